What follows belongs to an exercise in optimizing a design on an open flow for a short achievable clock period and few clock cycles; a production flow would make more cautious choices. Only simulation tests tie the RTL to the original design; equivalence was not proved. Runs are listed by start time; runs that overlapped did not see each other's results, and the first one shown may already differ from the original design. Not every run is shown, and edits may drop behaviour that the tests do not exercise. Power is estimated from default activity; no workload was simulated.

==> design/flow/design.v <==
module mips_sys(clk, reset, DIn, DOut, imem_addr, imem_data, dm_addr, dm_wdata, dm_we, dm_rdata);
    input clk, reset;
    input [31:0] DIn;
    output reg [31:0] DOut;
    output [15:0] imem_addr;
    input [31:0] imem_data;
    output reg [13:0] dm_addr;
    output reg [31:0] dm_wdata;
    output reg dm_we;
    input [31:0] dm_rdata;
    localparam [31:0] RESET_PC = 32'h0000_3000;
    localparam [31:0] INT_PC   = 32'h0000_4180;
    localparam [29:0] EPC_INIT = 30'h3210_fedc;
    localparam [31:0] PRID     = 32'h8384_8410;
    integer i;
    function [32:0] add32;
        input [31:0] a, b;
        input cin;
        reg [31:0] g, p, gn, pn;
        integer k, d;
        begin
            g = a & b;
            p = a ^ b;
            g[0] = g[0] | (p[0] & cin);
            for (d = 1; d < 32; d = d * 2) begin
                gn = g;
                pn = p;
                for (k = d; k < 32; k = k + 1) begin
                    gn[k] = g[k] | (p[k] & g[k - d]);
                    pn[k] = p[k] & p[k - d];
                end
                g = gn;
                p = pn;
            end
            add32 = {g[31], a ^ b ^ {g[30:0], cin}};
        end
    endfunction
    function [13:0] add14;
        input [13:0] a, b;
        reg [13:0] g, p, gn, pn;
        integer k, d;
        begin
            g = a & b;
            p = a ^ b;
            for (d = 1; d < 14; d = d * 2) begin
                gn = g;
                pn = p;
                for (k = d; k < 14; k = k + 1) begin
                    gn[k] = g[k] | (p[k] & g[k - d]);
                    pn[k] = p[k] & p[k - d];
                end
                g = gn;
                p = pn;
            end
            add14 = a ^ b ^ {g[12:0], 1'b0};
        end
    endfunction
    function [29:0] inc30;
        input [29:0] x;
        integer k;
        begin
            for (k = 0; k < 30; k = k + 1)
                inc30[k] = x[k] ^ (k == 0 ? 1'b1 : &(x | ~((30'd1 << k) - 30'd1)));
        end
    endfunction
    function [29:0] dec30;
        input [29:0] x;
        integer k;
        begin
            for (k = 0; k < 30; k = k + 1)
                dec30[k] = x[k] ^ (k == 0 ? 1'b1 : ~|(x & ((30'd1 << k) - 30'd1)));
        end
    endfunction
    function [31:0] dec32;
        input [31:0] x;
        integer k;
        begin
            for (k = 0; k < 32; k = k + 1)
                dec32[k] = x[k] ^ (k == 0 ? 1'b1 : ~|(x & ((32'd1 << k) - 32'd1)));
        end
    endfunction
    reg         boot;
    reg  [31:0] pc_f, ras;
    reg         v_d, pt_d;
    reg  [31:0] ir_d, pc4_d, tgt_d;
    reg         v_e, sq_e;
    reg  [31:0] a_e, b_e, c_e, pc4_e, tgt_e;
    reg  [1:0]  fa_e, fb_e, fc_e;         
    reg  [4:0]  dest_e, rt_e;
    reg  [1:0]  rd_e;
    reg         wk_e;                     
    reg         sub_e;
    reg         r_sum_e, r_slt_e, r_or_e, r_link_e, r_cp0_e;
    reg         addi_e, beq_e, bltzal_e, jr_e, mtc0_e, eret_e, pt_e;
    reg         load_e, lb_e, sw_e, sb_e, byte_e;
    reg         we_m, load_m, lb_m, st_m, sbm_m, dev_m, bl_m;
    reg  [4:0]  dest_m;
    reg  [31:0] res_m, c_m;
    reg         we_w;
    reg  [4:0]  dest_w;
    reg  [31:0] res_w;
    reg  [31:0] rf [1:31];
    reg  [31:0] sr;
    reg         cause_ip;
    reg  [29:0] epc;
    reg  [3:0]  tc_ctrl;
    reg  [31:0] tc_preset, tc_last, tc_count;
    reg         ctrl_wr;                  
    wire [31:0] pc4_f = {inc30(pc_f[31:2]), pc_f[1:0]};
    assign imem_addr = pc_f[15:0];
    wire [31:0] fi = imem_data;
    wire f_j    = fi[31:27] == 5'b00001;                        
    wire f_jal  = fi[31:26] == 6'h03;
    wire f_beqt = fi[31:26] == 6'h04 && (fi[15] || fi[25:21] == fi[20:16]);
    wire f_jr   = fi[31:26] == 6'h00 && fi[5:0] == 6'h08;
    wire f_eret = fi[31:26] == 6'h10 && fi[5:0] == 6'h18;
    wire f_pred = f_j || f_beqt || f_jr || f_eret;
    wire [31:0] jtgt_f = {pc4_f[31:28], fi[25:0], 2'b00};
    wire [31:0] btgt_f = {pc4_f[31:16], add14(pc4_f[15:2], fi[13:0]), pc4_f[1:0]};
    wire [31:0] ptgt_f = f_j ? jtgt_f : f_beqt ? btgt_f : f_jr ? ras : {epc, 2'b00};
    wire [5:0]  op_d  = ir_d[31:26];
    wire [4:0]  rs_d  = ir_d[25:21];
    wire [4:0]  rt_d  = ir_d[20:16];
    wire [4:0]  rd_d  = ir_d[15:11];
    wire [5:0]  fn_d  = ir_d[5:0];
    wire [15:0] imm_d = ir_d[15:0];
    wire sp_d     = op_d == 6'h00;
    wire d_addu   = sp_d && fn_d == 6'h21;
    wire d_subu   = sp_d && fn_d == 6'h23;
    wire d_slt    = sp_d && fn_d == 6'h2a;
    wire d_jr     = sp_d && fn_d == 6'h08;
    wire d_ori    = op_d == 6'h0d;
    wire d_lui    = op_d == 6'h0f;
    wire d_addiu  = op_d == 6'h09;
    wire d_addi   = op_d == 6'h08;
    wire d_lw     = op_d == 6'h23;
    wire d_sw     = op_d == 6'h2b;
    wire d_lb     = op_d == 6'h20;
    wire d_sb     = op_d == 6'h28;
    wire d_beq    = op_d == 6'h04;
    wire d_bltzal = op_d == 6'h01;
    wire d_jal    = op_d == 6'h03;
    wire d_cop0   = op_d == 6'h10;
    wire d_eret   = d_cop0 && fn_d == 6'h18;
    wire d_mfc0   = d_cop0 && !d_eret && rs_d == 5'd0;
    wire d_mtc0   = d_cop0 && !d_eret && rs_d == 5'd4;
    wire d_rtype  = d_addu || d_subu || d_slt;
    wire d_mem    = d_lw || d_sw || d_lb || d_sb;
    wire d_useimm = d_ori || d_lui || d_addiu || d_addi || d_mem;
    wire d_use1   = d_rtype || d_jr || d_useimm || d_beq || d_bltzal;
    wire d_use2   = d_rtype || d_beq || d_bltzal || d_sw || d_sb || d_mtc0 || d_addi;
    wire [4:0] p2_d = d_addi ? 5'd30 : rt_d;
    wire [4:0] dest_d = d_rtype ? rd_d : (d_jal || d_bltzal) ? 5'd31 : rt_d;
    wire wk_d = (d_rtype && rd_d != 5'd0) ||
                ((d_ori || d_lui || d_addiu || d_lw || d_lb || d_mfc0) && rt_d != 5'd0) ||
                d_jal;
    wire hz1 = rs_d != 5'd0 && v_e && (
                 (load_e && wk_e && dest_e == rs_d) ||
                 (addi_e && (rt_e == rs_d || rs_d == 5'd30)) ||
                 (bltzal_e && rs_d == 5'd31));
    wire hz2 = p2_d != 5'd0 && v_e && (
                 (load_e && wk_e && dest_e == p2_d) ||
                 (addi_e && (rt_e == p2_d || p2_d == 5'd30)) ||
                 (bltzal_e && p2_d == 5'd31));
    wire [1:0] fs1 = (rs_d != 5'd0 && wk_e && dest_e == rs_d) ? 2'd1 :
                     (rs_d != 5'd0 && we_m && dest_m == rs_d) ? 2'd2 : 2'd0;
    wire [1:0] fs2 = (p2_d != 5'd0 && wk_e && dest_e == p2_d) ? 2'd1 :
                     (p2_d != 5'd0 && we_m && dest_m == p2_d) ? 2'd2 : 2'd0;
    wire stall_d = v_d && ((d_use1 && hz1) || (d_use2 && hz2) || (sb_e && d_mem) || bltzal_e);
    wire [31:0] rf1 = rs_d == 5'd0 ? 32'b0 : (we_w && dest_w == rs_d) ? res_w : rf[rs_d];
    wire [31:0] rf2 = p2_d == 5'd0 ? 32'b0 : (we_w && dest_w == p2_d) ? res_w : rf[p2_d];
    wire [31:0] imm_val = d_ori ? {16'b0, imm_d} :
                          d_lui ? {imm_d, 16'b0} :
                          {{16{imm_d[15]}}, imm_d};
    wire ve = v_e && !sq_e;
    wire [31:0] A = fa_e == 2'd1 ? res_m : fa_e == 2'd2 ? res_w : a_e;
    wire [31:0] B = fb_e == 2'd1 ? res_m : fb_e == 2'd2 ? res_w : b_e;
    wire [31:0] C = fc_e == 2'd1 ? res_m : fc_e == 2'd2 ? res_w : c_e;
    wire [31:0] Bx = sub_e ? ~B : B;
    wire [32:0] sum33 = add32(A, Bx, sub_e);
    wire [31:0] sum = sum33[31:0];
    wire lt  = (A[31] ^ B[31]) ? A[31] : sum[31];
    wire eq  = A == B;
    wire ovf = (A[31] == B[31]) && (sum[31] != A[31]);
    wire [31:0] px = A ^ B;
    wire [31:0] ox = A | B;
    wire zs = !px[0] && (&(px[31:1] ~^ ox[30:0]));
    wire flagged = C[0] || ovf;
    wire irq = tc_ctrl[3] && tc_ctrl[2:1] == 2'b00 && tc_count == 32'b0;
    wire int_req = irq && !ctrl_wr && sr[10] && sr[0] && !sr[1];
    wire int_take = ve && int_req;
    reg [31:0] cp0_val;
    always @(*) begin
        case (rd_e)
            2'd0: cp0_val = sr;
            2'd1: cp0_val = {16'b0, 5'b0, cause_ip, 10'b0};
            2'd2: cp0_val = {epc, 2'b00};
            default: cp0_val = PRID;
        endcase
    end
    wire [31:0] res_e = ({32{r_sum_e}} & sum) |
                        ({32{r_slt_e}} & {31'b0, lt}) |
                        ({32{r_or_e}} & (A | B)) |
                        ({32{r_link_e}} & pc4_e) |
                        ({32{r_cp0_e}} & cp0_val) |
                        ({32{addi_e}} & (flagged ? {C[31:2], zs, 1'b1} : sum));
    wire tk = beq_e && eq;
    wire misp = (beq_e && (tk != pt_e)) || (jr_e && A != tgt_e);
    wire e_redirect = int_take || (ve && misp) || bl_m;
    wire [31:0] tgt_E = bl_m ? c_m : int_take ? INT_PC : jr_e ? A : tk ? tgt_e : pc4_e;
    wire e_ok = ve && !int_take && !boot;    
    wire we_e = wk_e || (addi_e && (flagged || rt_e != 5'd0)) || (bltzal_e && lt);
    wire [4:0] dst_e = (addi_e && flagged) ? 5'd30 : dest_e;
    wire dev_e = (|sum[31:15]) || (&sum[14:8]);
    reg [7:0] lbyte;
    always @(*) begin
        case (res_m[1:0])
            2'd0: lbyte = dm_rdata[7:0];
            2'd1: lbyte = dm_rdata[15:8];
            2'd2: lbyte = dm_rdata[23:16];
            default: lbyte = dm_rdata[31:24];
        endcase
    end
    reg [31:0] merged;
    always @(*) begin
        case (res_m[1:0])
            2'd0: merged = {dm_rdata[31:8], c_m[7:0]};
            2'd1: merged = {dm_rdata[31:16], c_m[7:0], dm_rdata[7:0]};
            2'd2: merged = {dm_rdata[31:24], c_m[7:0], dm_rdata[15:0]};
            default: merged = {c_m[7:0], dm_rdata[23:0]};
        endcase
    end
    reg [31:0] tc_rd, dev_rd;
    always @(*) begin
        case (res_m[3:0])
            4'h0: tc_rd = {28'b0, tc_ctrl};
            4'h4: tc_rd = tc_preset;
            4'h8: tc_rd = tc_count;
            default: tc_rd = 32'b0;
        endcase
        case (res_m[5:4])
            2'd0: dev_rd = tc_rd;
            2'd1: dev_rd = DIn;
            2'd2: dev_rd = DOut;
            default: dev_rd = 32'b0;
        endcase
    end
    wire [31:0] ld_m = dev_m ? dev_rd : lb_m ? {{24{lbyte[7]}}, lbyte} : dm_rdata;
    wire dev_wr = st_m && dev_m && !boot;
    wire tc_we = dev_wr && res_m[5:4] == 2'd0;
    wire out_we = dev_wr && res_m[5:4] == 2'd2;
    wire wr_ctrl = tc_we && res_m[3:0] == 4'h0;
    wire wr_pst = tc_we && res_m[3:0] == 4'h4;
    wire [3:0]  n_ctrl = wr_ctrl ? c_m[3:0] : tc_ctrl;
    wire [31:0] n_preset = wr_pst ? c_m : tc_preset;
    wire [31:0] pm1 = wr_pst ? dec32(c_m) : dec32(tc_preset);
    wire pz = wr_pst ? c_m == 32'b0 : tc_preset == 32'b0;
    wire [31:0] n_pre_dec = pz ? 32'b0 : pm1;           
    wire cz = tc_count == 32'b0;
    wire [31:0] cnt_dec = cz ? 32'b0 : dec32(tc_count);
    wire pchg = wr_pst ? c_m != tc_last : tc_preset != tc_last;
    wire load0 = tc_ctrl[2:1] == 2'b00 ? pchg : tc_ctrl[2:1] == 2'b01 ? cz : 1'b0;
    wire [31:0] n_count = !tc_ctrl[0] || tc_ctrl[2] ? tc_count : load0 ? n_pre_dec : cnt_dec;
    wire [31:0] n_last = tc_ctrl[0] ? n_preset : tc_last;
    always @(posedge clk or posedge reset) begin
        if (reset) boot <= 1'b1;
        else boot <= 1'b0;
    end
    always @(posedge clk) begin
        if (boot) begin
            pc_f <= RESET_PC;
            v_d <= 1'b0;
        end else if (e_redirect) begin
            pc_f <= tgt_E;
            v_d <= 1'b0;
        end else if (!stall_d) begin
            pc_f <= f_pred ? ptgt_f : pc4_f;
            v_d <= 1'b1;
        end
        if (!boot && !e_redirect && !stall_d && f_jal) ras <= pc4_f;
    end
    always @(posedge clk) begin
        if (!stall_d) begin
            ir_d <= imem_data;
            pc4_d <= pc4_f;
            pt_d <= f_pred;
            tgt_d <= f_jr ? ras : btgt_f;
        end
    end
    wire d_go = v_d && !stall_d && !boot;
    always @(posedge clk) begin
        v_e <= d_go;
        sq_e <= e_redirect;
        wk_e <= d_go && wk_d;
        addi_e <= d_go && d_addi;
        beq_e <= d_go && d_beq;
        bltzal_e <= d_go && d_bltzal;
        jr_e <= d_go && d_jr;
        mtc0_e <= d_go && d_mtc0;
        eret_e <= d_go && d_eret;
        load_e <= d_go && (d_lw || d_lb);
        sw_e <= d_go && d_sw;
        sb_e <= d_go && d_sb;
    end
    always @(posedge clk) begin
        a_e <= rf1;
        b_e <= d_useimm ? imm_val : rf2;
        c_e <= rf2;
        fa_e <= fs1;
        fb_e <= d_useimm ? 2'd0 : fs2;
        fc_e <= fs2;
        pc4_e <= pc4_d;
        tgt_e <= tgt_d;
        dest_e <= dest_d;
        rt_e <= rt_d;
        rd_e <= rd_d[1:0];
        sub_e <= d_subu || d_slt || d_bltzal;
        r_sum_e <= d_addu || d_subu || d_addiu || d_mem;
        r_slt_e <= d_slt;
        r_or_e <= d_ori || d_lui;
        r_link_e <= d_jal || d_bltzal;
        r_cp0_e <= d_mfc0;
        pt_e <= pt_d;
        lb_e <= d_lb;
        byte_e <= d_lb || d_sb;
    end
    always @(posedge clk) begin
        we_m <= e_ok && we_e;
        load_m <= e_ok && load_e;
        st_m <= e_ok && (sw_e || sb_e);
        sbm_m <= e_ok && sb_e && !dev_e;
        bl_m <= e_ok && bltzal_e && lt;
        dest_m <= dst_e;
        res_m <= res_e;
        c_m <= bltzal_e ? tgt_e : C;
        lb_m <= lb_e;
        dev_m <= dev_e;
    end
    always @(posedge clk) begin
        if (!sbm_m) dm_addr <= byte_e ? {sum[13:2], 2'b00} : sum[13:0];
        dm_wdata <= sbm_m ? merged : C;
    end
    always @(posedge clk or posedge reset) begin
        if (reset) dm_we <= 1'b0;
        else dm_we <= !boot && (sbm_m || (e_ok && sw_e && !dev_e));
    end
    always @(posedge clk) begin
        we_w <= we_m && !boot;
        dest_w <= dest_m;
        res_w <= load_m ? ld_m : res_m;
    end
    always @(posedge clk) begin
        for (i = 1; i < 32; i = i + 1)
            if (boot) rf[i] <= 32'b0;
            else if (we_w && dest_w == i) rf[i] <= res_w;
    end
    always @(posedge clk) begin
        cause_ip <= irq && !boot;
        if (boot) begin
            sr <= 32'h0000_0001;
            epc <= EPC_INIT;
        end else if (int_take) begin
            sr[1] <= 1'b1;
            epc <= dec30(pc4_e[31:2]);
        end else if (ve && mtc0_e && rd_e == 2'd0) begin
            sr <= C;
        end else if (ve && eret_e) begin
            sr[1] <= 1'b0;
        end
    end
    always @(posedge clk or posedge reset) begin
        if (reset) DOut <= 32'b0;
        else if (out_we) DOut <= c_m;
    end
    always @(posedge clk) begin
        if (boot) begin
            tc_ctrl <= 4'b0;
            tc_preset <= 32'b0;
            tc_last <= 32'b0;
            tc_count <= 32'b0;
            ctrl_wr <= 1'b0;
        end else begin
            ctrl_wr <= tc_we && res_m[3:0] == 4'h0;
            tc_ctrl <= n_ctrl;
            tc_preset <= n_preset;
            tc_last <= n_last;
            tc_count <= n_count;
        end
    end
endmodule
==> design/flow/flow/run.sh <==
#!/bin/bash
# Standard ORFS layout; the only change is a larger setup margin for the
# timing repair steps, so that repair keeps improving the paths well past the
# 10 ns the constraints ask for. Each step's full output goes to its own log.
set -euo pipefail
bash standard.sh synth > synth.log 2>&1
bash standard.sh SETUP_SLACK_MARGIN=7 finish > layout.log 2>&1
==> design/flow/standard.sh <==
#!/bin/bash
# synth_recipe.tcl (not shown) runs the flow's synth.tcl, then flattens the netlist and writes it again
# the make line also repeats each setting of config.mk as NAME=value (left out here)
make -C /OpenROAD-flow-scripts/flow DESIGN_CONFIG=/design/flow/config.mk WORK_HOME=/design/flow/orfs CLKGATE_MAP_FILE= SYNTH_SCRIPT=/design/flow/synth_recipe.tcl "${@:-finish}"
==> design/flow/config.mk <==
export PLATFORM = sky130hd
export DESIGN_NAME = mips_sys
export DESIGN_NICKNAME = mips_sys
export VERILOG_FILES = /design/flow/design.v
export SDC_FILE = /design/flow/constraint.sdc
export NUM_CORES = 4
export LEC_CHECK = 0
export ABC_CLOCK_PERIOD_IN_PS = 2500
export CAP_MARGIN = 20
export CORE_MARGIN = 2
export CORE_UTILIZATION = 30
export PLACE_DENSITY = 0.5
export SETUP_SLACK_MARGIN = 5
export SLEW_MARGIN = 20
==> design/flow/constraint.sdc <==
create_clock -name core_clock -period 10.0 [get_ports {clk}]
set_input_delay 2.0000 -clock core_clock [delete_from_list [all_inputs] [get_ports {clk}]]
set_output_delay 2.0000 -clock core_clock [all_outputs]
set_load 0.01 [all_outputs]
==> results.json, run 1 <==
{
  "outcome": "timing/DRC/antenna clean",
  "hold_buffers": 0,
  "largest_family_of_logic_cells_by_synthesized_area": "compound AO/OA/AOI/OAI gates",
  "ctsLongestPathBuffers": 4,
  "die_width_um": 536,
  "drt_pass1_iterations": 14,
  "htreeDepth": 4,
  "highest_layer": "met5",
  "path_max_fanout": 5,
  "synth_area_um2": 84800,
  "timing_hold_violations_final": 0,
  "hold-path-cell-count": 0,
  "avgViaCountPerCell": 6.63,
  "data_arrival_time_of_the_critical_path_ps": 5470,
  "antenna_found_initial": 57,
  "holdCritPathClass": "register to register",
  "end_kind": "register",
  "synthesis.instances": 10584,
  "num_rows": 195,
  "cts_tree": "yes",
  "hp-start": "tgt_d[29]$_DFFE_PP_",
  "pin_count_of_the_biggest_net_entering_global_routing": 175,
  "clk-insertion-delay-late_ps": 950,
  "worst-setup-path-type": "register to register",
  "synth-seq-cells": 1711,
  "globalRouteOverflowTotal": 0,
  "totalWireLength_um": 578000,
  "power.leakage_nw": 38.9,
  "start_util": 0.301,
  "ioPinCount": 193,
  "clock_root_buffer_master": "sky130_fd_sc_hd__clkbuf_16",
  "synth-edff-count": 143,
  "rr_worst_depth": 17,
  "yosysWarnings": 34,
  "post_synth_num_cell_types": 98,
  "power_frac_clock": 0.460,
  "die_h_um": 536,
  "power.sequential.fraction": 0.442,
  "via_count": 99003,
  "timing_max_transition_violations_final": 0,
  "groute.usage.overall": 0.380,
  "detailroute.wirelength.met2_um": 217000,
  "floorplan_die_area_um2": 287000,
  "syn-mean-instance-area_um2": 8.01,
  "grt_first_pass_wirelength_um": 759000,
  "cts_num_sinks": 1711,
  "core_area_um2": 282000,
  "share_of_final_layout_standard_cells_stronger_than_drive_strength_1": 0.227,
  "setup_tns_ps": 0,
  "buffer_ports.inserted": 192,
  "regMostFlops": "rf",
  "wirelength_met1_um": 214000,
  "power_density_nw_per_um2": 143,
  "final_antenna_net_count": 0,
  "worst_slack_ps": 5350,
  "worst_setup_path_startpoint": "fb_e[1]$_SDFF_PN0_",
  "fmaxAchievable_ghz": 0.215,
  "comb_power_share": 0.099,
  "synth.yosys.seq_area_share": 0.423,
  "final_period_minus_worst_setup_slack_ps": 4650,
  "first_iter_violations": 20048,
  "p_switching_mw": 4.41,
  "place.detailed.hpwl_um": 329000,
  "cts_inserted_buffers": 196,
  "synth_fp_nets": 10784,
  "async_flop_share": 0.0199,
  "sw_frac_of_total": 0.273,
  "pre_cts_setup_slack_ps": 3250,
  "placed_cell_area_um2": 91800,
  "vias_in_the_first_global_route": 88856,
  "remaining_drc_errors": 0,
  "maxCapViolCount": 0,
  "synth_fa_ha_area_frac": 0.0152,
  "synth_area_in_xor_xnor": 0.0277,
  "post_synth_and_or_nand_nor_area_fraction": 0.188,
  "final_cell_mix": "2394 x sky130_fd_sc_hd__nand2_1, 1468 x sky130_fd_sc_hd__dfxtp_1, 1290 x sky130_fd_sc_hd__a21oi_1, 565 x sky130_fd_sc_hd__buf_4, 414 x sky130_fd_sc_hd__a22oi_1",
  "post-route-period-util": 0.465,
  "final_core_utilization": 0.401,
  "nNetsFinal": 11209,
  "synthFlopType": "sky130_fd_sc_hd__dfxtp_1",
  "worst_clock_skew_ps": 114,
  "drt-wirelength-per-cell_um": 38.7,
  "slew-limit-headroom": 0.159,
  "clkTransAtPathRegs_ps": 60,
  "finalSetupViolations": 0,
  "design_power_mw": 16.2,
  "r2r_start": "fb_e[1]$_SDFF_PN0_",
  "final_common_cell": "sky130_fd_sc_hd__nand2_1",
  "signed_area_change_from_the_synthesized_netlist_to_the_final_layout_pct": 33.2,
  "synth-compound-area-share": 0.250,
  "worst-endpoint-required_ps": 10830,
  "worst_pin_slew_ps": 1260,
  "vdd_drop_max_mv": 0.145,
  "internal_power_mw": 11.7,
  "cp-start-kind": "register",
  "final_area_um2": 113000,
  "globalplace.congestion": 1.01,
  "max_reg_flops": 992,
  "routed-wl-met3_um": 97400,
  "yosys-mux-area-fraction": 0.0445,
  "grt_setup_unrepaired": "yes"
}
-- cell families (layout without fill, tap and decap cells) --
logic type	Yosys count	in the layout
AOI/OAI and AO/OA	3255	3255
xor gates and xnor gates	268	268
adders and majority gates	102	102
buffers and inverters	1145	1695
DFF	1711	1711
muxes	358	358
other	1	47
and+or+nand+nor	3744	3763
-- metal layers --
| metal | GRT usage | vias to the layer above |
|---|---|---|
| li1 | - | 38895 |
| met1 | 0.479 | 47592 |
| met2 | 0.505 | 9608 |
| met3 | 0.185 | 2855 |
| met4 | 0.246 | 53 |
| met5 | 0.0190 | - |
-- area by class of cell --
type                       count  area (um2)
sequential                  1711       36000
antenna                       46         115
inverter                     168         663
clock buffer                 278        5670
timing repair buffer        1185       13600
fill                       27675      169000
clock inverter                64         626
multi-input combinational   7747       51500
tap                         3743        4680
-- final timing paths --
path,endpoint,slack (ps)
setup / recovery,sbm_m$_DFF_P_,5350
hold / removal,tgt_e[29]$_DFF_P_,320
setup reg to reg,sbm_m$_DFF_P_,5350
hold reg to reg,tgt_e[29]$_DFF_P_,320
max in group asynchronous,DOut[2]$_DFFE_PP0P_,8040
min in group asynchronous,DOut[20]$_DFFE_PP0P_,1540
-- power by group through the flow --
stage	registers [mW]	clock network, mW	logic (mW)
floorplan	7.20	0	0.600
finish	7.14	7.42	1.59
detailed placement	7.30	0	1.13
CTS	7.13	7.38	1.43
global route	7.14	7.65	1.60
global placement	7.30	0	1.14
-- stage by stage --
step / hold WS [ps] / cells
floorplan: 310 / 10584
detailed placement: 322 / 13845
global placement: 315 / 13844
CTS: 309 / 14714
finish: 322 / 14942
global route: 311 / 14904
-- repair_timing --
item / CTS / global route
resized for setup: 1650 / 543
pin swaps: 321 / 343
gates cloned: 58 / 18
setup endpoints to repair: 1404 / 1172
endpoints found under the hold margin: 0 / 0
setup buffers: 469 / 164
-- cells in the mapped netlist, drive strengths merged (160+ instances only) --
cell / instances / area (um2)
nand2: 2495 / 9370
dfxtp: 1534 / 30700
a21oi: 1418 / 7100
clkbuf: 884 / 3320
nor2: 496 / 1860
a22oi: 437 / 3280
o21ai: 314 / 1580
a221oi: 291 / 2550
mux2i: 243 / 2430
a22o: 192 / 1680
inv: 166 / 623
nand4: 160 / 1000
-- worst max-delay path, cell delays in order, from the launching register on --
cell                      delay [ps]
sky130_fd_sc_hd__dfxtp_4         460
sky130_fd_sc_hd__buf_6           130
sky130_fd_sc_hd__buf_6           110
sky130_fd_sc_hd__mux2_4          310
sky130_fd_sc_hd__o21ai_4         270
sky130_fd_sc_hd__xnor2_2         180
sky130_fd_sc_hd__ha_4            240
sky130_fd_sc_hd__a211o_1         340
sky130_fd_sc_hd__a21oi_2         220
sky130_fd_sc_hd__o21ai_2         100
sky130_fd_sc_hd__and2_4          200
sky130_fd_sc_hd__o41ai_4         460
sky130_fd_sc_hd__a211o_1         210
sky130_fd_sc_hd__o211a_4         200
sky130_fd_sc_hd__o21ai_2          60
sky130_fd_sc_hd__or4_4           430
sky130_fd_sc_hd__nor4_4          410
sky130_fd_sc_hd__and4_1          250
Testbench counts, summed over its fixed seeds: cycles 80,496.
==> inputs of run 2 (changes only) <==
--- a/design/flow/design.v
+++ b/design/flow/design.v
@@ -85,7 +85,6 @@
     reg  [31:0] ir_d, pc4_d, tgt_d;
     reg         v_e, sq_e;
     reg  [31:0] a_e, b_e, c_e, pc4_e, tgt_e;
-    reg  [1:0]  fa_e, fb_e, fc_e;         
     reg  [4:0]  dest_e, rt_e;
     reg  [1:0]  rd_e;
     reg         wk_e;                     
@@ -93,12 +92,13 @@
     reg         r_sum_e, r_slt_e, r_or_e, r_link_e, r_cp0_e;
     reg         addi_e, beq_e, bltzal_e, jr_e, mtc0_e, eret_e, pt_e;
     reg         load_e, lb_e, sw_e, sb_e, byte_e;
-    reg         we_m, load_m, lb_m, st_m, sbm_m, dev_m, bl_m;
+    reg         we_m, load_m, lb_m, st_m, sbm_m, dev_m, bl_m, flag_m, zs_m;
     reg  [4:0]  dest_m;
     reg  [31:0] res_m, c_m;
     reg         we_w;
     reg  [4:0]  dest_w;
     reg  [31:0] res_w;
+    wire [31:0] res_e, val_m;
     reg  [31:0] rf [1:31];
     reg  [31:0] sr;
     reg         cause_ip;
@@ -162,20 +162,31 @@
                  (load_e && wk_e && dest_e == p2_d) ||
                  (addi_e && (rt_e == p2_d || p2_d == 5'd30)) ||
                  (bltzal_e && p2_d == 5'd31));
-    wire [1:0] fs1 = (rs_d != 5'd0 && wk_e && dest_e == rs_d) ? 2'd1 :
-                     (rs_d != 5'd0 && we_m && dest_m == rs_d) ? 2'd2 : 2'd0;
-    wire [1:0] fs2 = (p2_d != 5'd0 && wk_e && dest_e == p2_d) ? 2'd1 :
-                     (p2_d != 5'd0 && we_m && dest_m == p2_d) ? 2'd2 : 2'd0;
     wire stall_d = v_d && ((d_use1 && hz1) || (d_use2 && hz2) || (sb_e && d_mem) || bltzal_e);
-    wire [31:0] rf1 = rs_d == 5'd0 ? 32'b0 : (we_w && dest_w == rs_d) ? res_w : rf[rs_d];
-    wire [31:0] rf2 = p2_d == 5'd0 ? 32'b0 : (we_w && dest_w == p2_d) ? res_w : rf[p2_d];
+    reg [31:0] rfr1, rfr2;
+    always @(*) begin
+        rfr1 = 32'b0;
+        rfr2 = 32'b0;
+        for (i = 1; i < 32; i = i + 1) begin
+            rfr1 = rfr1 | ({32{rs_d == i}} & rf[i]);
+            rfr2 = rfr2 | ({32{p2_d == i}} & rf[i]);
+        end
+    end
+    wire e1 = rs_d != 5'd0 && wk_e && dest_e == rs_d;
+    wire m1 = rs_d != 5'd0 && we_m && dest_m == rs_d;
+    wire w1 = rs_d != 5'd0 && we_w && dest_w == rs_d;
+    wire e2 = p2_d != 5'd0 && wk_e && dest_e == p2_d;
+    wire m2 = p2_d != 5'd0 && we_m && dest_m == p2_d;
+    wire w2 = p2_d != 5'd0 && we_w && dest_w == p2_d;
+    wire [31:0] op1 = e1 ? res_e : m1 ? val_m : w1 ? res_w : rfr1;
+    wire [31:0] op2 = e2 ? res_e : m2 ? val_m : w2 ? res_w : rfr2;
     wire [31:0] imm_val = d_ori ? {16'b0, imm_d} :
                           d_lui ? {imm_d, 16'b0} :
                           {{16{imm_d[15]}}, imm_d};
     wire ve = v_e && !sq_e;
-    wire [31:0] A = fa_e == 2'd1 ? res_m : fa_e == 2'd2 ? res_w : a_e;
-    wire [31:0] B = fb_e == 2'd1 ? res_m : fb_e == 2'd2 ? res_w : b_e;
-    wire [31:0] C = fc_e == 2'd1 ? res_m : fc_e == 2'd2 ? res_w : c_e;
+    wire [31:0] A = a_e;
+    wire [31:0] B = b_e;
+    wire [31:0] C = c_e;
     wire [31:0] Bx = sub_e ? ~B : B;
     wire [32:0] sum33 = add32(A, Bx, sub_e);
     wire [31:0] sum = sum33[31:0];
@@ -198,16 +209,15 @@
             default: cp0_val = PRID;
         endcase
     end
-    wire [31:0] res_e = ({32{r_sum_e}} & sum) |
+    assign res_e = ({32{r_sum_e}} & sum) |
                         ({32{r_slt_e}} & {31'b0, lt}) |
                         ({32{r_or_e}} & (A | B)) |
                         ({32{r_link_e}} & pc4_e) |
-                        ({32{r_cp0_e}} & cp0_val) |
-                        ({32{addi_e}} & (flagged ? {C[31:2], zs, 1'b1} : sum));
+                        ({32{r_cp0_e}} & cp0_val);
     wire tk = beq_e && eq;
     wire misp = (beq_e && (tk != pt_e)) || (jr_e && A != tgt_e);
     wire e_redirect = int_take || (ve && misp) || bl_m;
-    wire [31:0] tgt_E = bl_m ? c_m : int_take ? INT_PC : jr_e ? A : tk ? tgt_e : pc4_e;
+    wire [31:0] tgt_E = bl_m ? c_m : int_take ? INT_PC : jr_e ? A : pt_e ? pc4_e : tgt_e;
     wire e_ok = ve && !int_take && !boot;    
     wire we_e = wk_e || (addi_e && (flagged || rt_e != 5'd0)) || (bltzal_e && lt);
     wire [4:0] dst_e = (addi_e && flagged) ? 5'd30 : dest_e;
@@ -246,6 +256,7 @@
         endcase
     end
     wire [31:0] ld_m = dev_m ? dev_rd : lb_m ? {{24{lbyte[7]}}, lbyte} : dm_rdata;
+    assign val_m = load_m ? ld_m : flag_m ? {c_m[31:2], zs_m, 1'b1} : res_m;
     wire dev_wr = st_m && dev_m && !boot;
     wire tc_we = dev_wr && res_m[5:4] == 2'd0;
     wire out_we = dev_wr && res_m[5:4] == 2'd2;
@@ -277,7 +288,7 @@
             pc_f <= f_pred ? ptgt_f : pc4_f;
             v_d <= 1'b1;
         end
-        if (!boot && !e_redirect && !stall_d && f_jal) ras <= pc4_f;
+        if (!stall_d && f_jal) ras <= pc4_f;
     end
     always @(posedge clk) begin
         if (!stall_d) begin
@@ -303,19 +314,16 @@
         sb_e <= d_go && d_sb;
     end
     always @(posedge clk) begin
-        a_e <= rf1;
-        b_e <= d_useimm ? imm_val : rf2;
-        c_e <= rf2;
-        fa_e <= fs1;
-        fb_e <= d_useimm ? 2'd0 : fs2;
-        fc_e <= fs2;
+        a_e <= op1;
+        b_e <= d_useimm ? imm_val : op2;
+        c_e <= op2;
         pc4_e <= pc4_d;
         tgt_e <= tgt_d;
         dest_e <= dest_d;
         rt_e <= rt_d;
         rd_e <= rd_d[1:0];
         sub_e <= d_subu || d_slt || d_bltzal;
-        r_sum_e <= d_addu || d_subu || d_addiu || d_mem;
+        r_sum_e <= d_addu || d_subu || d_addiu || d_addi || d_mem;
         r_slt_e <= d_slt;
         r_or_e <= d_ori || d_lui;
         r_link_e <= d_jal || d_bltzal;
@@ -333,6 +341,8 @@
         dest_m <= dst_e;
         res_m <= res_e;
         c_m <= bltzal_e ? tgt_e : C;
+        flag_m <= addi_e && flagged;
+        zs_m <= zs;
         lb_m <= lb_e;
         dev_m <= dev_e;
     end
@@ -347,7 +357,7 @@
     always @(posedge clk) begin
         we_w <= we_m && !boot;
         dest_w <= dest_m;
-        res_w <= load_m ? ld_m : res_m;
+        res_w <= val_m;
     end
     always @(posedge clk) begin
         for (i = 1; i < 32; i = i + 1)
--- a/design/flow/config.mk
+++ b/design/flow/config.mk
@@ -6,9 +6,9 @@
 export NUM_CORES = 4
 export LEC_CHECK = 0
 export ABC_CLOCK_PERIOD_IN_PS = 2500
-export CAP_MARGIN = 20
+export CAP_MARGIN = 40
 export CORE_MARGIN = 2
 export CORE_UTILIZATION = 30
 export PLACE_DENSITY = 0.5
 export SETUP_SLACK_MARGIN = 5
-export SLEW_MARGIN = 20
+export SLEW_MARGIN = 40
==> run 2 against run 1 <==
Against the previous run:
- utilization rose by 1.6 points
- cell count up 1.7%
- clock skew down 1.7 ps
- cell area rose by 2.9%
- sequential cell count fell by 4
- largest cell class unchanged
- first-iteration DRC count rose by 5.1%
- non-clock buffer count rose by 219
- die area shrank 1.2%
- highest routed layer unchanged
- still clean on timing, DRC and antenna
- clock power rose by 6.3%
- synthesized cell count hardly changed
- sequential share of layout area shrank 0.95 points
==> results.json, run 2 <==
{
  "outcome": "timing/DRC/antenna clean",
  "power.leakage_nw": 41.6,
  "post_synth_num_cell_types": 106,
  "worst-setup-path-type": "register to register",
  "final_area_um2": 116000,
  "async_flop_share": 0.0199,
  "globalRouteMet3Util": 0.178,
  "vias_in_the_first_global_route": 90625,
  "most_frequent_cells_after_synthesis": "2518 x sky130_fd_sc_hd__nand2_1, 1530 x sky130_fd_sc_hd__dfxtp_1, 1339 x sky130_fd_sc_hd__a21oi_1",
  "placed_cells": 13842,
  "avgViaCountPerCell": 6.66,
  "num_rows": 194,
  "timing_hold_violations_final": 0,
  "worst_clock_skew_ps": 112,
  "vdd_drop_max_mv": 0.139,
  "first_iter_violations": 21062,
  "worst_pin_slew_ps": 1050,
  "power_density_nw_per_um2": 139,
  "synth-seq-cells": 1707,
  "nNetsFinal": 11435,
  "worst-endpoint-required_ps": 10800,
  "netlist.area_leader.share": 0.366,
  "global_route.usage.met2": 0.540,
  "htreeDepth": 4,
  "final_antenna_net_count": 0,
  "clk-insertion-delay-late_ps": 950,
  "buffer_ports.inserted": 192,
  "synth_fp_nets": 10775,
  "final_common_cell": "sky130_fd_sc_hd__nand2_1",
  "maxCapViolCount": 0,
  "post-route-period-util": 0.412,
  "globalRouteOverflowTotal": 0,
  "clock_root_buffer_master": "sky130_fd_sc_hd__clkbuf_16",
  "die_h_um": 532,
  "synth_area_um2": 83800,
  "yosysWarnings": 2,
  "via_count": 101221,
  "ctsLongestPathBuffers": 4,
  "placed_cell_area_um2": 91500,
  "start_util": 0.301,
  "totalWireLength_um": 592000,
  "design_power_mw": 16.1,
  "finalSetupViolations": 0,
  "drt_pass1_iterations": 15,
  "die_width_um": 532,
  "finalNonFillerCells": 15189,
  "place.detailed.hpwl_um": 339000,
  "yosysTopAreaCell": "sky130_fd_sc_hd__dfxtp_1",
  "cts_num_sinks": 1707,
  "signed_area_change_from_the_synthesized_netlist_to_the_final_layout_pct": 38.7,
  "remaining_drc_errors": 0,
  "hold_buffers": 0,
  "met1_usage": 0.451,
  "cts_inserted_buffers": 203,
  "final_cell_mix": "2428 x sky130_fd_sc_hd__nand2_1, 1440 x sky130_fd_sc_hd__dfxtp_1, 1231 x sky130_fd_sc_hd__a21oi_1, 760 x sky130_fd_sc_hd__a22oi_1, 664 x sky130_fd_sc_hd__buf_4",
  "hold-worst-slack_ps": 302,
  "clkTransAtPathRegs_ps": 60,
  "cp-start-kind": "register",
  "grt_setup_unrepaired": "yes",
  "end_kind": "register",
  "fmaxAchievable_ghz": 0.243,
  "regMostFlops": "rf",
  "core_area_um2": 279000,
  "pin_count_of_the_biggest_net_entering_global_routing": 98,
  "grt_first_pass_wirelength_um": 776000,
  "synthFlopType": "sky130_fd_sc_hd__dfxtp_1",
  "antenna_found_initial": 53,
  "floorplan_die_area_um2": 283000,
  "timing_max_transition_violations_final": 0,
  "cts_tree": "yes",
  "max_reg_flops": 992,
  "synth_most_common_cell": "sky130_fd_sc_hd__nand2_1",
  "drt-wirelength-per-cell_um": 39.0,
  "holdCritPathClass": "register to register",
  "slew-limit-headroom": 0.301,
  "cell_types_with_the_largest_area_share_after_synthesis": "sky130_fd_sc_hd__dfxtp_1 37%, sky130_fd_sc_hd__nand2_1 11%, sky130_fd_sc_hd__a21oi_1 8.0%",
  "syn-mean-instance-area_um2": 7.92,
  "path_max_fanout": 7,
  "setup_tns_ps": 0,
  "globalplace.congestion": 1.01,
  "groute.usage.overall": 0.391,
  "ioPinCount": 193,
  "data_arrival_time_of_the_critical_path_ps": 4910,
  "busiest_layer": "met2",
  "synth.yosys.seq_area_share": 0.427,
  "synthesis.instances": 10575,
  "final_period_minus_worst_setup_slack_ps": 4120,
  "share_of_final_layout_standard_cells_stronger_than_drive_strength_1": 0.255,
  "synth-edff-count": 143
}
## run 2: changes by cell type after synthesis, moves of 57 or more
cell                       delta
sky130_fd_sc_hd__a22o_1     -130
sky130_fd_sc_hd__nor2b_1     -57
sky130_fd_sc_hd__mux2i_1    -113
sky130_fd_sc_hd__o21ai_0     -64
sky130_fd_sc_hd__nor2_1      +63
sky130_fd_sc_hd__a221oi_1   -193
sky130_fd_sc_hd__a21oi_1     -79
sky130_fd_sc_hd__a22oi_1    +377
## run 2: worst paths after layout
kind	startpoint	endpoint	slack, ps	cells past startpoint
min in group asynchronous	reset	DOut[23]$_DFFE_PP0P_	1550	3
max in group asynchronous	reset	DOut[12]$_DFFE_PP0P_	8070	3
hold reg to reg	tgt_d[6]$_DFFE_PN_	tgt_e[6]$_DFF_P_	300	0
setup reg to reg	sub_e$_DFF_P_	dm_we$_DFF_PP0_	5880	15
hold / removal	tgt_d[6]$_DFFE_PN_	tgt_e[6]$_DFF_P_	300	0
setup / recovery	sub_e$_DFF_P_	dm_we$_DFF_PP0_	5880	15
## run 2: logic make-up after synthesis
| kind of cell | share of synthesized area |
|---|---|
| AO/OA/AOI/OAI | 0.250 |
| XOR/XNOR | 0.0273 |
| adder cells (fa/ha/maj) | 0.0154 |
| buffers and inverters | 0.0542 |
| flip-flops | 0.427 |
| multiplexers | 0.0276 |
| other | 0.0000448 |
| AND/OR/NAND/NOR | 0.198 |
## run 2: power by group
group	leakage, nW	switching, mW	internal [mW]
Combinational	23.8	0.780	0.410
Sequential	14.4	0.107	6.95
Clock	3.36	3.30	4.59
## run 2: stage by stage
step                setup slack [ps]  utilization
global route                    5830        0.417
detailed placement              4320        0.328
global placement                4120        0.326
finish                          5880        0.417
floorplan                       5790            -
CTS                             5990        0.399
## run 2: worst max-delay path: stages, from the launching register on
cell and delay, ps:
sky130_fd_sc_hd__dfxtp_4 360, sky130_fd_sc_hd__buf_12 140, sky130_fd_sc_hd__buf_12 140, sky130_fd_sc_hd__xor2_1 140
sky130_fd_sc_hd__ha_1 350, sky130_fd_sc_hd__and4_1 200, sky130_fd_sc_hd__a21o_1 210, sky130_fd_sc_hd__o21bai_4 110
sky130_fd_sc_hd__and3_4 190, sky130_fd_sc_hd__o41ai_4 280, sky130_fd_sc_hd__buf_4 210, sky130_fd_sc_hd__xor2_4 80
sky130_fd_sc_hd__or4_1 510, sky130_fd_sc_hd__or4_4 430, sky130_fd_sc_hd__or4_4 510, sky130_fd_sc_hd__a21oi_4 150
## run 2: repair_timing
item                                    4_1_cts  5_1_grt
buffers inserted                            584      221
gates cloned                                 85       18
resized for setup                          1923      529
pin swaps                                   370      286
endpoints found under the setup margin     1144      842
## run 2: cell type report
class	count	area, um2
antenna	68	170
sequential	1707	36000
timing repair buffer	1404	16500
clock inverter	83	1030
tap	3724	4660
clock buffer	284	5820
multi-input combinational	7701	51000
timing repair inverter	14	229
fill	27288	162000
inverter	204	812
## run 2: per-layer routing
layer	part of all wire	vias up
met3	0.15	3537
met4	0.12	54
met1	0.34	48274
li1	-	39179
met2	0.39	10177
met5	0.0026	-
Testbench counts for the RTL of run 2, summed over its fixed seeds: cycles 80,496.
==> inputs of run 3 (changes only) <==
--- a/design/flow/design.v
+++ b/design/flow/design.v
@@ -92,7 +92,8 @@
     reg         r_sum_e, r_slt_e, r_or_e, r_link_e, r_cp0_e;
     reg         addi_e, beq_e, bltzal_e, jr_e, mtc0_e, eret_e, pt_e;
     reg         load_e, lb_e, sw_e, sb_e, byte_e;
-    reg         we_m, load_m, lb_m, st_m, sbm_m, dev_m, bl_m, flag_m, zs_m;
+    reg         we_m, load_m, lb_m, sbm_m, dev_m, bl_m, flag_m, zs_m;
+    reg         wctl_m, wpst_m, wout_m;    
     reg  [4:0]  dest_m;
     reg  [31:0] res_m, c_m;
     reg         we_w;
@@ -118,51 +119,54 @@
     wire [31:0] jtgt_f = {pc4_f[31:28], fi[25:0], 2'b00};
     wire [31:0] btgt_f = {pc4_f[31:16], add14(pc4_f[15:2], fi[13:0]), pc4_f[1:0]};
     wire [31:0] ptgt_f = f_j ? jtgt_f : f_beqt ? btgt_f : f_jr ? ras : {epc, 2'b00};
-    wire [5:0]  op_d  = ir_d[31:26];
+    wire [5:0] op_f = fi[31:26];
+    wire [4:0] rs_f = fi[25:21];
+    wire [4:0] rt_f = fi[20:16];
+    wire [4:0] rd_f = fi[15:11];
+    wire [5:0] fn_f = fi[5:0];
+    wire sp_f     = op_f == 6'h00;
+    wire f_addu   = sp_f && fn_f == 6'h21;
+    wire f_subu   = sp_f && fn_f == 6'h23;
+    wire f_slt    = sp_f && fn_f == 6'h2a;
+    wire f_ori    = op_f == 6'h0d;
+    wire f_lui    = op_f == 6'h0f;
+    wire f_addiu  = op_f == 6'h09;
+    wire f_addi   = op_f == 6'h08;
+    wire f_lw     = op_f == 6'h23;
+    wire f_sw     = op_f == 6'h2b;
+    wire f_lb     = op_f == 6'h20;
+    wire f_sb     = op_f == 6'h28;
+    wire f_beq    = op_f == 6'h04;
+    wire f_bltzal = op_f == 6'h01;
+    wire f_cop0   = op_f == 6'h10;
+    wire f_mfc0   = f_cop0 && !f_eret && rs_f == 5'd0;
+    wire f_mtc0   = f_cop0 && !f_eret && rs_f == 5'd4;
+    wire f_rtype  = f_addu || f_subu || f_slt;
+    wire f_mem    = f_lw || f_sw || f_lb || f_sb;
+    wire f_useimm = f_ori || f_lui || f_addiu || f_addi || f_mem;
+    wire f_use1   = f_rtype || f_jr || f_useimm || f_beq || f_bltzal;
+    wire f_use2   = f_rtype || f_beq || f_bltzal || f_sw || f_sb || f_mtc0 || f_addi;
+    wire [4:0] p2_f = f_addi ? 5'd30 : rt_f;
+    wire [4:0] dest_f = f_rtype ? rd_f : (f_jal || f_bltzal) ? 5'd31 : rt_f;
+    wire wk_f = (f_rtype && rd_f != 5'd0) ||
+                ((f_ori || f_lui || f_addiu || f_lw || f_lb || f_mfc0) && rt_f != 5'd0) ||
+                f_jal;
+    reg d_addu, d_subu, d_slt, d_jr, d_ori, d_lui, d_addiu, d_addi, d_lw, d_sw, d_lb, d_sb;
+    reg d_beq, d_bltzal, d_jal, d_eret, d_mfc0, d_mtc0, d_mem, d_useimm, d_use1, d_use2, wk_d;
+    reg [4:0] p2_d, dest_d;
     wire [4:0]  rs_d  = ir_d[25:21];
     wire [4:0]  rt_d  = ir_d[20:16];
     wire [4:0]  rd_d  = ir_d[15:11];
-    wire [5:0]  fn_d  = ir_d[5:0];
     wire [15:0] imm_d = ir_d[15:0];
-    wire sp_d     = op_d == 6'h00;
-    wire d_addu   = sp_d && fn_d == 6'h21;
-    wire d_subu   = sp_d && fn_d == 6'h23;
-    wire d_slt    = sp_d && fn_d == 6'h2a;
-    wire d_jr     = sp_d && fn_d == 6'h08;
-    wire d_ori    = op_d == 6'h0d;
-    wire d_lui    = op_d == 6'h0f;
-    wire d_addiu  = op_d == 6'h09;
-    wire d_addi   = op_d == 6'h08;
-    wire d_lw     = op_d == 6'h23;
-    wire d_sw     = op_d == 6'h2b;
-    wire d_lb     = op_d == 6'h20;
-    wire d_sb     = op_d == 6'h28;
-    wire d_beq    = op_d == 6'h04;
-    wire d_bltzal = op_d == 6'h01;
-    wire d_jal    = op_d == 6'h03;
-    wire d_cop0   = op_d == 6'h10;
-    wire d_eret   = d_cop0 && fn_d == 6'h18;
-    wire d_mfc0   = d_cop0 && !d_eret && rs_d == 5'd0;
-    wire d_mtc0   = d_cop0 && !d_eret && rs_d == 5'd4;
-    wire d_rtype  = d_addu || d_subu || d_slt;
-    wire d_mem    = d_lw || d_sw || d_lb || d_sb;
-    wire d_useimm = d_ori || d_lui || d_addiu || d_addi || d_mem;
-    wire d_use1   = d_rtype || d_jr || d_useimm || d_beq || d_bltzal;
-    wire d_use2   = d_rtype || d_beq || d_bltzal || d_sw || d_sb || d_mtc0 || d_addi;
-    wire [4:0] p2_d = d_addi ? 5'd30 : rt_d;
-    wire [4:0] dest_d = d_rtype ? rd_d : (d_jal || d_bltzal) ? 5'd31 : rt_d;
-    wire wk_d = (d_rtype && rd_d != 5'd0) ||
-                ((d_ori || d_lui || d_addiu || d_lw || d_lb || d_mfc0) && rt_d != 5'd0) ||
-                d_jal;
-    wire hz1 = rs_d != 5'd0 && v_e && (
-                 (load_e && wk_e && dest_e == rs_d) ||
-                 (addi_e && (rt_e == rs_d || rs_d == 5'd30)) ||
-                 (bltzal_e && rs_d == 5'd31));
-    wire hz2 = p2_d != 5'd0 && v_e && (
-                 (load_e && wk_e && dest_e == p2_d) ||
-                 (addi_e && (rt_e == p2_d || p2_d == 5'd30)) ||
-                 (bltzal_e && p2_d == 5'd31));
-    wire stall_d = v_d && ((d_use1 && hz1) || (d_use2 && hz2) || (sb_e && d_mem) || bltzal_e);
+    wire hzf1 = rs_f != 5'd0 && (
+                 ((d_lw || d_lb) && wk_d && dest_d == rs_f) ||
+                 (d_addi && (rt_d == rs_f || rs_f == 5'd30)));
+    wire hzf2 = p2_f != 5'd0 && (
+                 ((d_lw || d_lb) && wk_d && dest_d == p2_f) ||
+                 (d_addi && (rt_d == p2_f || p2_f == 5'd30)));
+    wire stall_n = (f_use1 && hzf1) || (f_use2 && hzf2) || (d_sb && f_mem) || d_bltzal;
+    reg stall_q;
+    wire stall_d = v_d && stall_q;
     reg [31:0] rfr1, rfr2;
     always @(*) begin
         rfr1 = 32'b0;
@@ -187,10 +191,10 @@
     wire [31:0] A = a_e;
     wire [31:0] B = b_e;
     wire [31:0] C = c_e;
-    wire [31:0] Bx = sub_e ? ~B : B;
+    wire [31:0] Bx = B;      
     wire [32:0] sum33 = add32(A, Bx, sub_e);
     wire [31:0] sum = sum33[31:0];
-    wire lt  = (A[31] ^ B[31]) ? A[31] : sum[31];
+    wire lt  = (A[31] == B[31]) ? A[31] : sum[31];    
     wire eq  = A == B;
     wire ovf = (A[31] == B[31]) && (sum[31] != A[31]);
     wire [31:0] px = A ^ B;
@@ -257,11 +261,9 @@
     end
     wire [31:0] ld_m = dev_m ? dev_rd : lb_m ? {{24{lbyte[7]}}, lbyte} : dm_rdata;
     assign val_m = load_m ? ld_m : flag_m ? {c_m[31:2], zs_m, 1'b1} : res_m;
-    wire dev_wr = st_m && dev_m && !boot;
-    wire tc_we = dev_wr && res_m[5:4] == 2'd0;
-    wire out_we = dev_wr && res_m[5:4] == 2'd2;
-    wire wr_ctrl = tc_we && res_m[3:0] == 4'h0;
-    wire wr_pst = tc_we && res_m[3:0] == 4'h4;
+    wire out_we = wout_m && !boot;
+    wire wr_ctrl = wctl_m;
+    wire wr_pst = wpst_m;
     wire [3:0]  n_ctrl = wr_ctrl ? c_m[3:0] : tc_ctrl;
     wire [31:0] n_preset = wr_pst ? c_m : tc_preset;
     wire [31:0] pm1 = wr_pst ? dec32(c_m) : dec32(tc_preset);
@@ -293,6 +295,13 @@
     always @(posedge clk) begin
         if (!stall_d) begin
             ir_d <= imem_data;
+            d_addu <= f_addu; d_subu <= f_subu; d_slt <= f_slt; d_jr <= f_jr;
+            d_ori <= f_ori; d_lui <= f_lui; d_addiu <= f_addiu; d_addi <= f_addi;
+            d_lw <= f_lw; d_sw <= f_sw; d_lb <= f_lb; d_sb <= f_sb;
+            d_beq <= f_beq; d_bltzal <= f_bltzal; d_jal <= f_jal; d_eret <= f_eret;
+            d_mfc0 <= f_mfc0; d_mtc0 <= f_mtc0; d_mem <= f_mem; d_useimm <= f_useimm;
+            d_use1 <= f_use1; d_use2 <= f_use2; wk_d <= wk_f;
+            p2_d <= p2_f; dest_d <= dest_f;
             pc4_d <= pc4_f;
             pt_d <= f_pred;
             tgt_d <= f_jr ? ras : btgt_f;
@@ -300,6 +309,7 @@
     end
     wire d_go = v_d && !stall_d && !boot;
     always @(posedge clk) begin
+        stall_q <= d_go && stall_n;
         v_e <= d_go;
         sq_e <= e_redirect;
         wk_e <= d_go && wk_d;
@@ -315,7 +325,7 @@
     end
     always @(posedge clk) begin
         a_e <= op1;
-        b_e <= d_useimm ? imm_val : op2;
+        b_e <= d_useimm ? imm_val : (d_subu || d_slt || d_bltzal) ? ~op2 : op2;
         c_e <= op2;
         pc4_e <= pc4_d;
         tgt_e <= tgt_d;
@@ -335,9 +345,11 @@
     always @(posedge clk) begin
         we_m <= e_ok && we_e;
         load_m <= e_ok && load_e;
-        st_m <= e_ok && (sw_e || sb_e);
         sbm_m <= e_ok && sb_e && !dev_e;
         bl_m <= e_ok && bltzal_e && lt;
+        wctl_m <= e_ok && (sw_e || sb_e) && dev_e && sum[5:0] == 6'h00;
+        wpst_m <= e_ok && (sw_e || sb_e) && dev_e && sum[5:0] == 6'h04;
+        wout_m <= e_ok && (sw_e || sb_e) && dev_e && sum[5:4] == 2'd2;
         dest_m <= dst_e;
         res_m <= res_e;
         c_m <= bltzal_e ? tgt_e : C;
@@ -390,7 +402,7 @@
             tc_count <= 32'b0;
             ctrl_wr <= 1'b0;
         end else begin
-            ctrl_wr <= tc_we && res_m[3:0] == 4'h0;
+            ctrl_wr <= wctl_m;
             tc_ctrl <= n_ctrl;
             tc_preset <= n_preset;
             tc_last <= n_last;
==> design/flow/flow/run.sh (replaced) <==
#!/bin/bash
# Standard ORFS layout with two changes:
#  - synthesis leaves adders as plain gates for ABC (ADDER_MAP_FILE empty)
#    instead of mapping them to the slow full/half-adder cells; registers are
#    untouched, so they keep the standard synthesis's names and cells;
#  - a larger setup margin for the timing repair steps, so that repair keeps
#    improving the paths well past the 10 ns the constraints ask for.
# Each step's full output goes to its own log in the work folder.
set -euo pipefail
bash standard.sh ADDER_MAP_FILE= synth > synth.log 2>&1
bash standard.sh ADDER_MAP_FILE= SETUP_SLACK_MARGIN=7 finish > layout.log 2>&1
==> run 3 against run 2 <==
Against the previous run:
- sequential cell count up 28
- sequential power up 2%
- total power up 0.74%
- fmax up 8.7%
- clock skew down 24 ps
- synthesized cell count down 1.1%
- critical path depth down 3
- largest power group unchanged
- routed wire length down 5.0%
- cell count down 1.5%
- critical path type is now input port to register
- still clean
- worst hold slack better by 26 ps
==> results.json, run 3 <==
{
  "path_max_fanout": 6,
  "num_rows": 193,
  "synth_most_common_cell": "sky130_fd_sc_hd__nand2_1",
  "core_area_um2": 276000,
  "ctsLongestPathBuffers": 4,
  "most_frequent_cells_after_synthesis": "2513 x sky130_fd_sc_hd__nand2_1, 1533 x sky130_fd_sc_hd__dfxtp_1, 1335 x sky130_fd_sc_hd__a21oi_1",
  "grt_first_pass_wirelength_um": 742000,
  "placed_cells": 13742,
  "holdCritPathClass": "register to register",
  "worst-endpoint-required_ps": 10780,
  "worst_pin_slew_ps": 1010,
  "vdd_drop_max_mv": 0.138,
  "cts_tree": "yes",
  "remaining_drc_errors": 0,
  "globalplace.congestion": 1.03,
  "max_stage_delay_ps": 680,
  "via_count": 97253,
  "cts_num_sinks": 1735,
  "vias_in_the_first_global_route": 86846,
  "totalWireLength_um": 562000,
  "end_kind": "register",
  "globalRouteOverflowTotal": 0,
  "die_h_um": 531,
  "pin_count_of_the_biggest_net_entering_global_routing": 192,
  "critical_path.cell_chain": "buf_8 > mux4_2 > nand2_8 > buf_4 > o21ai_4 > o211ai_1 > o21a_2 > nor2_1 > a21oi_2 > o21ai_2 > xnor2_1 > a22o_1",
  "final_period_minus_worst_setup_slack_ps": 3790,
  "hold-path-cell-count": 0,
  "synthesis.instances": 10462,
  "timing_max_transition_violations_final": 0,
  "drt_pass1_iterations": 14,
  "timing_hold_violations_final": 0,
  "ioPinCount": 193,
  "synth_fp_nets": 10560,
  "rr_worst_depth": 14,
  "rr_endpoint": "dm_we$_DFF_PP0_",
  "htreeDepth": 4,
  "p_switching_mw": 4.28,
  "worst_clock_skew_ps": 88.2,
  "clkTransAtPathRegs_ps": 60,
  "cell_types_with_the_largest_area_share_after_synthesis": "sky130_fd_sc_hd__dfxtp_1 37%, sky130_fd_sc_hd__nand2_1 11%, sky130_fd_sc_hd__a21oi_1 8.0%",
  "sw_frac_of_total": 0.263,
  "synth_area_um2": 83200,
  "r2r_start": "a_e[0]$_DFF_P_",
  "async_flop_share": 0.0196,
  "finalSetupViolations": 0,
  "internal_power_mw": 12.0,
  "synth.yosys.seq_area_share": 0.440,
  "post_synth_num_cell_types": 104,
  "power.sequential.fraction": 0.443,
  "clk-insertion-delay-late_ps": 920,
  "synth-edff-count": 168,
  "clock_root_buffer_master": "sky130_fd_sc_hd__clkbuf_16",
  "slew-limit-headroom": 0.306,
  "max_reg_flops": 992,
  "data_arrival_time_of_the_critical_path_ps": 4560,
  "final_antenna_net_count": 0,
  "place.detailed.hpwl_um": 335000,
  "power.leakage_nw": 40.3,
  "maxCapViolCount": 0,
  "power_density_nw_per_um2": 144,
  "design_power_mw": 16.3,
  "worst_path_dominant_cell_family": "compound AO/OA/AOI/OAI gates",
  "setup_tns_ps": 0,
  "yosysTopAreaCell": "sky130_fd_sc_hd__dfxtp_1",
  "fmaxAchievable_ghz": 0.264,
  "drt-wirelength-per-cell_um": 37.6,
  "final_cell_mix": "2426 x sky130_fd_sc_hd__nand2_1, 1421 x sky130_fd_sc_hd__dfxtp_1, 1235 x sky130_fd_sc_hd__a21oi_1, 715 x sky130_fd_sc_hd__buf_4, 708 x sky130_fd_sc_hd__a22oi_1",
  "hp-start": "lb_e$_DFF_P_",
  "synth-seq-cells": 1735,
  "fillcell_total": 27265,
  "grt_setup_unrepaired": "yes",
  "start_util": 0.301,
  "syn-mean-instance-area_um2": 7.95,
  "nNetsFinal": 11177,
  "netlist.area_leader.share": 0.369,
  "die_width_um": 531,
  "post-route-period-util": 0.379,
  "worst-r2r-setup-slack_ps": 6270,
  "final_common_cell": "sky130_fd_sc_hd__nand2_1",
  "share_of_final_layout_standard_cells_stronger_than_drive_strength_1": 0.251,
  "cp-start-kind": "input port",
  "power_frac_clock": 0.482,
  "floorplan_die_area_um2": 282000,
  "outcome": "timing/DRC/antenna clean",
  "signed_area_change_from_the_synthesized_netlist_to_the_final_layout_pct": 36.0,
  "avgViaCountPerCell": 6.50,
  "first_iter_violations": 20806,
  "groute.usage.overall": 0.378,
  "buffer_ports.inserted": 192,
  "antenna_found_initial": 59,
  "critical_path.slowest_cell": "sky130_fd_sc_hd__o211ai_1",
  "cts_inserted_buffers": 201,
  "yosysWarnings": 2,
  "regMostFlops": "rf",
  "comb_power_share": 0.075,
  "synthFlopType": "sky130_fd_sc_hd__dfxtp_1",
  "final_core_utilization": 0.410,
  "critical_path_buffers_and_inverters": 2,
  "worst_min_delay_path_endpoint": "lb_m$_DFF_P_",
  "worst-setup-path-type": "input port to register",
  "finalNonFillerCells": 14967
}
[run 3: changes by cell type in the layout (fill, tap and decap cells not counted), moves of 52 or more]
cell	before	now
sky130_fd_sc_hd__a22oi_1	760	708
sky130_fd_sc_hd__a22o_1	62	144
sky130_fd_sc_hd__a221oi_1	46	117
sky130_fd_sc_hd__xnor2_1	95	173
sky130_fd_sc_hd__inv_1	183	95
sky130_fd_sc_hd__ha_1	67	0
[run 3: per-stage QoR]
step / setup slack (ps) / instance area (um2) / hold WS (ps)
2_1_floorplan: 5720 / 84100 / 310
3_3_place_gp: 3980 / 90000 / 315
3_5_place_dp: 3990 / 91000 / 314
4_1_cts: 6220 / 108000 / 328
5_1_grt: 6160 / 113000 / 346
6_report: 6210 / 113000 / 328
[run 3: area by class of cell]
type / count / area, um2 / share of cell area
antenna: 29 / 72.6 / 0.000641
clock buffer: 277 / 5730 / 0.0506
sequential: 1735 / 36800 / 0.325
timing repair inverter: 4 / 57.6 / 0.000509
multi-input combinational: 7623 / 48600 / 0.430
clock inverter: 80 / 967 / 0.00855
inverter: 123 / 526 / 0.00464
tap: 3705 / 4640 / 0.0410
timing repair buffer: 1391 / 15700 / 0.139
[run 3: layer usage]
| layer | global-route usage | share of wire |
|---|---|---|
| met1 | 0.494 | 0.37 |
| met2 | 0.507 | 0.38 |
| met3 | 0.157 | 0.16 |
| met4 | 0.240 | 0.085 |
| met5 | 0.00308 | 0.0014 |
[run 3: cells by family (layout without fill, tap and decap cells)]
group | Yosys count | count (layout) | share of synthesized area
and+or+nand+nor | 3888 | 3892 | 0.198
AOI/OAI and AO/OA | 3160 | 3162 | 0.246
DFF | 1735 | 1735 | 0.440
buffers and inverters | 1110 | 1875 | 0.0517
xor gates and xnor gates | 340 | 340 | 0.0359
muxes | 214 | 214 | 0.0270
adders and majority gates | 14 | 14 | 0.00171
other | 1 | 30 | 0.0000451
[run 3: worst max-delay path by stage]
stage | start | end | slack, ps | depth (start not counted)
final | dm_rdata[23] | b_e[12]$_DFF_P_ | 6210 | 12
after global routing | tc_preset[4]$_SDFF_PP0_ | tc_count[21]$_SDFFE_PP0N_ | 6160 | 14
after CTS | c_m[2]$_DFF_P_ | tc_count[21]$_SDFFE_PP0N_ | 6220 | 16
after detailed placement | imem_data[26] | pc_f[20]$_SDFFE_PP0P_ | 3990 | 13
after global placement | imem_data[27] | pc_f[19]$_SDFFE_PP0P_ | 3980 | 15
after floorplan | imem_data[1] | pc_f[13]$_SDFFE_PP1P_ | 5720 | 13
[run 3: power groups by stage]
| stage | sequential [mW] | clock (mW) | combinational, mW |
|---|---|---|---|
| 3_3_place_gp | 7.36 | 0 | 0.868 |
| 3_5_place_dp | 7.36 | 0 | 0.882 |
| 2_1_floorplan | 7.28 | 0 | 0.453 |
| 5_1_grt | 7.20 | 8.05 | 1.22 |
| 6_report | 7.21 | 7.83 | 1.23 |
| 4_1_cts | 7.19 | 7.78 | 1.10 |
[run 3: repair_timing]
| item | in CTS | in global routing |
|---|---|---|
| setup endpoints to repair | 1043 | 794 |
| cloned | 43 | 16 |
| pin swaps | 354 | 305 |
| buffers inserted | 556 | 218 |
| gates resized for setup | 1769 | 579 |
| hold buffers | 0 | 0 |
Testbench counts for the RTL of run 3, summed over its fixed seeds: cycles 80,496.
==> inputs of run 4 (changes only) <==
--- a/design/flow/design.v
+++ b/design/flow/design.v
@@ -13,7 +13,7 @@
     localparam [29:0] EPC_INIT = 30'h3210_fedc;
     localparam [31:0] PRID     = 32'h8384_8410;
     integer i;
-    function [32:0] add32;
+    function [31:0] cry32;
         input [31:0] a, b;
         input cin;
         reg [31:0] g, p, gn, pn;
@@ -32,7 +32,31 @@
                 g = gn;
                 p = pn;
             end
-            add32 = {g[31], a ^ b ^ {g[30:0], cin}};
+            cry32 = g;
+        end
+    endfunction
+    function eq7;
+        input [6:0] a, b, k;
+        input cin;
+        reg [6:0] t;
+        integer j;
+        begin
+            t = a ^ b ^ k;
+            eq7 = t[0] == cin;
+            for (j = 0; j < 6; j = j + 1)
+                eq7 = eq7 && (((a[j] & b[j]) | (a[j] & t[j]) | (b[j] & t[j])) == t[j + 1]);
+        end
+    endfunction
+    function eq17z;
+        input [16:0] a, b;
+        input cin;
+        reg [16:0] t;
+        integer j;
+        begin
+            t = a ^ b;
+            eq17z = t[0] == cin;
+            for (j = 0; j < 16; j = j + 1)
+                eq17z = eq17z && (((a[j] & b[j]) | (a[j] & t[j]) | (b[j] & t[j])) == t[j + 1]);
         end
     endfunction
     function [13:0] add14;
@@ -99,7 +123,7 @@
     reg         we_w;
     reg  [4:0]  dest_w;
     reg  [31:0] res_w;
-    wire [31:0] res_e, val_m;
+    wire [31:0] res_e, val_m, valn_m;
     reg  [31:0] rf [1:31];
     reg  [31:0] sr;
     reg         cause_ip;
@@ -164,7 +188,8 @@
     wire hzf2 = p2_f != 5'd0 && (
                  ((d_lw || d_lb) && wk_d && dest_d == p2_f) ||
                  (d_addi && (rt_d == p2_f || p2_f == 5'd30)));
-    wire stall_n = (f_use1 && hzf1) || (f_use2 && hzf2) || (d_sb && f_mem) || d_bltzal;
+    wire hzl = (f_subu || f_slt || f_bltzal) && rt_f != 5'd0 && load_e && wk_e && dest_e == rt_f;
+    wire stall_n = (f_use1 && hzf1) || (f_use2 && hzf2) || (d_sb && f_mem) || d_bltzal || hzl;
     reg stall_q;
     wire stall_d = v_d && stall_q;
     reg [31:0] rfr1, rfr2;
@@ -184,6 +209,7 @@
     wire w2 = p2_d != 5'd0 && we_w && dest_w == p2_d;
     wire [31:0] op1 = e1 ? res_e : m1 ? val_m : w1 ? res_w : rfr1;
     wire [31:0] op2 = e2 ? res_e : m2 ? val_m : w2 ? res_w : rfr2;
+    wire [31:0] op2n = e2 ? res_e : m2 ? valn_m : w2 ? res_w : rfr2;
     wire [31:0] imm_val = d_ori ? {16'b0, imm_d} :
                           d_lui ? {imm_d, 16'b0} :
                           {{16{imm_d[15]}}, imm_d};
@@ -192,8 +218,8 @@
     wire [31:0] B = b_e;
     wire [31:0] C = c_e;
     wire [31:0] Bx = B;      
-    wire [32:0] sum33 = add32(A, Bx, sub_e);
-    wire [31:0] sum = sum33[31:0];
+    wire [31:0] cy = cry32(A, Bx, sub_e);
+    wire [31:0] sum = A ^ Bx ^ {cy[30:0], sub_e};
     wire lt  = (A[31] == B[31]) ? A[31] : sum[31];    
     wire eq  = A == B;
     wire ovf = (A[31] == B[31]) && (sum[31] != A[31]);
@@ -225,7 +251,9 @@
     wire e_ok = ve && !int_take && !boot;    
     wire we_e = wk_e || (addi_e && (flagged || rt_e != 5'd0)) || (bltzal_e && lt);
     wire [4:0] dst_e = (addi_e && flagged) ? 5'd30 : dest_e;
-    wire dev_e = (|sum[31:15]) || (&sum[14:8]);
+    wire mid1 = cy[7] ? eq7(A[14:8], Bx[14:8], 7'h7f, 1'b1) : eq7(A[14:8], Bx[14:8], 7'h7f, 1'b0);
+    wire hiz = cy[14] ? eq17z(A[31:15], Bx[31:15], 1'b1) : eq17z(A[31:15], Bx[31:15], 1'b0);
+    wire dev_e = !hiz || mid1;
     reg [7:0] lbyte;
     always @(*) begin
         case (res_m[1:0])
@@ -260,7 +288,8 @@
         endcase
     end
     wire [31:0] ld_m = dev_m ? dev_rd : lb_m ? {{24{lbyte[7]}}, lbyte} : dm_rdata;
-    assign val_m = load_m ? ld_m : flag_m ? {c_m[31:2], zs_m, 1'b1} : res_m;
+    assign valn_m = flag_m ? {c_m[31:2], zs_m, 1'b1} : res_m;
+    assign val_m = load_m ? ld_m : valn_m;
     wire out_we = wout_m && !boot;
     wire wr_ctrl = wctl_m;
     wire wr_pst = wpst_m;
@@ -309,7 +338,9 @@
     end
     wire d_go = v_d && !stall_d && !boot;
     always @(posedge clk) begin
-        stall_q <= d_go && stall_n;
+        stall_q <= (d_go && stall_n) ||
+                   (stall_d && (d_subu || d_slt || d_bltzal) && rt_d != 5'd0 &&
+                    load_e && wk_e && dest_e == rt_d);
         v_e <= d_go;
         sq_e <= e_redirect;
         wk_e <= d_go && wk_d;
@@ -325,7 +356,7 @@
     end
     always @(posedge clk) begin
         a_e <= op1;
-        b_e <= d_useimm ? imm_val : (d_subu || d_slt || d_bltzal) ? ~op2 : op2;
+        b_e <= d_useimm ? imm_val : (d_subu || d_slt || d_bltzal) ? ~op2n : op2;
         c_e <= op2;
         pc4_e <= pc4_d;
         tgt_e <= tgt_d;
==> run 4 against run 3 <==
Against the previous run:
- via count increased by 4.6%
- routed wire length is 3.5% higher
- count of clock-buffer cells in the layout grew 14
- setup slack lost 190 ps
- critical path depth stayed put
- non-clock buffer count fell by 73
- utilization is 0.37 points lower
- clock skew fell by 15 ps
- sequential share of layout area down 0.29 points
- worst hold slack got worse by 14 ps
- synthesized cell count rose by 3.5%
- highest routed layer unchanged
==> results.json, run 4 <==
{
  "worst-setup-path-type": "input port to register",
  "vdd_drop_max_mv": 0.123,
  "maxCapViolCount": 0,
  "synth.yosys.seq_area_share": 0.432,
  "synth-edff-count": 168,
  "slew-limit-headroom": 0.274,
  "power.leakage_nw": 40.8,
  "final_antenna_net_count": 0,
  "floorplan_die_area_um2": 287000,
  "holdCritPathClass": "register to register",
  "syn-mean-instance-area_um2": 7.82,
  "synth-seq-cells": 1735,
  "yosysTopAreaCell": "sky130_fd_sc_hd__dfxtp_1",
  "totalWireLength_um": 582000,
  "fmaxAchievable_ghz": 0.252,
  "finalNonFillerCells": 15265,
  "clkTransAtPathRegs_ps": 60,
  "synth_fp_nets": 10930,
  "synthFlopType": "sky130_fd_sc_hd__dfxtp_1",
  "drt_pass1_iterations": 17,
  "first_iter_violations": 23008,
  "avgViaCountPerCell": 6.67,
  "cp-start-kind": "input port",
  "worst_clock_skew_ps": 72.9,
  "htreeDepth": 4,
  "final_common_cell": "sky130_fd_sc_hd__nand2_1",
  "clock_root_buffer_master": "sky130_fd_sc_hd__clkbuf_16",
  "signed_area_change_from_the_synthesized_netlist_to_the_final_layout_pct": 34.9,
  "core_area_um2": 282000,
  "nNetsFinal": 11412,
  "share_of_final_layout_standard_cells_stronger_than_drive_strength_1": 0.242,
  "vias_in_the_first_global_route": 88642,
  "fillcell_total": 27748,
  "synth_area_um2": 84700,
  "netlist.area_leader.share": 0.362,
  "synth_most_common_cell": "sky130_fd_sc_hd__nand2_1",
  "async_flop_share": 0.0196,
  "globalRouteOverflowTotal": 0,
  "ioPinCount": 193,
  "grt_setup_unrepaired": "yes",
  "placed_cells": 14016,
  "start_util": 0.301,
  "final_period_minus_worst_setup_slack_ps": 3970,
  "data_arrival_time_of_the_critical_path_ps": 4760,
  "via_count": 101769,
  "buffer_ports.inserted": 192,
  "most_frequent_cells_after_synthesis": "2558 x sky130_fd_sc_hd__nand2_1, 1533 x sky130_fd_sc_hd__dfxtp_1, 1314 x sky130_fd_sc_hd__a21oi_1",
  "worst-endpoint-required_ps": 10780,
  "outcome": "timing/DRC/antenna clean",
  "die_width_um": 535,
  "grt_first_pass_wirelength_um": 763000,
  "worst-r2r-setup-slack_ps": 6220,
  "ctsLongestPathBuffers": 4,
  "cts_tree": "yes",
  "groute.usage.overall": 0.382,
  "worst_setup_path_startpoint": "imem_data[1]",
  "die_h_um": 535,
  "end_kind": "register",
  "setup_tns_ps": 0,
  "timing_hold_violations_final": 0,
  "max_reg_flops": 992,
  "cell_types_with_the_largest_area_share_after_synthesis": "sky130_fd_sc_hd__dfxtp_1 36%, sky130_fd_sc_hd__nand2_1 11%, sky130_fd_sc_hd__a21oi_1 7.8%",
  "rr_worst_depth": 13,
  "place.detailed.hpwl_um": 329000,
  "rr_endpoint": "pc_f[14]$_SDFFE_PP0P_",
  "drt-wirelength-per-cell_um": 38.1,
  "cts_num_sinks": 1735,
  "r2r_start": "pc_f[4]$_SDFFE_PP0P_",
  "globalplace.congestion": 1.03,
  "worst_pin_slew_ps": 1090,
  "synthesis.instances": 10832,
  "pin_count_of_the_biggest_net_entering_global_routing": 176,
  "antenna_found_initial": 66,
  "timing_max_transition_violations_final": 0,
  "hold-worst-slack_ps": 314,
  "regMostFlops": "rf",
  "remaining_drc_errors": 0,
  "num_rows": 195,
  "path_max_fanout": 7,
  "post-route-period-util": 0.397,
  "cts_inserted_buffers": 199,
  "hold_buffers": 0,
  "final_cell_mix": "2500 x sky130_fd_sc_hd__nand2_1, 1418 x sky130_fd_sc_hd__dfxtp_1, 1235 x sky130_fd_sc_hd__a21oi_1, 811 x sky130_fd_sc_hd__a22oi_1, 629 x sky130_fd_sc_hd__buf_4",
  "finalSetupViolations": 0,
  "post_synth_num_cell_types": 91,
  "clk-insertion-delay-late_ps": 950,
  "crit_path_end": "pc_f[14]$_SDFFE_PP0P_",
  "power_density_nw_per_um2": 141,
  "yosysWarnings": 2
}
## run 4: cell count changes after synthesis, sizes merged, moves of 29 or more
cell,before,now
a22oi,726,861
a22o,145,21
nand3,137,255
a221oi,155,46
clkbuf,873,976
and3,13,73
nand2,2513,2558
nor2,627,583
xnor2,216,172
buf,114,78
and2,27,59
o21ai,282,312
a2bb2oi,9,38
nor4,48,77
## run 4: layout make-up
type	instances	area [um2]	share of cell area
Inverter	115	508	0.00444
Sequential cell	1735	36900	0.323
Clock buffer	291	5820	0.0509
Tap cell	3743	4680	0.0410
Multi-Input combinational cell	7944	50600	0.442
Antenna cell	55	138	0.00120
Clock inverter	63	837	0.00732
Timing Repair Buffer	1318	14900	0.130
Timing Repair inverter	1	6.26	0.0000547
## run 4: kinds of logic (layout without fill, tap and decap cells)
family                     count (synthesis)  after routing  synth area share
buffers and inverters                   1169           1788            0.0528
and+or+nand+nor                         4176           4192             0.212
AOI/OAI and AO/OA                       3190           3190             0.240
xor gates and xnor gates                 307            307            0.0317
adders and majority gates                 16             16           0.00189
other                                      1             56         0.0000443
muxes                                    238            238            0.0296
DFF                                     1735           1735             0.432
## run 4: report_power, final
group | internal (mW) | leakage (nW) | total, mW | switching, mW
Sequential | 7.07 | 14.7 | 7.20 | 0.126
Combinational | 0.394 | 22.8 | 1.17 | 0.773
Clock | 4.49 | 3.28 | 7.79 | 3.30
Total | 12.0 | 40.8 | 16.2 | 4.20
## run 4: timing repair
item                                    in CTS  in global routing
gates resized for setup                   1832                576
gates cloned                                55                 13
hold endpoints to repair                     0                  0
pin swaps                                  383                394
setup buffers                              541                223
endpoints found under the setup margin     845                676
## run 4: how the worst min path moves through the flow
stage	from	end	cells past startpoint
floorplan	lb_e$_DFF_P_	lb_m$_DFF_P_	0
finish	pc4_d[2]$_DFFE_PN_	pc4_e[2]$_DFF_P_	0
detailed placement	lb_e$_DFF_P_	lb_m$_DFF_P_	0
global route	lb_e$_DFF_P_	lb_m$_DFF_P_	0
CTS	pc4_d[2]$_DFFE_PN_	pc4_e[2]$_DFF_P_	0
global placement	lb_e$_DFF_P_	lb_m$_DFF_P_	0
## run 4: critical path: stages
cell and delay [ps]:
sky130_fd_sc_hd__buf_12 110, sky130_fd_sc_hd__o21ai_4 60, sky130_fd_sc_hd__a211o_1 370, sky130_fd_sc_hd__a211oi_4 310, sky130_fd_sc_hd__buf_4 170, sky130_fd_sc_hd__a41oi_4 140
sky130_fd_sc_hd__o311a_1 360, sky130_fd_sc_hd__or3_4 400, sky130_fd_sc_hd__a41oi_2 190, sky130_fd_sc_hd__nand4_1 110, sky130_fd_sc_hd__or4_1 390, sky130_fd_sc_hd__nor3b_1 140
## run 4: metrics by stage
stage	setup WS (ps)	instance area, um2	util	power, mW
floorplan	5240	85700	-	7.72
global placement	3890	90900	0.323	8.14
detailed placement	3990	91800	0.326	8.15
CTS	6060	109000	0.388	15.9
global route	5970	114000	0.406	16.4
finish	6030	114000	0.406	16.2
## run 4: per-layer routing
layer | up-vias | GRT usage | part of all wire
met1 | 48734 | 0.490 | 0.37
met2 | 10407 | 0.496 | 0.37
met4 | 58 | 0.241 | 0.087
li1 | 39538 | - | -
met3 | 3032 | 0.191 | 0.18
met5 | - | 0.0128 | 0.0027
Testbench counts for the RTL of run 4, summed over its fixed seeds: cycles 80,521.

==> afterwards: timing with drivers on the ports <==
How much do the figures lean on ideal ports? The routed layouts below were timed once more, with nothing changed but the port constraints.
Step 1: set_driving_cell puts a clkbuf_16 on clk and a buf_2 on each other input, an assumption about the parent block.
Step 2 times the ports against the registers' clock, not the clock port: input delays grow and output delays shrink by t, the midpoint of the rising clock arrivals with the driver on.
Three values: no drivers, after step 1, after step 2; two values: the first two.
run	shift t [ns]	setup slack, ns	worst setup path at the end	cell pins on the clock port's net
run 1	0.990	5.355 / 5.355 / 4.990	input to register	1
run 2	0.998	5.885 / 5.885 / 5.461	input to register	1
run 3	0.975	6.215 / 6.265 / 5.290	input to register	1
run 4	1.006	6.027 / 5.912 / 4.905	input to register	1
After both steps every run listed still meets setup and hold. For run 4, which loses most, drivers alone change the setup slack by -0.115 ns; drivers and shift together by -1.122 ns.
